This is an optimization exercise on Yosys and OpenROAD, whose aim is small area, not a production implementation. At most, simulation tests tie the RTL to the original design; equivalence was not proved. Order is by start time. A run may have started before the one above it ended, and the first run may already hold edits. Some runs may be left out. An edit can pass the tests and still lose a function that they never use. For runs 2, 6 and 7, only the layout was checked, not whether the RTL still works. In runs 10 to 15 the design's own scripts or RTL, not TritonCTS, make the clock network. No driver is modelled on the clock port, so clock power and skew are understated where the tree is cut down; a real chip needs a root buffer or a tree. No activity file was given, so power comes from the tool's default toggle rates.

--- design/flow/design.v ---
`timescale 1ns / 1ps
module clock_divider(
	input clk,
	input rst,
	output timer_tick,
	output display_tick
);
	reg temp_display;
	reg temp_timer;
	integer cycles;
	always @ (posedge clk) begin
		if (rst) begin
			cycles <= 0;
			temp_display <= 1'b0;
			temp_timer <= 1'b0;
		end
		else begin
			cycles <= cycles + 1;
			if (cycles % 10 == 0) begin   
				temp_display <= ~temp_display;
			end
			if (cycles == 5_000) begin  
				temp_timer <= ~temp_timer;
				cycles <= 0;
			end
		end
	end
	assign display_tick = !rst && (cycles % 10 == 0) && !temp_display;
	assign timer_tick = !rst && (cycles == 5_000) && !temp_timer;
endmodule
`timescale 1ns / 1ps
module comparator(
   clk,
   rst,
  	sw,  
   number,
   is_equal
);
  	input clk;
   input rst;
   input [7:0]   sw;
  	input [7:0]	number;
   output reg is_equal;
   always@ (posedge clk) begin
        if (rst)
            is_equal <= 0;
        else if (sw == number)
            is_equal <= 1;
        else
            is_equal <= 0;
    end
endmodule
`timescale 1ns / 1ps
module random_number(
	clk,
	rst,
	is_equal,
   randnum
);
  input clk;
  input rst;
  input is_equal;
  output reg [7:0] randnum;  
  reg [7:0] ctr;
  always @(posedge clk) begin
	  if (rst) begin
		  ctr <= 0;
		  randnum <= 0;
	  end
	  else begin
		  ctr <= ctr + 1;
		  if (is_equal) begin
			 randnum <= ctr + 1;
		  end
	  end
  end
endmodule
`timescale 1ns / 1ps
module score_counter(
	clk,
	rst,
	is_equal,
	game_end,
	score
);
	input clk;
	input rst;
	input is_equal;
	input game_end;
	output reg [3:0] score;
	always @ (posedge clk) begin
		if (rst)
			score <= 0;
		else if (game_end)
			score <= score;
		else if (is_equal)
			score <= score + 1;
	end
endmodule
`timescale 1ns / 1ps
module timer(
	clk,
	timer_tick,
	rst,
	time_remaining,
	game_end
);
	input clk;
	input timer_tick;
	input rst;
	output reg [5:0] time_remaining;
	output reg game_end;
	wire [5:0] next_time = (time_remaining > 0) ? time_remaining - 6'd1 : time_remaining;
	always @ (posedge clk) begin
		if (rst) begin
			time_remaining <= 40;
			game_end <= 1'b0;
		end
		else if (timer_tick) begin
			time_remaining <= next_time;
			game_end <= (next_time == 0);
		end
	end
endmodule
`timescale 1ns / 1ps
module number_display (
	clk,
	rst,
	display_tick,
	number,
	game_end,
	score,
   seg,
	an
);
	input clk;
	input rst;
	input display_tick;
	input [7:0] number;  
	input game_end;
	input [3:0] score;
	 output reg [3:0] an;     
    output reg [6:0] seg;    
	 reg [3:0] LED_BCD;
    reg [1:0] LED_activating_counter;
    wire is_neg = number[7];  
    wire [7:0] absolute_value = is_neg ? (~number + 8'b1) : number;
    always @(posedge clk) begin
        if (rst)
            LED_activating_counter <= 0;
        else if (display_tick) begin
            if (LED_activating_counter == 3)
                LED_activating_counter <= 0;
            else
                LED_activating_counter <= LED_activating_counter + 1;
        end
    end
    always @(*) begin
		  if (game_end) begin
			case(LED_activating_counter)
			  2'b00: begin
					an = 4'b0111;
					LED_BCD = 5;
			  end
			  2'b01: begin
					an = 4'b1011;
					LED_BCD = 4'b1011;
					end
			  2'b10: begin
					an = 4'b1101;
					LED_BCD = (score / 10);
					end
			  default: begin
					an = 4'b1110;
					LED_BCD = score % 10;
					end
			  endcase
		  end
		  else begin
			  case(LED_activating_counter)
			  2'b00: begin
					an = 4'b0111;
					if (is_neg == 1)
						 LED_BCD = 4'b1010;
					else
						LED_BCD = 4'b1111;  
			  end
			  2'b01: begin
					an = 4'b1011;
					LED_BCD = (absolute_value/100)%10;
					end
			  2'b10: begin
					an = 4'b1101;
					LED_BCD = (absolute_value/10)%10;
					end
			  default: begin
					an = 4'b1110;
					LED_BCD = absolute_value%10;
					end
			  endcase
			end
    end
    always @(*) begin
    case(LED_BCD)
        4'b0000: seg = 7'b0000001;  
        4'b0001: seg = 7'b1001111;  
        4'b0010: seg = 7'b0010010;  
        4'b0011: seg = 7'b0000110;  
        4'b0100: seg = 7'b1001100;  
        4'b0101: seg = 7'b0100100;  
        4'b0110: seg = 7'b0100000;  
        4'b0111: seg = 7'b0001111;  
        4'b1000: seg = 7'b0000000;  
        4'b1001: seg = 7'b0000100;  
        4'b1010: seg = 7'b1111110;  
		  4'b1011: seg = 7'b1110110;  
        default: seg = 7'b1111111;  
        endcase
    end
endmodule
`timescale 1ns / 1ps
module timer_display(
	clk,
	rst,
	display_tick,
	time_remaining,   
	timer_seg,
	timer_anode
);
	input clk;
	input rst;
	input display_tick;
	input [5:0] time_remaining;
	output reg [6:0] timer_seg;
	output reg timer_anode;
	reg [3:0] LED_BCD;
	always @(posedge clk) begin
		if (rst)
			timer_anode <= 1'b0;
		else if (display_tick)
			timer_anode <= ~timer_anode;
	end
	always @(*) begin
		if (timer_anode == 1)
			LED_BCD = time_remaining % 10;
		else
			LED_BCD = (time_remaining / 10);
    end
    always @(*) begin
    case(LED_BCD)
        4'b0000: timer_seg = 7'b0111111;  
        4'b0001: timer_seg = 7'b0110000;  
        4'b0010: timer_seg = 7'b1011011;  
        4'b0011: timer_seg = 7'b1111001;  
        4'b0100: timer_seg = 7'b1110100;  
        4'b0101: timer_seg = 7'b1101101;  
        4'b0110: timer_seg = 7'b1101111;  
        4'b0111: timer_seg = 7'b0111000;  
        4'b1000: timer_seg = 7'b1111111;  
        4'b1001: timer_seg = 7'b1111101;  
        4'b1010: timer_seg = 7'b1111110;  
        default: timer_seg = 7'b0000000;  
        endcase
    end
endmodule
`timescale 1ns / 1ps
module game(
	clk,
	sw,
	btnR,
	an,
	seg,
	timer_seg,
	timer_anode
);
	input clk;
	input [7:0] sw;
	input btnR;
	output [3:0] an;
	output [6:0] seg;
	output [6:0] timer_seg;
	output timer_anode;
	wire timer_tick;
	wire display_tick;
	wire [7:0] randnum;
	wire is_equal;
	wire [3:0] score;
	wire [5:0] time_remaining;
	wire game_end;
	wire rst = btnR;
	clock_divider clk_div(
		.clk(clk),
		.rst(rst),
		.timer_tick(timer_tick),
		.display_tick(display_tick)
	);
	random_number rand_gen(
		.clk(clk),
		.rst(rst),
		.is_equal(is_equal),
		.randnum(randnum)
	);
	timer time_ctr(
		.clk(clk),
		.timer_tick(timer_tick),
		.rst(rst),
		.time_remaining(time_remaining),
		.game_end(game_end)
	);
	score_counter scorer(
		.clk(clk),
		.rst(rst),
		.is_equal(is_equal),
		.game_end(game_end),
		.score(score)
	);
	comparator compare(
		.clk(clk),
		.rst(rst),
		.sw(sw),
		.number(randnum),
		.is_equal(is_equal)
	);
	number_display num_display(
		.clk(clk),
		.rst(rst),
		.display_tick(display_tick),
		.number(randnum),
		.game_end(game_end),
		.score(score),
		.seg(seg),
		.an(an)
	);
	timer_display time_display(
		.clk(clk),
		.rst(rst),
		.display_tick(display_tick),
		.time_remaining(time_remaining),
		.timer_seg(timer_seg),
		.timer_anode(timer_anode)
	);
endmodule
--- design/flow/run.sh ---
#!/bin/bash
# synth_recipe.tcl (not shown) runs the flow's synth.tcl, then flattens the netlist and writes it again
# the make line also repeats each setting of config.mk as NAME=value (left out here)
make -C /OpenROAD-flow-scripts/flow DESIGN_CONFIG=/design/flow/config.mk WORK_HOME=/design/flow/orfs CLKGATE_MAP_FILE= SYNTH_SCRIPT=/design/flow/synth_recipe.tcl finish
--- design/flow/config.mk ---
export PLATFORM = sky130hd
export DESIGN_NAME = game
export DESIGN_NICKNAME = game
export VERILOG_FILES = /design/flow/design.v
export SDC_FILE = /design/flow/constraint.sdc
export NUM_CORES = 4
export LEC_CHECK = 0
export ABC_AREA = 1
export CAP_MARGIN = 20
export CORE_MARGIN = 2
export CORE_UTILIZATION = 40
export SLEW_MARGIN = 20
--- design/flow/constraint.sdc ---
create_clock -name core_clock -period 20.0 [get_ports {clk}]
set_input_delay 4.0000 -clock core_clock [delete_from_list [all_inputs] [get_ports {clk}]]
set_output_delay 4.0000 -clock core_clock [all_outputs]
set_load 0.01 [all_outputs]
==> results.py, run 1 <==
metrics = {
    "synthesis": {
        "async_flop_share_pct": 0,
        "ys_top_cells_by_area": "nand2_1, dfxtp_1, inv_1",
        "synth-main-ff-cell": "dfxtp_1",
        "syn_area_um2": 9550,
        "yosysMostFrequentCell": "nand2_1",
        "yosys.area.top_type": "nand2_1",
        "seq_area_frac_synth_pct": 13.6,
        "synth_common_cells": "nand2_1, inv_1, nand3_1",
        "synth_top_area_share_pct": 15.6,
        "synth-simple-area-share_pct": 46.0,
        "synthMuxAreaShare_pct": 0,
        "ys_types": 51,
        "yosys_warnings": 7,
        "avgSynthCellArea_um2": 5.76,
        "synth-compound-area-share_pct": 12.6,
        "synth_top_family_by_area": "simple AND/OR/NAND/NOR gates",
        "synth_edf_count": 0,
        "synthXorXnorAreaFrac_pct": 5.87,
        "synthAdderAreaFrac_pct": 9.43,
        "synth_nets": 1741,
        "ys_seq_elements": 65,
        "synthCells": 1659,
    },
    "die": {
        "core_um2": 23500,
        "die_h_um": 159,
        "dieArea_um2": 25100,
        "placementRows": 56,
        "die_w_um": 159,
        "start_util_pct": 40.7,
        "io_pins": 29,
    },
    "setup_path": {
        "critPathMaxFanout": 12,
        "cp.buffers_inverters": 17,
        "worstSetupStartpointType": "flip-flop",
        "crit_arrival_ns": 13.47,
        "cpMostUsedCell": "inv_1",
        "cpMaxStageDelayCell": "clkdlybuf4s50_1",
        "path_class": "reg2out",
        "cp.required_ns": 16.00,
        "worst_path_largest_cell_delay_ns": 0.56,
        "cp-end-kind": "output pin",
        "path_delay_family": "simple AND/OR/NAND/NOR gates",
    },
    "clocking": {
        "cts.repair.resized": 0,
        "h-tree-depth": 3,
        "post_cts_buffers": 0,
        "clkLatencyLatePin_ns": 0.34,
        "numCtsBuffers": 9,
        "path_clk_slew_ns": 0.05,
        "ctsHoldBuffers": 0,
        "tritoncts": "done",
        "clockRootBuffer": "clkbuf_16",
        "cts_buffer_depth": 2,
        "clock_sinks": 65,
    },
    "timing": {
        "holdWs_ns": 0.451,
        "relSlewSlack_pct": 47.4,
        "tns_ns": 0,
        "finalSetupViolations": 0,
        "rsz0062_at_grt": "no",
        "fin_skew_ns": 0.00836,
        "hold_viol": 0,
        "fin_crit_sh_pct": 87.3,
        "drv_slew": 0,
        "finalWorstSetupSlack_ns": 2.53,
        "tightest_slew_ns": 0.783,
        "fmax_mhz": 57.2,
        "layout_min_cycle_time_ns": 17.47,
    },
    "drt": {
        "drt_iter0_drc": 393,
        "vias": 9748,
        "vias_per_cell": 4.85,
        "wl_per_cell_um": 10.7,
        "ant_nets": 0,
        "drc": 0,
        "drt-total-wl_um": 21400,
        "firstDrtPassIters": 5,
        "met3WireLength_um": 401,
        "routed-wl-met2_um": 9980,
        "wl_met1_um": 10700,
        "topRoutingLayerUsed": "met4",
    },
    "pwr": {
        "ir_worst_vdd_uv": 35.0,
        "finalPower_mw": 0.539,
        "powerDensity_nw_per_um2": 51.5,
        "p_leak_nw": 5.80,
    },
    "layout": {
        "design_area_um2": 10500,
        "syn2layout_area_growth_pct": 9.52,
        "drive_gt1_share_pct": 11.9,
        "finalNetCount": 1768,
        "antenna_cells": 0,
    },
    "global_routing": {
        "antenna_found_initial": 0,
        "grt_max_degree": 32,
        "grt_pass1_vias": 8623,
        "grt_usage_pct": 17.4,
        "gr-total-overflow": 0,
        "grt_pass1_wl_um": 37000,
    },
    "place": {
        "io_buffers": 28,
        "gp_congestion": 0.829,
        "post-place-ws_ns": 2.93,
        "place_area_um2": 10200,
        "hpwl_um": 17500,
    },
    "run_status": {
        "outcome": "finished clean",
    },
    "worst_hold_path": {
        "min_path_type": "reg2reg",
    },
    "run": {
        "max-cap-violations": 0,
    },
}
-- stage by stage --
step,utilization [%],cells
3_3_place_gp,43.4,1994
5_1_grt,44.6,2010
4_1_cts,44.6,2010
3_5_place_dp,43.4,1994
2_1_floorplan,-,1659
6_report,44.6,2010
-- flip-flops by register name (all words and copies together), names as in the netlist --
signal                              flops
clk_div.cycles                         32
clk_div.temp_timer                      1
num_display.LED_activating_counter      2
time_ctr.time_remaining                 6
compare.is_equal                        1
rand_gen.randnum                        8
clk_div.temp_display                    1
scorer.score                            4
rand_gen.ctr                            8
time_ctr.game_end                       1
time_display.timer_anode                1
-- cell type report --
cell class | count | area, um^2
clock inverters | 3 | 15.0
clock buffers | 13 | 260
inverters | 299 | 1120
flip-flops and latches | 65 | 1300
fillers | 2536 | 13000
repair buffers | 31 | 303
multi-input cells | 1280 | 7060
well taps | 319 | 399
-- tightest hold or removal path, stage by stage, from the launching register on --
cell	delay, ns
dfxtp_1	0.30
nand2_1	0.06
nand2_1	0.04
-- kinds of logic after synthesis --
| kind of cell | count (synthesis) |
|---|---|
| and+or+nand+nor | 931 |
| AOI/OAI and AO/OA | 212 |
| adders and majority gates | 72 |
| DFF | 65 |
| other | 1 |
| buffers and inverters | 314 |
| xor gates and xnor gates | 64 |
-- final timing paths --
check	from	endpoint	slack [ns]	cells past startpoint
setup / recovery	rand_gen.randnum[0]	seg[3]	2.53	84
hold / removal	clk_div.temp_timer	clk_div.temp_timer	0.45	2
setup reg to reg	clk_div.cycles[0]	num_display.LED_activating_counter[0]	7.53	132
hold reg to reg	clk_div.temp_timer	clk_div.temp_timer	0.45	2
-- placed cells by master, fill, tap and decap left out, types with 3 or more instances in the layout --
cell type	netlist	layout
clkinv_2	1	4
buf_4	0	3
nor2_2	8	8
xnor2_1	7	7
a21oi_1	55	55
nor3_1	30	30
nand2_2	73	73
or2_2	8	8
nand2_1	398	398
o2111ai_1	5	5
clkbuf_16	0	9
ha_1	72	72
nand3_1	175	175
and2_1	3	3
nand4_1	24	24
o31ai_1	10	10
o21ai_0	100	100
inv_2	48	48
nand3b_1	4	4
dfxtp_1	65	65
nor2_1	153	153
o21ai_1	10	10
a211oi_1	3	3
clkdlybuf4s50_1	0	28
nor4_1	10	10
o21a_1	3	3
nand3_2	27	27
inv_1	249	249
o211ai_1	8	8
xor2_1	57	57
nand2_4	12	12
-- per-layer routing --
layer	vias to the layer above	global-route usage, %
met5	-	0
met4	0	4.42
met3	21	2.15
met2	79	30.6
met1	4258	22.5
li1	5390	-
-- where the power goes --
group / internal, mW / switching (mW)
Combinational: 0.103 / 0.153
Sequential: 0.132 / 0.00319
Clock: 0.0900 / 0.0572
Total: 0.325 / 0.213
==> run 2: changes to the inputs <==
==> design/flow/design.v (replaced) <==
`timescale 1ns / 1ps
module game(
	input clk,
	input [7:0] sw,
	input btnR,
	output [3:0] an,
	output reg [6:0] seg,
	output reg [6:0] timer_seg,
	output timer_anode
);
	reg [3:0] l;
	reg [8:0] h;
	reg T;
	reg [1:0] k;
	reg [5:0] t;
	reg [7:0] ctr;
	reg [7:0] N;
	reg E;
	reg [3:0] S;
	wire l0 = (l == 4'd0);
	wire l9 = l[3] & l[0];                                
	wire wrap = h[8] & h[7] & h[6] & h[5] & h[4] & h[2];   
	wire dtick = l0 & (T == h[0]);
	wire ttick = wrap & ~T;
	wire G = (t == 6'd0);
	always @(posedge clk) begin
		if (btnR) begin
			l <= 0; h <= 0; T <= 0; k <= 0; t <= 6'd40;
			ctr <= 0; N <= 0; E <= 0; S <= 0;
		end else begin
			if (wrap) begin
				l <= 0; h <= 0; T <= ~T;
			end else if (l9) begin
				l <= 0; h <= h + 9'd1;
			end else
				l <= l + 4'd1;
			if (dtick) k <= k + 2'd1;
			if (ttick && !G) t <= t - 6'd1;
			ctr <= ctr + 8'd1;
			if (E) N <= ctr + 8'd1;
			E <= (sw == N);
			if (!G && E) S <= S + 4'd1;
		end
	end
	assign an = ~(4'b1000 >> k);
	assign timer_anode = k[0];
	wire [7:0] M = N[7] ? (~N + 8'd1) : N;
	function [3:0] a3; input [3:0] x; a3 = (x >= 4'd5) ? x + 4'd3 : x; endfunction
	wire [3:0] s1 = a3({1'b0, M[7:5]});
	wire [3:0] s2 = a3({s1[2:0], M[4]});
	wire [3:0] s3 = a3({s2[2:0], M[3]});
	wire [3:0] s4 = a3({s3[2:0], M[2]});
	wire [3:0] s5 = a3({s4[2:0], M[1]});
	wire [3:0] r2 = a3({1'b0, s1[3], s2[3], s3[3]});
	wire [3:0] r3 = a3({r2[2:0], s4[3]});
	wire hd = r3[3];
	wire [3:0] td = {r3[2:0], s5[3]};
	wire [3:0] ud = {s5[2:0], M[0]};
	wire [3:0] tt = (t >= 6'd40) ? 4'd4 : (t >= 6'd30) ? 4'd3 : (t >= 6'd20) ? 4'd2 : (t >= 6'd10) ? 4'd1 : 4'd0;
	wire [5:0] tm = t - tt * 6'd10;
	wire [3:0] tu = tm[3:0];
	reg [3:0] L;
	always @(*) begin
		if (G)
			case (k)
				2'd0: L = 4'd5;
				2'd1: L = 4'd11;
				2'd2: L = S[3] & (S[2] | S[1]) ? 4'd1 : 4'd0;
				default: L = S[3] & (S[2] | S[1]) ? S - 4'd10 : S;
			endcase
		else
			case (k)
				2'd0: L = N[7] ? 4'd10 : 4'd15;
				2'd1: L = {3'b0, hd};
				2'd2: L = td;
				default: L = ud;
			endcase
	end
	always @(*) begin
		case (L)
			4'd0: seg = 7'b0000001;
			4'd1: seg = 7'b1001111;
			4'd2: seg = 7'b0010010;
			4'd3: seg = 7'b0000110;
			4'd4: seg = 7'b1001100;
			4'd5: seg = 7'b0100100;
			4'd6: seg = 7'b0100000;
			4'd7: seg = 7'b0001111;
			4'd8: seg = 7'b0000000;
			4'd9: seg = 7'b0000100;
			4'd10: seg = 7'b1111110;
			4'd11: seg = 7'b1110110;
			default: seg = 7'b1111111;
		endcase
	end
	wire [3:0] TL = k[0] ? tu : tt;
	always @(*) begin
		case (TL)
			4'd0: timer_seg = 7'b0111111;
			4'd1: timer_seg = 7'b0110000;
			4'd2: timer_seg = 7'b1011011;
			4'd3: timer_seg = 7'b1111001;
			4'd4: timer_seg = 7'b1110100;
			4'd5: timer_seg = 7'b1101101;
			4'd6: timer_seg = 7'b1101111;
			4'd7: timer_seg = 7'b0111000;
			4'd8: timer_seg = 7'b1111111;
			4'd9: timer_seg = 7'b1111101;
			4'd10: timer_seg = 7'b1111110;
			default: timer_seg = 7'b0000000;
		endcase
	end
endmodule
==> run 2 against run 1 <==
Clock skew shrank 0.0031 ns; flip-flop and latch count shrank 22; utilization grew 1.7 points; clock-buffer cell count shrank 7; cell count shrank 65%; synthesized cell count shrank 66%; total power shrank 60%; critical path type unchanged; global-route usage shrank 1.6 points; largest power group is now sequential cells; setup slack gained 7.3 ns; largest cell class unchanged; sequential power shrank 34%.
==> results.py, run 2 <==
metrics = {
    "synthesis": {
        "synthCells": 561,
        "synth_edf_count": 0,
        "synth_common_cells": "nand2_1, inv_1, dfxtp_1, nor2_1, ha_1",
        "async_flop_share_pct": 0,
        "synth-main-ff-cell": "dfxtp_1",
        "yosysMostFrequentCell": "nand2_1",
        "ys_seq_elements": 43,
        "syn_area_um2": 3790,
        "ys_types": 43,
        "synth_top_area_share_pct": 22.7,
        "yosys_warnings": 1,
        "synth_nets": 610,
        "ys_top_cells_by_area": "dfxtp_1, ha_1, nand2_1",
        "avgSynthCellArea_um2": 6.76,
        "seq_area_frac_synth_pct": 22.7,
        "yosys.area.top_type": "dfxtp_1",
    },
    "die": {
        "die_h_um": 101,
        "io_pins": 29,
        "placementRows": 35,
        "dieArea_um2": 10300,
        "start_util_pct": 41.2,
        "die_w_um": 101,
        "core_um2": 9200,
    },
    "global_routing": {
        "grt_max_degree": 20,
        "gr-total-overflow": 0,
        "antenna_found_initial": 0,
        "grt_usage_pct": 15.8,
        "grt_pass1_wl_um": 13600,
        "grt_pass1_vias": 3249,
    },
    "pwr": {
        "combPwrFrac_pct": 35.5,
        "finalPower_mw": 0.214,
        "netSwitchingPower_mw": 0.0681,
        "p_leak_nw": 2.10,
        "clockPowerShare_pct": 22.7,
        "swShare_pct": 31.8,
        "seqPwrFrac_pct": 41.8,
        "ir_worst_vdd_uv": 30.6,
        "power.internal_mw": 0.146,
        "powerDensity_nw_per_um2": 50.3,
    },
    "clocking": {
        "post_cts_buffers": 0,
        "clock_sinks": 43,
        "numCtsBuffers": 5,
        "path_clk_slew_ns": 0.07,
        "tritoncts": "done",
        "clkLatencyLatePin_ns": 0.28,
        "cts.repair.resized": 0,
        "clockRootBuffer": "clkbuf_8",
        "cts_buffer_depth": 2,
        "ctsHoldBuffers": 0,
        "h-tree-depth": 2,
    },
    "timing": {
        "drv_slew": 0,
        "layout_min_cycle_time_ns": 10.13,
        "tightest_slew_ns": 0.656,
        "hold_viol": 0,
        "relSlewSlack_pct": 56.2,
        "fin_crit_sh_pct": 50.7,
        "fmax_mhz": 98.7,
        "rsz0062_at_grt": "no",
        "finalSetupViolations": 0,
        "fin_skew_ns": 0.00524,
        "tns_ns": 0,
        "holdWs_ns": 0.475,
    },
    "layout": {
        "layout_common_cells": "nand2_1, inv_1, dfxtp_1, nor2_1, ha_1",
        "drive_gt1_share_pct": 12.7,
        "num-fill-cells": 960,
        "final_common_cell": "nand2_1",
        "regArea_um2": 861,
        "top_regs": "h: 9 flops, N: 8 flops, ctr: 8 flops",
        "antenna_cells": 0,
        "finalNetCount": 640,
        "top_register": "h",
        "multi_input_area_um2": 2500,
        "largest_reg_flops": 9,
        "final_util_pct": 46.3,
        "syn2layout_area_growth_pct": 12.4,
    },
    "setup_path": {
        "rrSetupSlack_ns": 17.76,
        "path_class": "reg2out",
        "cpMaxStageDelayCell": "clkdlybuf4s50_1",
        "critPathMaxFanout": 6,
        "timing.rr.start": "t[1]",
        "r2r-end": "t[3]",
        "crit_arrival_ns": 6.13,
        "cp-end-kind": "output pin",
        "reg2regPathDepth": 9,
        "worstSetupStartpointType": "flip-flop",
        "cp.required_ns": 16.00,
        "cpMostUsedCell": "nand2_1",
        "worst_path_largest_cell_delay_ns": 0.52,
    },
    "worst_hold_path": {
        "min_path_type": "reg2reg",
        "min-delay-start": "h[7]",
        "min_path_cells": 2,
        "holdPathEnd": "h[7]",
    },
    "run": {
        "max-cap-violations": 0,
    },
    "drt": {
        "wl_per_cell_um": 10.8,
        "drt_iter0_drc": 108,
        "drt-total-wl_um": 7550,
        "vias_per_cell": 4.89,
        "firstDrtPassIters": 4,
        "drc": 0,
        "vias": 3426,
        "ant_nets": 0,
    },
    "run_status": {
        "outcome": "finished clean",
    },
    "place": {
        "gp_congestion": 0.878,
        "io_buffers": 28,
        "hpwl_um": 6200,
    },
}
-- run 2: cell count changes after synthesis, moves of 18 or more --
| cell | delta |
|---|---|
| nand2_2 | -52 |
| dfxtp_1 | -22 |
| a21oi_1 | -23 |
| nand3_1 | -139 |
| nand2_1 | -290 |
| inv_2 | -38 |
| nor3_1 | -24 |
| ha_1 | -34 |
| o21ai_0 | -63 |
| nand3_2 | -18 |
| xor2_1 | -45 |
| nor2_1 | -110 |
| inv_1 | -152 |
-- run 2: per-layer routing --
layer  wire length, um  share of wire, %  vias to the layer above  track usage (%)
met2              3750                50                       40             29.2
li1                  -                 -                     1845                -
met5                 0                 0                        -                0
met4                69              0.91                        0             3.95
met1              3550                47                     1534             19.1
met3               182               2.4                        7             2.35
-- run 2: cell families (layout without fill, tap and decap cells) --
kind of cell / Yosys count / after routing / synth area share [%]
buffers and inverters: 113 / 142 / 11.4
AO/OA/AOI/OAI: 89 / 89 / 13.0
XOR/XNOR: 16 / 16 / 3.90
adder cells (fa/ha/maj): 39 / 39 / 13.1
flip-flops: 43 / 43 / 22.7
AND/OR/NAND/NOR: 261 / 261 / 36.0
-- run 2: layout make-up --
class,count,share of cell area [%]
clock buffer,6,1.70
inverter,108,9.58
multi-input combinational,405,58.7
tap,111,3.26
timing repair buffer,28,6.58
sequential,43,20.2
-- run 2: per-stage QoR --
step / area (um^2) / worst slack, ns / cells
2_1_floorplan: 3790 / 11.23 / 561
3_3_place_gp: 4190 / 10.49 / 695
3_5_place_dp: 4190 / 10.22 / 695
4_1_cts: 4260 / 9.89 / 701
5_1_grt: 4260 / 9.17 / 701
6_report: 4260 / 9.87 / 701
-- run 2: critical path, delay by kind of cell, from the launching register on --
family | cells | cell delay, ns
fa+ha+maj | 6 | 1.17
buf+inv | 10 | 1.19
flops | 1 | 0.36
simple gates | 30 | 3.14
-- run 2: power groups by stage --
stage,Combinational [mW],Sequential (mW),Clock [mW]
6_report,0.0761,0.0896,0.0486
4_1_cts,0.0770,0.0896,0.0516
3_3_place_gp,0.0758,0.0915,0
2_1_floorplan,0.0460,0.0911,0
5_1_grt,0.0861,0.0900,0.0553
3_5_place_dp,0.0768,0.0916,0
-- run 2: worst max-delay path by stage --
stage / from / end / slack (ns) / cells past startpoint
6_report: N[0] / seg[3] / 9.87 / 46
2_1_floorplan: N[0] / seg[3] / 11.23 / 45
3_3_place_gp: N[0] / seg[3] / 10.49 / 46
5_1_grt: N[1] / seg[3] / 9.17 / 46
3_5_place_dp: N[1] / seg[3] / 10.22 / 46
4_1_cts: N[1] / seg[3] / 9.89 / 46
==> run 3: changes to the inputs <==
--- a/design/flow/design.v
+++ b/design/flow/design.v
@@ -14,3 +14,4 @@
 	reg [1:0] k;
-	reg [5:0] t;
+	reg [2:0] tt;    
+	reg [3:0] tu;    
 	reg [7:0] ctr;
@@ -24,6 +25,6 @@
 	wire ttick = wrap & ~T;
-	wire G = (t == 6'd0);
+	wire G = (tt == 3'd0) & (tu == 4'd0);
 	always @(posedge clk) begin
 		if (btnR) begin
-			l <= 0; h <= 0; T <= 0; k <= 0; t <= 6'd40;
+			l <= 0; h <= 0; T <= 0; k <= 0; tt <= 3'd4; tu <= 4'd0;
 			ctr <= 0; N <= 0; E <= 0; S <= 0;
@@ -37,3 +38,8 @@
 			if (dtick) k <= k + 2'd1;
-			if (ttick && !G) t <= t - 6'd1;
+			if (ttick && !G) begin
+				if (tu == 4'd0) begin
+					tu <= 4'd9; tt <= tt - 3'd1;
+				end else
+					tu <= tu - 4'd1;
+			end
 			ctr <= ctr + 8'd1;
@@ -47,3 +53,8 @@
 	wire [7:0] M = N[7] ? (~N + 8'd1) : N;
-	function [3:0] a3; input [3:0] x; a3 = (x >= 4'd5) ? x + 4'd3 : x; endfunction
+	function [3:0] a3; input [3:0] x;
+		a3 = {x[3] | x[2]&x[1] | x[2]&x[0],
+		      x[2]&~x[1]&~x[0] | x[3]&x[0],
+		      ~x[2]&x[1] | x[2]&x[1]&x[0] | x[3]&~x[0],
+		      ~x[3]&~x[2]&x[0] | x[2]&x[1]&~x[0] | x[3]&~x[0]};
+	endfunction
 	wire [3:0] s1 = a3({1'b0, M[7:5]});
@@ -58,5 +69,2 @@
 	wire [3:0] ud = {s5[2:0], M[0]};
-	wire [3:0] tt = (t >= 6'd40) ? 4'd4 : (t >= 6'd30) ? 4'd3 : (t >= 6'd20) ? 4'd2 : (t >= 6'd10) ? 4'd1 : 4'd0;
-	wire [5:0] tm = t - tt * 6'd10;
-	wire [3:0] tu = tm[3:0];
 	reg [3:0] L;
@@ -95,3 +103,3 @@
 	end
-	wire [3:0] TL = k[0] ? tu : tt;
+	wire [3:0] TL = k[0] ? tu : {1'b0, tt};
 	always @(*) begin
@@ -108,3 +116,2 @@
 			4'd9: timer_seg = 7'b1111101;
-			4'd10: timer_seg = 7'b1111110;
 			default: timer_seg = 7'b0000000;
==> run 3 against run 2 <==
Clock power rose by 45%; maximum frequency rose by 30%; die area fell by 15%; sequential share of layout area rose by 3.5 points; largest cell class unchanged; via count fell by 15%.
==> results.py, run 3 <==
metrics = {
    "drt": {
        "topRoutingLayerUsed": "met4",
        "ant_nets": 0,
        "drt-total-wl_um": 6460,
        "routed-wl-met2_um": 3080,
        "met3WireLength_um": 136,
        "drc": 0,
        "wl_per_cell_um": 10.3,
        "vias_per_cell": 4.68,
        "wl_met1_um": 3190,
        "firstDrtPassIters": 4,
        "vias": 2929,
        "drt_iter0_drc": 77,
    },
    "timing": {
        "finalWorstSetupSlack_ns": 12.19,
        "fin_skew_ns": 0.00587,
        "finalSetupViolations": 0,
        "fin_crit_sh_pct": 39.1,
        "hold_viol": 0,
        "relSlewSlack_pct": 61.5,
        "tns_ns": 0,
        "layout_min_cycle_time_ns": 7.81,
        "fmax_mhz": 128,
        "drv_slew": 0,
        "tightest_slew_ns": 0.572,
        "rsz0062_at_grt": "no",
    },
    "synthesis": {
        "syn_area_um2": 3200,
        "ys_top_cells_by_area": "dfxtp_1, nand2_1, ha_1",
        "synth_edf_count": 0,
        "avgSynthCellArea_um2": 6.51,
        "seq_area_frac_synth_pct": 27.5,
        "synth_nets": 530,
        "yosysMostFrequentCell": "nand2_1",
        "ys_seq_elements": 44,
        "async_flop_share_pct": 0,
        "yosys.area.top_type": "dfxtp_1",
        "yosys_warnings": 1,
        "synth-main-ff-cell": "dfxtp_1",
        "ys_types": 36,
        "synth_common_cells": "nand2_1, inv_1, nor2_1",
        "synthCells": 492,
        "synth_top_area_share_pct": 27.5,
    },
    "layout": {
        "drive_gt1_share_pct": 8.97,
        "design_area_um2": 3720,
        "finalNetCount": 561,
        "syn2layout_area_growth_pct": 16.1,
        "final_cells": 626,
        "layout_common_cells": "nand2_1, inv_1, nor2_1",
        "final_common_cell": "nand2_1",
        "antenna_cells": 0,
        "largest_reg_flops": 9,
        "top_regs": "h: 9 flops, N: 8 flops, ctr: 8 flops",
        "top_register": "h",
    },
    "clocking": {
        "tritoncts": "done",
        "cts_buffer_depth": 2,
        "numCtsBuffers": 5,
        "path_clk_slew_ns": 0.08,
        "post_cts_buffers": 0,
        "h-tree-depth": 2,
        "clkLatencyLatePin_ns": 0.29,
        "clock_sinks": 44,
        "clockRootBuffer": "clkbuf_8",
        "cts.repair.resized": 0,
        "ctsHoldBuffers": 0,
    },
    "setup_path": {
        "cp-end-kind": "output pin",
        "critPathMaxFanout": 4,
        "rrSetupSlack_ns": 17.97,
        "crit_arrival_ns": 3.81,
        "cp.required_ns": 16.00,
        "path_class": "reg2out",
        "r2r-end": "tt[1]",
        "worstSetupStartpointType": "flip-flop",
        "timing.rr.start": "tt[0]",
        "reg2regPathDepth": 10,
    },
    "place": {
        "post-place-ws_ns": 12.53,
        "hpwl_um": 5190,
        "dp.cells": 618,
        "io_buffers": 28,
        "place_area_um2": 3600,
        "gp_congestion": 0.858,
    },
    "worst_hold_path": {
        "min-delay-start": "ctr[0]",
        "min_path_type": "reg2reg",
        "holdPathEnd": "ctr[0]",
        "min_path_cells": 1,
    },
    "die": {
        "core_um2": 7730,
        "dieArea_um2": 8730,
        "io_pins": 29,
        "placementRows": 32,
        "die_w_um": 93.5,
        "start_util_pct": 41.4,
        "die_h_um": 93.5,
    },
    "pwr": {
        "powerDensity_nw_per_um2": 63.7,
        "ir_worst_vdd_uv": 45.1,
        "p_leak_nw": 1.72,
    },
    "global_routing": {
        "grt_pass1_wl_um": 11700,
        "antenna_found_initial": 0,
        "grt_pass1_vias": 2819,
        "grt_usage_pct": 16.1,
        "gr-total-overflow": 0,
        "grt_max_degree": 21,
    },
    "run_status": {
        "outcome": "finished clean",
    },
    "run": {
        "max-cap-violations": 0,
    },
}
-- run 3: changes by cell type after synthesis, sizes merged, moves of 2 or more --
cell / change
a21oi: +3
a221oi: -2
a31oi: +3
and2: -2
ha: -10
inv: -22
nand2: -18
nand3: -14
nand4: -6
nor2: +9
o21ai: -9
xnor2: +4
xor2: -4
-- run 3: cells by family (layout without fill, tap and decap cells) --
family          after synthesis  after routing  synth area share [%]
simple gates                228            228                  31.9
buf+inv                      92            124                  10.9
compound gates               84             84                  14.3
flops                        44             44                  27.5
fa+ha+maj                    28             28                  10.9
xor+xnor                     16             16                  4.38
-- run 3: where the power goes --
part | switching (mW) | total [mW] | internal (mW)
registers | 0.00225 | 0.0915 | 0.0893
logic | 0.0388 | 0.0747 | 0.0360
clock network | 0.0299 | 0.0707 | 0.0408
-- run 3: cell type report --
type / instances / area [um^2]
Inverter: 87 / 329
Sequential cell: 44 / 881
Fill cell: 802 / 4010
Clock inverter: 2 / 38.8
Clock buffer: 6 / 82.6
Timing Repair Buffer: 29 / 288
Tap cell: 102 / 128
Multi-Input combinational cell: 356 / 1970
-- run 3: worst max path at each step --
stage	cells past startpoint	slack (ns)	end	startpoint
finish	26	12.19	seg[3]	N[1]
global placement	28	12.60	seg[3]	N[1]
CTS	26	12.19	seg[3]	N[1]
floorplan	27	13.39	seg[3]	N[1]
global route	28	11.77	seg[3]	N[1]
detailed placement	26	12.53	seg[3]	N[1]
-- run 3: layer usage --
layer	up-vias	GRT usage (%)
li1	1611	-
met1	1288	19.5
met2	24	29.3
met3	6	2.82
met4	0	3.80
met5	-	0
-- run 3: metrics by stage --
stage               utilization [%]  hold WS [ns]  power [mW]
floorplan                         -         0.430       0.137
global placement               46.5         0.453       0.169
global route                   48.1         0.502       0.254
detailed placement             46.5         0.457       0.169
finish                         48.1         0.478       0.237
CTS                            48.1         0.479       0.241
-- run 3: worst max-delay path, cell delays in order (launching register included) --
cell,delay [ns]
dfxtp_1,0.41
inv_1,0.08
ha_1,0.23
nand3_2,0.10
nand3_1,0.08
nand2_2,0.14
nand2_2,0.08
nor2_2,0.15
nand3_2,0.13
nand2_1,0.12
nor2_1,0.06
nor2_2,0.12
nand3_1,0.09
nand3_1,0.14
nand2_1,0.07
nand2_1,0.07
nand2_1,0.05
nand2_1,0.06
nand2_1,0.07
nand2_1,0.13
inv_1,0.11
ha_1,0.29
inv_1,0.04
nand2_1,0.07
nand3_1,0.06
nand2_1,0.06
clkdlybuf4s50_1,0.52
==> run 4: changes to the inputs <==
==> design/flow/flow/run.sh (new file) <==
#!/bin/bash
# Own layout flow: the standard synthesis, then an area re-mapping of its combinational
# logic (flip-flops untouched), then the standard layout steps with port buffers of the
# smallest buffer cell. Each tool's output goes to a log file in this folder.
set -euo pipefail
R=orfs/results/$FLOW_PLATFORM/game/base
LIB=$FLOW_HOME/platforms/$FLOW_PLATFORM/lib/sky130_fd_sc_hd__tt_025C_1v80.lib
bash standard.sh synth > 1_standard_synth.log 2>&1
cp $R/1_2_yosys.v $R/1_2_yosys_standard.v
sed -e "s|@IN@|$R/1_2_yosys_standard.v|; s|@OUT@|$R/1_2_yosys.v|; s|@ABC@|flow/area.abc|; s|@LIB@|$LIB|g; s|@TOP@|$FLOW_TOP|g" flow/reopt.ys > reopt_run.ys
yosys -s reopt_run.ys > 2_reopt_yosys.log 2>&1
rm -f $R/1_synth.odb
bash standard.sh "BUFFER_PORTS_ARGS=-buffer_cell sky130_fd_sc_hd__buf_1" finish > 3_standard_layout.log 2>&1
==> design/flow/flow/area.abc (new file) <==
strash
balance -l; resub -K 6 -l; rewrite -l; resub -K 6 -N 2 -l; refactor -l; resub -K 8 -l; balance -l; resub -K 8 -N 2 -l; rewrite -l; resub -K 10 -l; rewrite -z -l; resub -K 10 -N 2 -l; balance -l; resub -K 12 -l; refactor -z -l; resub -K 12 -N 2 -l; rewrite -z -l; balance -l
dch -f
amap
topo
==> design/flow/flow/reopt.ys (new file) <==
# Re-map the combinational logic of the standard synthesis netlist for area.
# The flip-flops (and their instance names) are kept as they are.
read_liberty -ignore_miss_func @LIB@
read_verilog @IN@
hierarchy -top @TOP@
setattr -mod -set keep_hierarchy 1 sky130_fd_sc_hd__dfxtp_1
flatten
rename -hide w:*.*
opt_clean -purge
opt -fast
abc -script @ABC@ -liberty @LIB@ -dont_use *probe* -dont_use *lpflow* -dont_use *clkdly* -dont_use *dlygate* -dont_use *dlymetal*
opt_clean -purge
hilomap -singleton -hicell sky130_fd_sc_hd__conb_1 HI -locell sky130_fd_sc_hd__conb_1 LO
splitnets
opt_clean -purge
select @TOP@
tee -o reopt_stat.txt stat -liberty @LIB@
write_verilog -noattr -selected @OUT@
==> design/flow/standard.sh (new file) <==
#!/bin/bash
# synth_recipe.tcl (not shown) runs the flow's synth.tcl, then flattens the netlist and writes it again
# the make line also repeats each setting of config.mk as NAME=value (left out here)
make -C /OpenROAD-flow-scripts/flow DESIGN_CONFIG=/design/flow/config.mk WORK_HOME=/design/flow/orfs CLKGATE_MAP_FILE= SYNTH_SCRIPT=/design/flow/synth_recipe.tcl "${@:-finish}"
removed: design/flow/run.sh
==> run 4 against run 3 <==
Still clean on timing, DRC and antenna; first-iteration DRC count is 3.9% higher; critical path depth rose by 16; total power fell by 5.4%; clock power increased by about 30%; sequential share of layout area increased by 9.9 points; synthesized cell count fell by 32%; clock skew is 0.0010 ns higher.
==> results.py, run 4 <==
metrics = {
    "global_routing": {
        "grt_usage_pct": 17.1,
        "antenna_found_initial": 0,
        "grt_max_degree": 28,
        "grt_pass1_wl_um": 8760,
        "gr-total-overflow": 0,
        "grt_pass1_vias": 2034,
    },
    "setup_path": {
        "cp-end-kind": "output pin",
        "rrSetupSlack_ns": 17.52,
        "cp.required_ns": 16.00,
        "worst_path_largest_cell_delay_ns": 0.38,
        "critPathMaxFanout": 9,
        "cpMaxStageDelayCell": "o21ai_0",
        "r2r-end": "tt[2]",
        "worstSetupStartpointType": "flip-flop",
        "reg2regPathDepth": 13,
        "timing.rr.start": "tu[1]",
        "path_class": "reg2out",
        "crit_arrival_ns": 6.40,
        "cpMostUsedCell": "nor2_1",
    },
    "pwr": {
        "ir_worst_vdd_uv": 52.9,
        "p_leak_nw": 0.945,
        "powerDensity_nw_per_um2": 85.5,
    },
    "layout": {
        "syn2layout_area_growth_pct": 16.0,
        "finalNetCount": 380,
        "final_common_cell": "nor2_1",
        "num-fill-cells": 579,
        "final_cells": 443,
        "largest_reg_flops": 9,
        "layout_common_cells": "nor2_1, clkinv_1, dfxtp_1",
        "drive_gt1_share_pct": 2.43,
        "top_register": "h",
        "antenna_cells": 0,
        "top_regs": "h: 9 flops, N: 8 flops, ctr: 8 flops",
    },
    "timing": {
        "tightest_slew_ns": 0.669,
        "fmax_mhz": 96.2,
        "fin_skew_ns": 0.00688,
        "finalSetupViolations": 0,
        "holdWs_ns": 0.448,
        "rsz0062_at_grt": "no",
        "relSlewSlack_pct": 54.8,
        "layout_min_cycle_time_ns": 10.40,
        "fin_crit_sh_pct": 52.0,
        "tns_ns": 0,
        "drv_slew": 0,
        "hold_viol": 0,
    },
    "clocking": {
        "path_clk_slew_ns": 0.08,
        "cts_buffer_depth": 2,
        "numCtsBuffers": 5,
        "clock_sinks": 44,
        "cts.repair.resized": 0,
        "post_cts_buffers": 0,
        "tritoncts": "done",
        "clockRootBuffer": "clkbuf_8",
        "clkLatencyLatePin_ns": 0.29,
        "h-tree-depth": 2,
        "ctsHoldBuffers": 0,
    },
    "place": {
        "gp_congestion": 0.816,
        "io_buffers": 28,
        "hpwl_um": 3690,
        "dp.cells": 435,
    },
    "worst_hold_path": {
        "holdPathEnd": "ctr[0]",
        "min_path_type": "reg2reg",
        "min-delay-start": "ctr[0]",
        "min_path_cells": 1,
    },
    "die": {
        "die_w_um": 79.2,
        "placementRows": 27,
        "die_h_um": 79.2,
        "dieArea_um2": 6270,
        "core_um2": 5470,
        "start_util_pct": 41.3,
        "io_pins": 29,
    },
    "drt": {
        "firstDrtPassIters": 4,
        "drc": 0,
        "drt-total-wl_um": 4860,
        "wl_per_cell_um": 11.0,
        "drt_iter0_drc": 80,
        "ant_nets": 0,
        "vias_per_cell": 5.08,
        "vias": 2251,
    },
    "synthesis": {
        "avgSynthCellArea_um2": 6.77,
        "yosys_warnings": 1,
        "synthCells": 334,
        "synth_nets": 344,
        "syn_area_um2": 2260,
    },
    "run_status": {
        "outcome": "finished clean",
    },
    "run": {
        "max-cap-violations": 0,
    },
}
[run 4: layout make-up]
| type | count | area (um^2) | area share, % |
|---|---|---|---|
| multi-input cells | 242 | 1200 | 45.8 |
| clock inverters | 3 | 90.1 | 3.44 |
| repair buffers | 29 | 113 | 4.29 |
| inverters | 48 | 180 | 6.87 |
| well taps | 72 | 90.1 | 3.44 |
| clock buffers | 5 | 68.8 | 2.62 |
| flip-flops and latches | 44 | 881 | 33.6 |
[run 4: how the worst max path moves through the flow]
stage                     slack [ns]  start     end
after detailed placement       10.06   N[7]  seg[2]
after global placement         10.25   N[7]  seg[2]
after floorplan                10.71   N[7]  seg[2]
after global routing            8.61   N[7]  seg[2]
after CTS                       9.69   N[7]  seg[2]
final                           9.60   N[7]  seg[2]
[run 4: layer usage]
metal  GRT usage [%]  up-vias  share of wire (%)  wire [um]
met5               0        -                  0          0
met4            5.69        0                1.2         60
met3            3.07        6                2.9        142
met2            28.4       29                 46       2220
met1            22.4      987                 50       2440
li1                -     1229                  -          -
[run 4: power breakdown]
| group | internal (mW) | total (mW) | switching [mW] |
|---|---|---|---|
| logic | 0.0140 | 0.0417 | 0.0277 |
| clock network | 0.0624 | 0.0918 | 0.0294 |
| registers | 0.0890 | 0.0906 | 0.00164 |
| total | 0.165 | 0.224 | 0.0588 |
[run 4: through the flow]
stage	power (mW)	setup WS [ns]	instance area, um^2	util [%]
CTS	0.227	9.69	2620	47.9
detailed placement	0.134	10.06	2460	45.0
floorplan	0.121	10.71	2260	-
finish	0.224	9.60	2620	47.9
global route	0.237	8.61	2620	47.9
global placement	0.134	10.25	2460	45.0
[run 4: worst max-delay path, delay by kind of cell (launching register included)]
kind            cells  cell delay (ns)
compound gates     12             1.99
buf+inv             6             0.80
simple gates       24             2.94
flops               1             0.35
==> run 5: changes to the inputs <==
--- a/design/flow/flow/run.sh
+++ b/design/flow/flow/run.sh
@@ -12,2 +12,2 @@
 rm -f $R/1_synth.odb
-bash standard.sh "BUFFER_PORTS_ARGS=-buffer_cell sky130_fd_sc_hd__buf_1" finish > 3_standard_layout.log 2>&1
+bash standard.sh "BUFFER_PORTS_ARGS=-buffer_cell sky130_fd_sc_hd__buf_1" "CTS_ARGS=-sink_clustering_enable -repair_clock_nets -dont_use_dummy_load -sink_clustering_size 50 -sink_clustering_max_diameter 500 -buf_list sky130_fd_sc_hd__clkbuf_8 -root_buf sky130_fd_sc_hd__clkbuf_8" finish > 3_standard_layout.log 2>&1
==> run 5 against run 4 <==
Still clean on timing, DRC and antenna; flip-flop and latch count did not move; utilization is 1.6 points lower; critical path depth unchanged; combinational power about the same; routed wire length down 0.93%; total power down 19%; clock skew is 0.0088 ns higher; global-route usage is essentially flat; critical endpoint unchanged.
==> results.py, run 5 <==
metrics = {
    "layout": {
        "syn2layout_area_growth_pct": 12.0,
        "top_regs": "h: 9 flops, N: 8 flops, ctr: 8 flops",
        "top_register": "h",
        "final_common_cell": "nor2_1",
        "finalNetCount": 380,
        "final_cells": 440,
        "drive_gt1_share_pct": 1.63,
        "largest_reg_flops": 9,
        "antenna_cells": 0,
        "layout_common_cells": "nor2_1, clkinv_1, dfxtp_1",
    },
    "global_routing": {
        "grt_pass1_wl_um": 8720,
        "gr-total-overflow": 0,
        "antenna_found_initial": 0,
        "grt_usage_pct": 17.0,
        "grt_pass1_vias": 2012,
        "grt_max_degree": 28,
    },
    "clocking": {
        "h-tree-depth": 2,
        "numCtsBuffers": 5,
        "path_clk_slew_ns": 0.07,
        "post_cts_buffers": 0,
        "ctsHoldBuffers": 0,
        "clock_sinks": 44,
        "cts.repair.resized": 0,
        "clkLatencyLatePin_ns": 0.29,
        "clockRootBuffer": "clkbuf_8",
        "tritoncts": "done",
        "cts_buffer_depth": 2,
    },
    "die": {
        "core_um2": 5470,
        "die_h_um": 79.2,
        "die_w_um": 79.2,
        "placementRows": 27,
        "dieArea_um2": 6270,
        "io_pins": 29,
        "start_util_pct": 41.3,
    },
    "drt": {
        "drc": 0,
        "wl_per_cell_um": 11.0,
        "vias": 2265,
        "vias_per_cell": 5.15,
        "drt-total-wl_um": 4820,
        "firstDrtPassIters": 4,
        "drt_iter0_drc": 68,
        "ant_nets": 0,
    },
    "place": {
        "dp.cells": 435,
        "hpwl_um": 3690,
        "io_buffers": 28,
        "gp_congestion": 0.816,
    },
    "pwr": {
        "p_leak_nw": 0.903,
        "powerDensity_nw_per_um2": 71.5,
        "ir_worst_vdd_uv": 46.8,
        "finalPower_mw": 0.181,
    },
    "timing": {
        "rsz0062_at_grt": "no",
        "hold_viol": 0,
        "fin_crit_sh_pct": 51.8,
        "drv_slew": 0,
        "tns_ns": 0,
        "layout_min_cycle_time_ns": 10.35,
        "relSlewSlack_pct": 54.7,
        "fin_skew_ns": 0.0157,
        "fmax_mhz": 96.6,
        "finalSetupViolations": 0,
        "tightest_slew_ns": 0.670,
    },
    "setup_path": {
        "cp-end-kind": "output pin",
        "cpMaxStageDelayCell": "o21ai_0",
        "path_class": "reg2out",
        "cpMostUsedCell": "nor2_1",
        "worstSetupStartpointType": "flip-flop",
        "crit_arrival_ns": 6.35,
        "critPathMaxFanout": 9,
        "cp.required_ns": 16.00,
        "worst_path_largest_cell_delay_ns": 0.38,
    },
    "synthesis": {
        "syn_area_um2": 2260,
        "avgSynthCellArea_um2": 6.77,
        "synthCells": 334,
        "synth_nets": 344,
        "yosys_warnings": 1,
    },
    "run": {
        "max-cap-violations": 0,
    },
    "run_status": {
        "outcome": "finished clean",
    },
    "worst_hold_path": {
        "min_path_type": "reg2reg",
    },
}
[run 5: cell count changes in the layout (fill, tap and decap cells not counted)]
cell       before  now
bufinv_16       3    0
[run 5: layout make-up]
cell class,count,area (um^2)
fill,592,2940
sequential,44,881
tap,72,90.1
inverter,48,180
timing repair buffer,29,113
clock buffer,5,68.8
multi-input combinational,242,1200
[run 5: layer usage]
metal | track usage (%) | part of all wire [%]
met5 | 0 | 0
met4 | 5.69 | 1.2
met3 | 3.07 | 3.2
met2 | 28.4 | 45
met1 | 22.2 | 50
[run 5: critical path: cells and delay by family, from the launching register on]
kind | cells | cell delay (ns)
flip-flops | 1 | 0.35
buffers and inverters | 6 | 0.79
AND/OR/NAND/NOR | 24 | 2.93
AO/OA/AOI/OAI | 12 | 2.00
[run 5: power breakdown]
group	leakage [nW]	switching (mW)	internal, mW
Combinational	0.511	0.0277	0.0140
Clock	0.0359	0.0261	0.0225
Sequential	0.356	0.00164	0.0891
Total	0.903	0.0554	0.126
[run 5: stage by stage]
stage	cell area, um^2	utilization [%]	setup WS (ns)	hold slack, ns
after floorplan	2260	-	10.71	0.407
after global placement	2460	45.0	10.25	0.427
after detailed placement	2460	45.0	10.06	0.431
after CTS	2530	46.3	9.70	0.449
after global routing	2530	46.3	8.63	0.460
final	2530	46.3	9.65	0.446
[run 5: worst paths after layout]
check / slack, ns / depth (start not counted) / to / start
max: 9.65 / 42 / seg[2] / N[7]
min: 0.45 / 1 / ctr[0] / ctr[0]
max reg2reg: 17.52 / 13 / tt[2] / tu[1]
min reg2reg: 0.45 / 1 / ctr[0] / ctr[0]
==> run 6: changes to the inputs <==
--- a/design/flow/design.v
+++ b/design/flow/design.v
@@ -26,2 +26,8 @@
 	wire G = (tt == 3'd0) & (tu == 4'd0);
+	wire [7:0] ctr_n = btnR ? 8'd0 : ctr + 8'd1;
+	always @(posedge clk) begin
+		ctr <= ctr_n;
+		if (E | btnR) N <= ctr_n;
+		E <= ~btnR & (sw == N);
+	end
 	always @(posedge clk) begin
@@ -29,3 +35,3 @@
 			l <= 0; h <= 0; T <= 0; k <= 0; tt <= 3'd4; tu <= 4'd0;
-			ctr <= 0; N <= 0; E <= 0; S <= 0;
+			S <= 0;
 		end else begin
@@ -44,5 +50,2 @@
 			end
-			ctr <= ctr + 8'd1;
-			if (E) N <= ctr + 8'd1;
-			E <= (sw == N);
 			if (!G && E) S <= S + 4'd1;
@@ -80,3 +83,3 @@
 			case (k)
-				2'd0: L = N[7] ? 4'd10 : 4'd15;
+				2'd0: L = N[7] ? 4'd15 : 4'd10;
 				2'd1: L = {3'b0, hd};
@@ -98,4 +101,8 @@
 			4'd9: seg = 7'b0000100;
-			4'd10: seg = 7'b1111110;
+			4'd10: seg = 7'b1111111;
 			4'd11: seg = 7'b1110110;
+			4'd12: seg = 7'b1001100;
+			4'd13: seg = 7'b0100100;
+			4'd14: seg = 7'b1111101;
+			4'd15: seg = 7'b1111110;
 			default: seg = 7'b1111111;
==> design/flow/flow/area.abc (replaced) <==
strash
balance -l; resub -K 6 -l; rewrite -l; resub -K 6 -N 2 -l; refactor -l; resub -K 8 -l; balance -l; resub -K 8 -N 2 -l; rewrite -l; resub -K 10 -l; rewrite -z -l; resub -K 10 -N 2 -l; balance -l; resub -K 12 -l; refactor -z -l; resub -K 12 -N 2 -l; rewrite -z -l; balance -l
&get -n
&deepsyn -T 60
&put
balance -l; resub -K 6 -l; rewrite -l; resub -K 6 -N 2 -l; refactor -l; resub -K 8 -l; balance -l; resub -K 8 -N 2 -l; rewrite -l; resub -K 10 -l; rewrite -z -l; resub -K 10 -N 2 -l; balance -l; resub -K 12 -l; refactor -z -l; resub -K 12 -N 2 -l; rewrite -z -l; balance -l
dch -f
amap
topo
--- a/design/flow/config.mk
+++ b/design/flow/config.mk
@@ -10,3 +10,3 @@
 export CORE_MARGIN = 2
-export CORE_UTILIZATION = 40
+export CORE_UTILIZATION = 65
 export SLEW_MARGIN = 20
==> run 6 against run 5 <==
The flow now stops in netlist read-in after synthesis.
==> results.py, run 6 <==
metrics = {
    "synthesis": {
        "yosys_warnings": 1,
    },
    "run_status": {
        "outcome": "stopped before the end",
        "firstError": "[ERROR STA-0171] /design/flow/orfs/results/sky130hd/game/base/1_2_yosys.v line 244, syntax error",
        "stop_stage": "netlist read-in after synthesis",
    },
}
==> run 7: changes to the inputs <==
--- a/design/flow/config.mk
+++ b/design/flow/config.mk
@@ -10,3 +10,3 @@
 export CORE_MARGIN = 2
-export CORE_UTILIZATION = 65
+export CORE_UTILIZATION = 40
 export SLEW_MARGIN = 20
==> run 7 against run 6 <==
The run again fails in netlist read-in after synthesis.
==> results.py, run 7 <==
metrics = {
    "run_status": {
        "stop_stage": "netlist read-in after synthesis",
        "outcome": "stopped before the end",
        "firstError": "[ERROR STA-0171] /design/flow/orfs/results/sky130hd/game/base/1_2_yosys.v line 244, syntax error",
    },
    "synthesis": {
        "yosys_warnings": 1,
    },
}
==> run 8: changes to the inputs <==
--- a/design/flow/design.v
+++ b/design/flow/design.v
@@ -26,8 +26,2 @@
 	wire G = (tt == 3'd0) & (tu == 4'd0);
-	wire [7:0] ctr_n = btnR ? 8'd0 : ctr + 8'd1;
-	always @(posedge clk) begin
-		ctr <= ctr_n;
-		if (E | btnR) N <= ctr_n;
-		E <= ~btnR & (sw == N);
-	end
 	always @(posedge clk) begin
@@ -35,3 +29,3 @@
 			l <= 0; h <= 0; T <= 0; k <= 0; tt <= 3'd4; tu <= 4'd0;
-			S <= 0;
+			ctr <= 0; N <= 0; E <= 0; S <= 0;
 		end else begin
@@ -50,2 +44,5 @@
 			end
+			ctr <= ctr + 8'd1;
+			if (E) N <= ctr + 8'd1;
+			E <= (sw == N);
 			if (!G && E) S <= S + 4'd1;
@@ -62,4 +59,3 @@
 	endfunction
-	wire [3:0] s1 = a3({1'b0, M[7:5]});
-	wire [3:0] s2 = a3({s1[2:0], M[4]});
+	wire [3:0] s2 = a3(M[7:4]);
 	wire [3:0] s3 = a3({s2[2:0], M[3]});
@@ -67,4 +63,3 @@
 	wire [3:0] s5 = a3({s4[2:0], M[1]});
-	wire [3:0] r2 = a3({1'b0, s1[3], s2[3], s3[3]});
-	wire [3:0] r3 = a3({r2[2:0], s4[3]});
+	wire [3:0] r3 = a3({1'b0, s2[3], s3[3], s4[3]});
 	wire hd = r3[3];
@@ -83,3 +78,3 @@
 			case (k)
-				2'd0: L = N[7] ? 4'd15 : 4'd10;
+				2'd0: L = N[7] ? 4'd10 : 4'd15;
 				2'd1: L = {3'b0, hd};
@@ -101,3 +96,3 @@
 			4'd9: seg = 7'b0000100;
-			4'd10: seg = 7'b1111111;
+			4'd10: seg = 7'b1111110;
 			4'd11: seg = 7'b1110110;
@@ -105,4 +100,4 @@
 			4'd13: seg = 7'b0100100;
-			4'd14: seg = 7'b1111101;
-			4'd15: seg = 7'b1111110;
+			4'd14: seg = 7'b1111100;
+			4'd15: seg = 7'b1111111;
 			default: seg = 7'b1111111;
==> design/flow/flow/run.sh (replaced) <==
#!/bin/bash
# Own layout flow:
#  1. the standard synthesis (standard.sh synth), unchanged;
#  2. an area re-mapping of its combinational logic with Yosys/ABC (reopt.ys, area.abc);
#     the flip-flops, their names and cell types are kept as the standard synthesis made them;
#  3. the standard floorplan and placement, with the smallest buffer cell on each port;
#  4. a small manual clock tree (mycts.tcl) in place of TritonCTS, picked by trial runs;
#  5. the standard flow from CTS (repair, routing) to the finished layout.
# Each tool's output goes to its own log file in this folder.
set -euo pipefail
R=orfs/results/$FLOW_PLATFORM/game/base
LIB=$FLOW_HOME/platforms/$FLOW_PLATFORM/lib/sky130_fd_sc_hd__tt_025C_1v80.lib
export CKT_DIR=$PWD/flow

bash standard.sh synth > 1_standard_synth.log 2>&1

cp $R/1_2_yosys.v $R/1_2_yosys_standard.v
sed -e "s|@IN@|$R/1_2_yosys_standard.v|; s|@OUT@|$R/1_2_yosys.v|; s|@ABC@|flow/area.abc|; s|@LIB@|$LIB|g; s|@TOP@|$FLOW_TOP|g" flow/reopt.ys > reopt_run.ys
yosys -s reopt_run.ys > 2_reopt_yosys.log 2>&1
rm -f $R/1_synth.odb

ARGS=("BUFFER_PORTS_ARGS=-buffer_cell sky130_fd_sc_hd__buf_1" "PRE_CTS_TCL=$CKT_DIR/ckt_hook.tcl")
bash standard.sh "${ARGS[@]}" place > 3_standard_place.log 2>&1

choice=""
for cfg in "2 sky130_fd_sc_hd__clkbuf_8" "3 sky130_fd_sc_hd__clkbuf_8" "2 sky130_fd_sc_hd__clkbuf_16" \
           "4 sky130_fd_sc_hd__clkbuf_8" "3 sky130_fd_sc_hd__clkbuf_16" "4 sky130_fd_sc_hd__clkbuf_16"; do
  set -- $cfg
  echo "== trial $cfg" >> 4_clock_trials.log
  s=$(CKT_DB=$R/3_place.odb CKT_SDC=$R/3_place.sdc CKT_N=$1 CKT_CELL=$2 \
      openroad -no_init -exit flow/ckt_trial.tcl 2>&1 | tee -a 4_clock_trials.log | awk '/^CKT_SLEW/{print $2}')
  if [ -n "$s" ] && awk -v s="$s" 'BEGIN { exit !(s <= 0.105) }'; then choice="$cfg"; break; fi
done
[ -n "$choice" ] || choice="4 sky130_fd_sc_hd__clkbuf_16"
echo "$choice" > ckt_choice.txt
echo "chosen: $choice" >> 4_clock_trials.log

bash standard.sh "${ARGS[@]}" finish > 5_standard_layout.log 2>&1
==> design/flow/flow/ckt_hook.tcl (new file) <==
# PRE_CTS_TCL hook: replaces clock_tree_synthesis by the manual tree chosen in ckt_choice.txt.
source $::env(CKT_DIR)/mycts.tcl
set ckt_f [open $::env(CKT_DIR)/../ckt_choice.txt r]
set ckt_choice [string trim [read $ckt_f]]
close $ckt_f
rename clock_tree_synthesis orfs_clock_tree_synthesis
proc clock_tree_synthesis {args} {
  global ckt_choice
  my_apply_tree {*}$ckt_choice
}
==> design/flow/flow/ckt_trial.tcl (new file) <==
# One trial of a manual clock tree on the placed design: prints the worst clock slew.
set plat $::env(FLOW_HOME)/platforms/$::env(FLOW_PLATFORM)
read_liberty $plat/lib/sky130_fd_sc_hd__tt_025C_1v80.lib
read_db $::env(CKT_DB)
read_sdc $::env(CKT_SDC)
source $plat/setRC.tcl
source $::env(CKT_DIR)/mycts.tcl
my_apply_tree $::env(CKT_N) $::env(CKT_CELL)
detailed_placement
puts "CKT_SLEW [my_ckt_worst_slew]"
==> design/flow/flow/mycts.tcl (new file) <==
# Manual clock tree, used in place of clock_tree_synthesis: the clock port drives a few clock
# buffers straight away, and each buffer drives one group of flip-flops. The groups come from a
# k-means split of the flip-flop positions. The smallest tree (by cell area) whose worst
# flip-flop clock slew, estimated from the placement, stays under a target is picked by
# trial runs (ckt_trial.tcl), one per candidate tree.
proc my_ckt_sinks {} {
  set block [ord::get_db_block]
  set pts {}
  foreach it [[$block findNet clk] getITerms] {
    set inst [$it getInst]
    set bb [$inst getBBox]
    lappend pts [list [expr {([$bb xMin] + [$bb xMax]) / 2.0}] \
      [expr {([$bb yMin] + [$bb yMax]) / 2.0}] [$inst getName] [[$it getMTerm] getName]]
  }
  return $pts
}

proc my_ckt_kmeans {pts ngroups} {
  set n [llength $pts]
  set sorted [lsort -real -index 0 $pts]
  set cent {}
  for {set g 0} {$g < $ngroups} {incr g} {
    set p [lindex $sorted [expr {int(($g + 0.5) * $n / $ngroups)}]]
    lappend cent [list [lindex $p 0] [lindex $p 1]]
  }
  for {set iter 0} {$iter < 100} {incr iter} {
    set sx {}; set sy {}; set cnt {}
    for {set g 0} {$g < $ngroups} {incr g} { lappend sx 0.0; lappend sy 0.0; lappend cnt 0 }
    set asg {}
    foreach p $pts {
      set best 0; set bd 1e30
      for {set g 0} {$g < $ngroups} {incr g} {
        set c [lindex $cent $g]
        set d [expr {abs([lindex $p 0] - [lindex $c 0]) + abs([lindex $p 1] - [lindex $c 1])}]
        if {$d < $bd} { set bd $d; set best $g }
      }
      lappend asg $best
      lset sx $best [expr {[lindex $sx $best] + [lindex $p 0]}]
      lset sy $best [expr {[lindex $sy $best] + [lindex $p 1]}]
      lset cnt $best [expr {[lindex $cnt $best] + 1}]
    }
    for {set g 0} {$g < $ngroups} {incr g} {
      if {[lindex $cnt $g] > 0} {
        lset cent $g [list [expr {[lindex $sx $g] / [lindex $cnt $g]}] [expr {[lindex $sy $g] / [lindex $cnt $g]}]]
      }
    }
  }
  return [list $asg $cent]
}

proc my_ckt_worst_slew {} {
  estimate_parasitics -placement
  set worst 0
  foreach p [get_pins -hierarchical */CLK] {
    set s [get_property $p slew_max]
    if {$s > $worst} { set worst $s }
  }
  return $worst
}

proc my_apply_tree {ngroups cell} {
  set dbu [[ord::get_db_block] getDbUnitsPerMicron]
  set pts [my_ckt_sinks]
  lassign [my_ckt_kmeans $pts $ngroups] asg cent
  for {set g 0} {$g < $ngroups} {incr g} {
    set loads {}
    foreach p $pts a $asg {
      if {$a == $g} { lappend loads [get_pins "[lindex $p 2]/[lindex $p 3]"] }
    }
    if {[llength $loads] == 0} continue
    set c [lindex $cent $g]
    set x [expr {[lindex $c 0] / $dbu}]; set y [expr {[lindex $c 1] / $dbu}]
    puts "my_apply_tree: group $g, [llength $loads] flip-flops, $cell at $x $y"
    insert_buffer -buffer_cell $cell -net clk -load_pins $loads -location [list $x $y] \
      -buffer_name clkbuf_leaf_${g}_ -net_name clknet_leaf_${g}_
  }
  set_propagated_clock [all_clocks]
}
--- a/design/flow/flow/reopt.ys
+++ b/design/flow/flow/reopt.ys
@@ -5,3 +5,3 @@
 hierarchy -top @TOP@
-setattr -mod -set keep_hierarchy 1 sky130_fd_sc_hd__dfxtp_1
+setattr -mod -set keep_hierarchy 1 sky130_fd_sc_hd__*df* sky130_fd_sc_hd__*dl*
 flatten
==> run 8 against run 7 <==
The run fails in clock tree synthesis.
==> results.py, run 8 <==
metrics = {
    "synthesis": {
        "syn_area_um2": 2240,
        "synth_nets": 332,
        "yosys_warnings": 1,
        "synthCells": 322,
        "avgSynthCellArea_um2": 6.96,
    },
    "place": {
        "dp.cells": 422,
        "io_buffers": 28,
        "hpwl_um": 3790,
        "gp_congestion": 0.800,
    },
    "die": {
        "start_util_pct": 40.9,
        "placementRows": 27,
        "io_pins": 29,
        "die_w_um": 78.9,
        "die_h_um": 78.9,
    },
    "run_status": {
        "outcome": "stopped before the end",
        "stop_stage": "clock tree synthesis",
        "firstError": "Error: cts.tcl, 36 can't read \"ckt_choice\": no such variable",
    },
}
run 8: worst max path at each step:
stage	depth (start not counted)	start	to	slack, ns
2_1_floorplan	21	N[6]	seg[3]	11.81
3_3_place_gp	22	N[6]	seg[3]	11.63
3_5_place_dp	22	N[6]	seg[3]	11.32
run 8: per-stage QoR:
step	setup slack, ns	hold slack [ns]	area [um^2]	utilization, %	power (mW)
3_3_place_gp	11.63	0.430	2440	44.5	0.127
2_1_floorplan	11.81	0.420	2240	-	0.116
3_5_place_dp	11.32	0.441	2440	44.5	0.127
run 8: power by group through the flow:
stage               clock [mW]  sequential (mW)  combinational (mW)
floorplan                    0           0.0923              0.0240
global placement             0           0.0926              0.0347
detailed placement           0           0.0926              0.0348
==> run 9: changes to the inputs <==
--- a/design/flow/config.mk
+++ b/design/flow/config.mk
@@ -10,3 +10,3 @@
 export CORE_MARGIN = 2
-export CORE_UTILIZATION = 40
+export CORE_UTILIZATION = 65
 export SLEW_MARGIN = 20
==> run 9 against run 8 <==
The run again fails in clock tree synthesis; synthesized cell count unchanged; synthesized area unchanged.
==> results.py, run 9 <==
metrics = {
    "place": {
        "place_area_um2": 2400,
        "io_buffers": 28,
        "hpwl_um": 3560,
        "dp.cells": 396,
        "gp_congestion": 0.881,
    },
    "die": {
        "start_util_pct": 67.7,
        "die_w_um": 62.7,
        "placementRows": 21,
        "die_h_um": 62.7,
        "io_pins": 29,
    },
    "synthesis": {
        "yosys_warnings": 1,
        "synth_nets": 332,
        "syn_area_um2": 2240,
        "avgSynthCellArea_um2": 6.96,
        "synthCells": 322,
    },
    "run_status": {
        "firstError": "Error: cts.tcl, 36 can't read \"ckt_choice\": no such variable",
        "outcome": "stopped before the end",
        "stop_stage": "clock tree synthesis",
    },
}
## run 9: worst max-delay path by stage
| stage | start | end | slack (ns) | cells past startpoint |
|---|---|---|---|---|
| after floorplan | N[6] | seg[3] | 11.81 | 21 |
| after global placement | N[6] | seg[3] | 11.65 | 22 |
| after detailed placement | N[6] | seg[3] | 11.41 | 22 |
## run 9: stage by stage
step	setup WS [ns]	power [mW]	hold WS, ns
detailed placement	11.41	0.127	0.440
global placement	11.65	0.127	0.436
floorplan	11.81	0.116	0.420
## run 9: power groups by stage
stage / logic [mW] / clock network (mW) / registers (mW)
floorplan: 0.0240 / 0 / 0.0923
global placement: 0.0343 / 0 / 0.0925
detailed placement: 0.0346 / 0 / 0.0926
==> run 10: changes to the inputs <==
==> design/flow/flow/ckt_hook.tcl (replaced) <==
# PRE_CTS_TCL hook: replaces clock_tree_synthesis by the manual tree chosen in ckt_choice.txt.
source $::env(CKT_DIR)/mycts.tcl
set ckt_f [open $::env(CKT_DIR)/../ckt_choice.txt r]
set ::ckt_choice [string trim [read $ckt_f]]
close $ckt_f
rename clock_tree_synthesis orfs_clock_tree_synthesis
proc clock_tree_synthesis {args} {
  puts "manual clock tree: $::ckt_choice"
  my_apply_tree {*}$::ckt_choice
}
--- a/design/flow/config.mk
+++ b/design/flow/config.mk
@@ -10,3 +10,3 @@
 export CORE_MARGIN = 2
-export CORE_UTILIZATION = 65
+export CORE_UTILIZATION = 40
 export SLEW_MARGIN = 20
==> run 10 against run 9 <==
The run now finishes clean; synthesized area did not move; synthesized cell count did not move.
==> results.py, run 10 <==
metrics = {
    "run_status": {
        "outcome": "finished clean",
    },
    "clocking": {
        "clkLatencyLatePin_ns": 0.15,
        "post_cts_buffers": 0,
        "cts.repair.resized": 0,
        "path_clk_slew_ns": 0.09,
        "ctsHoldBuffers": 0,
    },
    "pwr": {
        "p_leak_nw": 0.811,
        "power.internal_mw": 0.119,
        "swShare_pct": 27.8,
        "netSwitchingPower_mw": 0.0461,
        "ir_worst_vdd_uv": 46.6,
        "combPwrFrac_pct": 21.0,
        "powerDensity_nw_per_um2": 66.6,
        "seqPwrFrac_pct": 54.7,
        "clockPowerShare_pct": 24.2,
    },
    "timing": {
        "tightest_slew_ns": 0.635,
        "finalSetupViolations": 0,
        "fin_skew_ns": 0.00547,
        "hold_viol": 0,
        "fin_crit_sh_pct": 44.6,
        "tns_ns": 0,
        "drv_slew": 0,
        "rsz0062_at_grt": "no",
        "fmax_mhz": 112,
        "layout_min_cycle_time_ns": 8.93,
        "relSlewSlack_pct": 57.7,
    },
    "global_routing": {
        "grt_max_degree": 24,
        "antenna_found_initial": 0,
        "gr-total-overflow": 0,
        "grt_pass1_wl_um": 8510,
        "grt_usage_pct": 15.9,
        "grt_pass1_vias": 2014,
    },
    "run": {
        "max-cap-violations": 0,
    },
    "setup_path": {
        "path_class": "reg2out",
        "critPathMaxFanout": 5,
        "cp-end-kind": "output pin",
        "worstSetupStartpointType": "flip-flop",
        "crit_arrival_ns": 4.93,
        "cp.required_ns": 16.00,
    },
    "layout": {
        "syn2layout_area_growth_pct": 10.9,
        "finalNetCount": 364,
        "layout_common_cells": "nor2_1, clkinv_1, dfxtp_1",
        "final_common_cell": "nor2_1",
        "drive_gt1_share_pct": 0.568,
        "final_cells": 424,
        "largest_reg_flops": 9,
        "top_regs": "h: 9 flops, N: 8 flops, ctr: 8 flops",
        "top_register": "h",
        "antenna_cells": 0,
    },
    "synthesis": {
        "synthCells": 322,
        "syn_area_um2": 2240,
        "synth_nets": 332,
        "avgSynthCellArea_um2": 6.96,
        "yosys_warnings": 1,
    },
    "worst_hold_path": {
        "min_path_type": "reg2reg",
    },
    "die": {
        "die_w_um": 78.9,
        "die_h_um": 78.9,
        "placementRows": 27,
        "io_pins": 29,
        "dieArea_um2": 6220,
        "core_um2": 5470,
        "start_util_pct": 40.9,
    },
    "place": {
        "hpwl_um": 3790,
        "gp_congestion": 0.800,
        "io_buffers": 28,
        "dp.cells": 422,
    },
    "drt": {
        "vias": 2223,
        "drc": 0,
        "drt-total-wl_um": 4790,
        "firstDrtPassIters": 4,
        "vias_per_cell": 5.24,
        "ant_nets": 0,
        "drt_iter0_drc": 90,
        "wl_per_cell_um": 11.3,
    },
}
==> run 10: final timing paths <==
check             from      to  slack [ns]  cells past startpoint
setup reg to reg  h[6]   tt[1]       18.09                     10
setup / recovery  N[6]  seg[3]       11.07                     22
hold reg to reg   h[3]    h[3]        0.45                      1
hold / removal    h[3]    h[3]        0.45                      1
==> run 10: critical path, stage by stage (launching register included) <==
cell       delay, ns
dfxtp_1         0.36
clkinv_1        0.15
nor2_1          0.19
clkinv_1        0.13
a2111oi_0       0.45
a311o_1         0.25
nor2_1          0.06
a21oi_1         0.16
o41ai_1         0.11
or2_0           0.24
o31ai_1         0.44
clkinv_1        0.19
nor2_1          0.16
o22ai_1         0.10
a311o_1         0.35
o22ai_1         0.30
clkinv_1        0.17
o21ai_0         0.32
nand2_1         0.11
o21ai_0         0.11
or2_0           0.16
o21a_1          0.12
buf_1           0.14
==> run 10: cell type report, clock buffers not listed <==
type	count	area (um^2)
fill	604	2990
inverter	57	214
multi-input combinational	221	1150
sequential	44	881
tap	72	90.1
timing repair buffer	28	105
==> run 10: power by group through the flow <==
| stage | clock network, mW | logic [mW] | registers, mW |
|---|---|---|---|
| after floorplan | 0 | 0.0240 | 0.0923 |
| after global placement | 0 | 0.0347 | 0.0926 |
| after detailed placement | 0 | 0.0348 | 0.0926 |
| after CTS | 0.0423 | 0.0350 | 0.0906 |
| after global routing | 0.0448 | 0.0394 | 0.0909 |
| final | 0.0401 | 0.0348 | 0.0906 |
==> run 10: per-layer routing <==
| metal | track usage [%] | vias up | share of wire (%) |
|---|---|---|---|
| met5 | 0 | - | 0 |
| met4 | 1.03 | 0 | 0.83 |
| met3 | 0.682 | 3 | 3.7 |
| met2 | 29.6 | 47 | 48 |
| met1 | 21.3 | 986 | 48 |
| li1 | - | 1187 | - |
==> run 10: metrics by stage <==
step	setup WS, ns	hold slack (ns)	utilization, %	total power [mW]	area, um^2
6_report	11.07	0.455	45.4	0.166	2490
5_1_grt	10.41	0.473	45.4	0.175	2490
4_1_cts	11.12	0.454	45.4	0.168	2490
3_5_place_dp	11.32	0.441	44.5	0.127	2440
3_3_place_gp	11.63	0.430	44.5	0.127	2440
2_1_floorplan	11.81	0.420	-	0.116	2240
==> run 11: changes to the inputs <==
--- a/design/flow/config.mk
+++ b/design/flow/config.mk
@@ -10,3 +10,3 @@
 export CORE_MARGIN = 2
-export CORE_UTILIZATION = 40
+export CORE_UTILIZATION = 65
 export SLEW_MARGIN = 20
==> run 11 against run 10 <==
Cell count shrank 5.9%; flip-flop and latch count is the same; critical path depth unchanged; first-iteration DRC count up 51%; combinational power barely moved; global-route usage up 8.0 points; setup slack improved by 0.11 ns; total power shrank 3.6%; routed wire length down 7.0%; utilization increased by 28 points; clock skew increased by 0.0089 ns; largest cell class unchanged.
==> results.py, run 11 <==
metrics = {
    "run_status": {
        "outcome": "finished clean",
    },
    "timing": {
        "tns_ns": 0,
        "tightest_slew_ns": 0.632,
        "layout_min_cycle_time_ns": 8.82,
        "fin_skew_ns": 0.0144,
        "relSlewSlack_pct": 57.9,
        "finalSetupViolations": 0,
        "fmax_mhz": 113,
        "fin_crit_sh_pct": 44.1,
        "hold_viol": 0,
        "rsz0062_at_grt": "no",
        "drv_slew": 0,
    },
    "setup_path": {
        "critPathMaxFanout": 5,
        "worstPathCellList": "clkinv_1 -> nor2_1 -> clkinv_1 -> a2111oi_0 -> a311o_1 -> nor2_1 -> a21oi_1 -> o41ai_1 -> or2_0 -> o31ai_1 -> clkinv_1 -> nor2_1 -> o22ai_1 -> a311o_1 -> o22ai_1 -> clkinv_1 -> o21ai_0 -> nand2_1 -> o21ai_0 -> or2_0 -> o21a_1 -> buf_1",
        "cp.buffers_inverters": 5,
        "cpMostUsedCell": "clkinv_1",
        "cp.required_ns": 16.00,
        "worstSetupStartpointType": "flip-flop",
        "crit_arrival_ns": 4.82,
        "worst_path_largest_cell_delay_ns": 0.43,
        "cpMaxStageDelayCell": "a2111oi_0",
        "path_delay_family": "compound AO/OA/AOI/OAI gates",
        "path_class": "reg2out",
        "timing.rr.start": "l[3]",
        "cp-startpoint": "N[6]",
        "cp-end-kind": "output pin",
    },
    "place": {
        "hpwl_um": 3560,
        "io_buffers": 28,
        "gp_congestion": 0.881,
    },
    "layout": {
        "drive_gt1_share_pct": 0.850,
        "layout_common_cells": "nor2_1, clkinv_1, dfxtp_1",
        "finalNetCount": 365,
        "top_regs": "h: 9 flops, N: 8 flops, ctr: 8 flops",
        "antenna_cells": 0,
        "top_register": "h",
        "final_common_cell": "nor2_1",
        "largest_reg_flops": 9,
        "syn2layout_area_growth_pct": 9.10,
        "final_util_pct": 73.8,
    },
    "clocking": {
        "post_cts_buffers": 0,
        "clkLatencyLatePin_ns": 0.15,
        "ctsHoldBuffers": 0,
        "cts.repair.resized": 0,
        "path_clk_slew_ns": 0.10,
    },
    "synthesis": {
        "avgSynthCellArea_um2": 6.96,
        "synthCells": 322,
        "synth_nets": 332,
        "yosys_warnings": 1,
        "syn_area_um2": 2240,
    },
    "global_routing": {
        "antenna_found_initial": 0,
        "grt_pass1_wl_um": 8180,
        "gr-total-overflow": 0,
        "grt_usage_pct": 23.9,
        "grt_max_degree": 17,
        "grt_pass1_vias": 2027,
    },
    "die": {
        "start_util_pct": 67.7,
        "dieArea_um2": 3930,
        "placementRows": 21,
        "die_w_um": 62.7,
        "die_h_um": 62.7,
        "io_pins": 29,
        "core_um2": 3310,
    },
    "drt": {
        "vias": 2251,
        "drc": 0,
        "drt-total-wl_um": 4460,
        "vias_per_cell": 5.64,
        "firstDrtPassIters": 4,
        "drt_iter0_drc": 136,
        "ant_nets": 0,
        "wl_per_cell_um": 11.2,
    },
    "pwr": {
        "p_leak_nw": 0.808,
        "ir_worst_vdd_uv": 65.7,
        "powerDensity_nw_per_um2": 65.3,
    },
    "worst_hold_path": {
        "min_path_type": "reg2reg",
        "min-delay-start": "h[3]",
    },
    "run": {
        "max-cap-violations": 0,
    },
}
-- run 11: cell count changes in the layout (fill, tap and decap cells not counted), sizes merged --
cell    before  now
clkbuf       2    3
-- run 11: layout make-up, clock buffers not listed --
cell class              count  area [um^2]
multi-input cells         221         1150
repair buffers             28          105
flip-flops and latches     44          881
well taps                  46         57.6
fillers                   296          866
inverters                  57          214
-- run 11: final timing paths --
check | to | slack [ns] | depth (start not counted)
worst max-delay path | seg[3] | 11.18 | 22
worst min-delay path | h[3] | 0.46 | 1
worst max register to register | h[8] | 18.12 | 11
worst min register to register | h[3] | 0.46 | 1
-- run 11: power breakdown --
group	leakage (nW)	internal, mW	switching, mW
sequential	0.356	0.0890	0.00158
clock	0.0216	0.0138	0.0206
combinational	0.431	0.0123	0.0224
total	0.808	0.115	0.0446
-- run 11: stage by stage --
step                      hold slack, ns  worst slack, ns  total power, mW  cells  instance area [um^2]
after detailed placement           0.440            11.41            0.127    396                  2400
after CTS                          0.461            11.23            0.160    399                  2440
after global routing               0.497            10.59            0.169    399                  2440
final                              0.462            11.18            0.160    399                  2440
after global placement             0.436            11.65            0.127    396                  2400
after floorplan                    0.420            11.81            0.116    322                  2240
-- run 11: layer usage --
| metal | share of wire, % | wire (um) | vias up | global-route usage [%] |
|---|---|---|---|---|
| li1 | - | - | 1199 | - |
| met1 | 50 | 2240 | 1006 | 33.6 |
| met2 | 45 | 2010 | 43 | 42.5 |
| met3 | 3.5 | 156 | 3 | 0.901 |
| met4 | 1.1 | 49 | 0 | 2.22 |
| met5 | 0 | 0 | - | 0 |
==> run 12: changes to the inputs <==
--- a/design/flow/flow/run.sh
+++ b/design/flow/flow/run.sh
@@ -25,3 +25,5 @@
 choice=""
-for cfg in "2 sky130_fd_sc_hd__clkbuf_8" "3 sky130_fd_sc_hd__clkbuf_8" "2 sky130_fd_sc_hd__clkbuf_16" \
+# candidate trees, smallest cell area first
+for cfg in "2 sky130_fd_sc_hd__clkbuf_4" "3 sky130_fd_sc_hd__clkbuf_4" "2 sky130_fd_sc_hd__clkbuf_8" \
+           "4 sky130_fd_sc_hd__clkbuf_4" "3 sky130_fd_sc_hd__clkbuf_8" "2 sky130_fd_sc_hd__clkbuf_16" \
            "4 sky130_fd_sc_hd__clkbuf_8" "3 sky130_fd_sc_hd__clkbuf_16" "4 sky130_fd_sc_hd__clkbuf_16"; do
@@ -31,3 +33,3 @@
       openroad -no_init -exit flow/ckt_trial.tcl 2>&1 | tee -a 4_clock_trials.log | awk '/^CKT_SLEW/{print $2}')
-  if [ -n "$s" ] && awk -v s="$s" 'BEGIN { exit !(s <= 0.105) }'; then choice="$cfg"; break; fi
+  if [ -n "$s" ] && awk -v s="$s" 'BEGIN { exit !(s <= 0.115) }'; then choice="$cfg"; break; fi
 done
--- a/design/flow/config.mk
+++ b/design/flow/config.mk
@@ -10,3 +10,3 @@
 export CORE_MARGIN = 2
-export CORE_UTILIZATION = 65
+export CORE_UTILIZATION = 75
 export SLEW_MARGIN = 20
==> run 12 against run 11 <==
Cell count is 3.8% lower; first-iteration DRC count is 22% higher; critical path depth unchanged; clock skew is 0.0054 ns higher; cell area shrank 0.77%; clock power hardly changed; utilization is 13 points higher; maximum frequency down 1.1%; sequential share of layout area is 0.28 points higher; hold slack worse by 0.0056 ns; synthesized area did not move; global-route usage up 5.7 points.
==> results.py, run 12 <==
metrics = {
    "worst_hold_path": {
        "min_path_cells": 1,
        "min-delay-start": "h[3]",
        "min_path_type": "reg2reg",
        "holdPathEnd": "h[3]",
    },
    "global_routing": {
        "gr-total-overflow": 0,
        "antenna_found_initial": 0,
        "grt_pass1_vias": 2107,
        "grt_usage_pct": 29.6,
        "grt_pass1_wl_um": 8340,
        "grt_max_degree": 19,
    },
    "setup_path": {
        "critPathMaxFanout": 5,
        "worst_path_largest_cell_delay_ns": 0.46,
        "path_class": "reg2out",
        "rrSetupSlack_ns": 17.98,
        "r2r-end": "h[8]",
        "crit_arrival_ns": 4.91,
        "path_delay_family": "compound AO/OA/AOI/OAI gates",
        "cpMostUsedCell": "clkinv_1",
        "cp.buffers_inverters": 5,
        "cp-end-kind": "output pin",
        "cpMaxStageDelayCell": "a2111oi_0",
        "cp.required_ns": 16.00,
        "reg2regPathDepth": 11,
        "worstPathCellList": "clkinv_1 -> nor2_1 -> clkinv_1 -> a2111oi_0 -> a311o_1 -> nor2_1 -> a21oi_1 -> o41ai_1 -> or2_0 -> o31ai_1 -> clkinv_1 -> nor2_1 -> o22ai_1 -> a311o_1 -> o22ai_1 -> clkinv_1 -> o21ai_0 -> nand2_1 -> o21ai_0 -> or2_0 -> o21a_1 -> buf_1",
        "cp-startpoint": "N[6]",
        "worstSetupStartpointType": "flip-flop",
        "timing.rr.start": "l[3]",
    },
    "timing": {
        "layout_min_cycle_time_ns": 8.91,
        "drv_slew": 0,
        "fin_crit_sh_pct": 44.6,
        "tightest_slew_ns": 0.635,
        "hold_viol": 0,
        "finalWorstSetupSlack_ns": 11.09,
        "rsz0062_at_grt": "no",
        "fmax_mhz": 112,
        "finalSetupViolations": 0,
        "tns_ns": 0,
        "fin_skew_ns": 0.0198,
        "relSlewSlack_pct": 57.7,
    },
    "layout": {
        "design_area_um2": 2430,
        "final_common_cell": "nor2_1",
        "top_regs": "h: 9 flops, N: 8 flops, ctr: 8 flops",
        "multi_input_area_um2": 1150,
        "layout_common_cells": "nor2_1, clkinv_1, dfxtp_1",
        "num-fill-cells": 173,
        "finalNetCount": 365,
        "antenna_cells": 0,
        "regArea_um2": 881,
        "syn2layout_area_growth_pct": 8.26,
        "largest_reg_flops": 9,
        "top_register": "h",
        "drive_gt1_share_pct": 0.850,
    },
    "pwr": {
        "powerDensity_nw_per_um2": 66.1,
        "ir_worst_vdd_uv": 68.3,
        "p_leak_nw": 0.808,
    },
    "clocking": {
        "cts.repair.resized": 0,
        "ctsHoldBuffers": 0,
        "clkLatencyLatePin_ns": 0.15,
        "post_cts_buffers": 0,
        "path_clk_slew_ns": 0.10,
    },
    "drt": {
        "vias_per_cell": 6.22,
        "drt_iter0_drc": 166,
        "vias": 2389,
        "firstDrtPassIters": 21,
        "ant_nets": 0,
        "drc": 0,
        "wl_per_cell_um": 13.1,
        "drt-total-wl_um": 5010,
    },
    "die": {
        "dieArea_um2": 3440,
        "placementRows": 19,
        "start_util_pct": 79.9,
        "die_h_um": 58.7,
        "io_pins": 29,
        "die_w_um": 58.7,
        "core_um2": 2810,
    },
    "synthesis": {
        "avgSynthCellArea_um2": 6.96,
        "synth_nets": 332,
        "synthCells": 322,
        "syn_area_um2": 2240,
        "yosys_warnings": 1,
    },
    "place": {
        "place_area_um2": 2380,
        "gp_congestion": 0.943,
        "io_buffers": 28,
        "post-place-ws_ns": 11.40,
        "hpwl_um": 3840,
    },
    "run_status": {
        "outcome": "finished clean",
    },
    "run": {
        "max-cap-violations": 0,
    },
}
run 12: metal layers:
metal | vias up | GRT usage (%) | wire length, um
li1 | 1198 | - | -
met1 | 1071 | 37.4 | 2170
met2 | 111 | 55.1 | 2470
met3 | 9 | 2.42 | 325
met4 | 0 | 6.17 | 48
met5 | - | 0 | 0
run 12: worst max-delay path by stage:
| stage | slack [ns] | cells after the start | endpoint |
|---|---|---|---|
| after CTS | 11.22 | 22 | seg[3] |
| final | 11.09 | 22 | seg[3] |
| after floorplan | 11.81 | 21 | seg[3] |
| after detailed placement | 11.40 | 22 | seg[3] |
| after global routing | 10.69 | 22 | seg[3] |
| after global placement | 11.70 | 22 | seg[3] |
run 12: stage by stage:
step,instances,hold slack [ns],util (%),power [mW]
after floorplan,322,0.420,-,0.116
after global placement,381,0.435,85.0,0.126
after detailed placement,381,0.437,85.0,0.127
after CTS,384,0.456,86.5,0.160
after global routing,384,0.477,86.5,0.167
final,384,0.457,86.5,0.160
run 12: power breakdown:
| group | internal, mW | total, mW | switching, mW |
|---|---|---|---|
| registers | 0.0890 | 0.0906 | 0.00166 |
| clock network | 0.0138 | 0.0343 | 0.0205 |
| logic | 0.0123 | 0.0353 | 0.0231 |
run 12: cell type report, clock buffers not listed:
cell class / instances / area share [%]
multi-input combinational: 221 / 47.2
sequential: 44 / 36.3
inverter: 57 / 8.82
timing repair buffer: 28 / 4.33
tap: 31 / 1.60
run 12: worst register-to-register path, delay by kind of cell (launching register included):
family        cells  cell delay [ns]
simple gates     11             1.58
flops             1             0.40
==> run 13: changes to the inputs <==
--- a/design/flow/flow/run.sh
+++ b/design/flow/flow/run.sh
@@ -33,3 +33,3 @@
       openroad -no_init -exit flow/ckt_trial.tcl 2>&1 | tee -a 4_clock_trials.log | awk '/^CKT_SLEW/{print $2}')
-  if [ -n "$s" ] && awk -v s="$s" 'BEGIN { exit !(s <= 0.115) }'; then choice="$cfg"; break; fi
+  if [ -n "$s" ] && awk -v s="$s" 'BEGIN { exit !(s <= 0.122) }'; then choice="$cfg"; break; fi
 done
--- a/design/flow/flow/mycts.tcl
+++ b/design/flow/flow/mycts.tcl
@@ -28,14 +28,35 @@
     for {set g 0} {$g < $ngroups} {incr g} { lappend sx 0.0; lappend sy 0.0; lappend cnt 0 }
-    set asg {}
+    # balanced assignment: each group takes at most ceil(n / ngroups) flip-flops; points
+    # are placed in order of how much they lose by not getting their nearest centre
+    set cap [expr {($n + $ngroups - 1) / $ngroups}]
+    set order {}
+    set i 0
     foreach p $pts {
-      set best 0; set bd 1e30
+      set ds {}
       for {set g 0} {$g < $ngroups} {incr g} {
         set c [lindex $cent $g]
-        set d [expr {abs([lindex $p 0] - [lindex $c 0]) + abs([lindex $p 1] - [lindex $c 1])}]
-        if {$d < $bd} { set bd $d; set best $g }
+        lappend ds [list $g [expr {abs([lindex $p 0] - [lindex $c 0]) + abs([lindex $p 1] - [lindex $c 1])}]]
       }
-      lappend asg $best
-      lset sx $best [expr {[lindex $sx $best] + [lindex $p 0]}]
-      lset sy $best [expr {[lindex $sy $best] + [lindex $p 1]}]
-      lset cnt $best [expr {[lindex $cnt $best] + 1}]
+      set ds [lsort -real -index 1 $ds]
+      set regret [expr {[llength $ds] > 1 ? [lindex $ds 1 1] - [lindex $ds 0 1] : 0}]
+      lappend order [list $i $regret $ds]
+      incr i
+    }
+    set asg [lrepeat $n 0]
+    set used [lrepeat $ngroups 0]
+    foreach o [lsort -real -decreasing -index 1 $order] {
+      lassign $o i regret ds
+      foreach d $ds {
+        set g [lindex $d 0]
+        if {[lindex $used $g] < $cap} {
+          lset asg $i $g
+          lset used $g [expr {[lindex $used $g] + 1}]
+          break
+        }
+      }
+    }
+    foreach p $pts a $asg {
+      lset sx $a [expr {[lindex $sx $a] + [lindex $p 0]}]
+      lset sy $a [expr {[lindex $sy $a] + [lindex $p 1]}]
+      lset cnt $a [expr {[lindex $cnt $a] + 1}]
     }
--- a/design/flow/config.mk
+++ b/design/flow/config.mk
@@ -10,3 +10,3 @@
 export CORE_MARGIN = 2
-export CORE_UTILIZATION = 75
+export CORE_UTILIZATION = 65
 export SLEW_MARGIN = 20
==> run 13 against run 12 <==
Still clean on timing, DRC and antenna; setup slack improved by 0.047 ns; utilization decreased by 13 points; synthesized cell count unchanged; flip-flop and latch count unchanged; die area is 14% higher; total power decreased by 2.7%; hold slack better by 0.012 ns; largest cell class unchanged; largest power group unchanged.
==> results.py, run 13 <==
metrics = {
    "setup_path": {
        "cp.buffers_inverters": 5,
        "cpMostUsedCell": "clkinv_1",
        "rrSetupSlack_ns": 18.12,
        "critPathMaxFanout": 5,
        "worstPathCellList": "clkinv_1 -> nor2_1 -> clkinv_1 -> a2111oi_0 -> a311o_1 -> nor2_1 -> a21oi_1 -> o41ai_1 -> or2_0 -> o31ai_1 -> clkinv_1 -> nor2_1 -> o22ai_1 -> a311o_1 -> o22ai_1 -> clkinv_1 -> o21ai_0 -> nand2_1 -> o21ai_0 -> or2_0 -> o21a_1 -> buf_1",
        "crit_arrival_ns": 4.87,
        "cp.required_ns": 16.00,
        "cpMaxStageDelayCell": "o31ai_1",
        "path_class": "reg2out",
        "worstSetupStartpointType": "flip-flop",
        "path_delay_family": "compound AO/OA/AOI/OAI gates",
        "cp-end-kind": "output pin",
        "worst_path_largest_cell_delay_ns": 0.45,
    },
    "pwr": {
        "powerDensity_nw_per_um2": 64.1,
        "ir_worst_vdd_uv": 50.4,
        "p_leak_nw": 0.805,
        "finalPower_mw": 0.156,
    },
    "place": {
        "dp.cells": 396,
        "hpwl_um": 3560,
        "place_area_um2": 2400,
        "gp_congestion": 0.881,
        "io_buffers": 28,
    },
    "die": {
        "start_util_pct": 67.7,
        "die_h_um": 62.7,
        "dieArea_um2": 3930,
        "placementRows": 21,
        "die_w_um": 62.7,
        "core_um2": 3310,
        "io_pins": 29,
    },
    "clocking": {
        "ctsHoldBuffers": 0,
        "clkLatencyLatePin_ns": 0.17,
        "cts.repair.resized": 0,
        "path_clk_slew_ns": 0.12,
        "post_cts_buffers": 0,
    },
    "global_routing": {
        "gr-total-overflow": 0,
        "grt_pass1_wl_um": 8230,
        "globalRouteMet3Util_pct": 1.08,
        "grt.met1_usage_pct": 33.6,
        "grt-busiest-layer": "met2",
        "grt_use_met2_pct": 42.7,
        "antenna_found_initial": 0,
        "grt_pass1_vias": 2033,
        "grt_max_degree": 14,
        "grt_usage_pct": 24.1,
    },
    "timing": {
        "relSlewSlack_pct": 58.8,
        "finalSetupViolations": 0,
        "rsz0062_at_grt": "no",
        "fin_crit_sh_pct": 44.3,
        "fmax_mhz": 113,
        "drv_slew": 0,
        "layout_min_cycle_time_ns": 8.87,
        "tns_ns": 0,
        "hold_viol": 0,
        "fin_skew_ns": 0.0206,
        "tightest_slew_ns": 0.618,
    },
    "synthesis": {
        "yosys_warnings": 1,
        "synthCells": 322,
        "synth_nets": 332,
        "avgSynthCellArea_um2": 6.96,
        "syn_area_um2": 2240,
    },
    "layout": {
        "drive_gt1_share_pct": 1.13,
        "top_regs": "h: 9 flops, N: 8 flops, ctr: 8 flops",
        "final_cells": 400,
        "antenna_cells": 0,
        "design_area_um2": 2430,
        "final_common_cell": "nor2_1",
        "syn2layout_area_growth_pct": 8.60,
        "final_util_pct": 73.5,
        "top_register": "h",
        "largest_reg_flops": 9,
        "finalNetCount": 366,
        "layout_common_cells": "nor2_1, clkinv_1, dfxtp_1",
    },
    "drt": {
        "vias_per_cell": 5.60,
        "vias": 2238,
        "wl_per_cell_um": 11.2,
        "drc": 0,
        "drt-total-wl_um": 4490,
        "drt_iter0_drc": 131,
        "firstDrtPassIters": 4,
        "ant_nets": 0,
    },
    "run": {
        "max-cap-violations": 0,
    },
    "run_status": {
        "outcome": "finished clean",
    },
    "worst_hold_path": {
        "min_path_type": "reg2reg",
    },
}
[run 13: changes by cell type in the layout (fill, tap and decap cells not counted)]
| cell | previous run | this run |
|---|---|---|
| clkbuf_4 | 0 | 4 |
| clkbuf_8 | 3 | 0 |
[run 13: final timing paths]
kind / startpoint / end / depth (start not counted)
worst max-delay path: N[6] / seg[3] / 22
worst min-delay path: h[3] / h[3] / 1
worst max register to register: l[3] / h[8] / 11
worst min register to register: h[3] / h[3] / 1
[run 13: worst register-to-register path: stages, from the launching register on]
cell and delay [ns]:
dfxtp_1 0.40, nand2_1 0.10, nor2_1 0.16, nand2_1 0.11
nor2_1 0.19, nand2_1 0.10, nor2_1 0.17, and2_0 0.24
nand2_1 0.10, nor2_1 0.14, nor2_1 0.05, nor2_1 0.07
[run 13: layout make-up, clock buffers not listed]
cell class              count  area [um^2]
inverters                  57          214
repair buffers             28          105
flip-flops and latches     44          881
multi-input cells         221         1150
well taps                  46         57.6
fillers                   295          877
[run 13: routing by layer]
| layer | vias to the layer above | routed length, um |
|---|---|---|
| li1 | 1201 | - |
| met1 | 993 | 2270 |
| met2 | 39 | 2000 |
| met3 | 5 | 148 |
| met4 | 0 | 60 |
| met5 | - | 0 |
[run 13: per-stage QoR]
| stage | setup slack [ns] | hold WS (ns) |
|---|---|---|
| finish | 11.13 | 0.468 |
| global route | 10.54 | 0.502 |
| CTS | 11.18 | 0.462 |
| detailed placement | 11.41 | 0.440 |
| global placement | 11.65 | 0.436 |
| floorplan | 11.81 | 0.420 |
[run 13: power breakdown]
group / total, mW / internal [mW] / switching [mW] / leakage [nW]
sequential: 0.0906 / 0.0890 / 0.00160 / 0.356
clock: 0.0307 / 0.00962 / 0.0211 / 0.0184
combinational: 0.0347 / 0.0123 / 0.0224 / 0.431
total: 0.156 / 0.111 / 0.0451 / 0.805
==> run 14: changes to the inputs <==
--- a/design/flow/flow/run.sh
+++ b/design/flow/flow/run.sh
@@ -3,3 +3,4 @@
 #  1. the standard synthesis (standard.sh synth), unchanged;
-#  2. an area re-mapping of its combinational logic with Yosys/ABC (reopt.ys, area.abc);
+#  2. an area re-mapping of its combinational logic with Yosys/ABC (reopt.ys, area.abc),
+#     from four seeds, keeping the smallest;
 #     the flip-flops, their names and cell types are kept as the standard synthesis made them;
@@ -17,4 +18,17 @@
 cp $R/1_2_yosys.v $R/1_2_yosys_standard.v
-sed -e "s|@IN@|$R/1_2_yosys_standard.v|; s|@OUT@|$R/1_2_yosys.v|; s|@ABC@|flow/area.abc|; s|@LIB@|$LIB|g; s|@TOP@|$FLOW_TOP|g" flow/reopt.ys > reopt_run.ys
-yosys -s reopt_run.ys > 2_reopt_yosys.log 2>&1
+# ABC's deep synthesis is run from a few random seeds at once; the smallest result is kept
+best=""; best_area=""
+for seed in 1 2 3 4; do
+  sed -e "s|@SEED@|$seed|" flow/area.abc > area_$seed.abc
+  sed -e "s|@IN@|$R/1_2_yosys_standard.v|; s|@OUT@|reopt_$seed.v|; s|@ABC@|area_$seed.abc|; s|@LIB@|$LIB|g; s|@TOP@|$FLOW_TOP|g; s|reopt_stat.txt|reopt_stat_$seed.txt|" flow/reopt.ys > reopt_run_$seed.ys
+  yosys -s reopt_run_$seed.ys > 2_reopt_yosys_$seed.log 2>&1 &
+done
+wait
+for seed in 1 2 3 4; do
+  a=$(awk '/Chip area/ {print $NF}' reopt_stat_$seed.txt)
+  echo "seed $seed: $a" >> 2_reopt_choice.log
+  if [ -z "$best" ] || awk -v a="$a" -v b="$best_area" 'BEGIN { exit !(a < b) }'; then best=$seed; best_area=$a; fi
+done
+echo "kept seed $best" >> 2_reopt_choice.log
+cp reopt_$best.v $R/1_2_yosys.v
 rm -f $R/1_synth.odb
--- a/design/flow/flow/area.abc
+++ b/design/flow/flow/area.abc
@@ -3,3 +3,3 @@
 &get -n
-&deepsyn -T 60
+&deepsyn -T 60 -S @SEED@
 &put
==> run 14 against run 13 <==
Via count shrank 1.4%; hold slack lost 0.0023 ns; sequential share of layout area grew 0.32 points; register-to-register slack lost 0.06 ns; first-iteration DRC count shrank 2.3%; clock skew shrank 0.013 ns; largest power group unchanged; global-route usage shrank 0.26 points; flip-flop and latch count is the same; critical endpoint is now seg[1]; clock power is essentially flat; critical path type unchanged; synthesized area shrank 0.95%; largest cell class unchanged.
==> results.py, run 14 <==
metrics = {
    "pwr": {
        "seqPwrFrac_pct": 57.7,
        "power.internal_mw": 0.111,
        "combPwrFrac_pct": 22.6,
        "netSwitchingPower_mw": 0.0465,
        "swShare_pct": 29.6,
        "powerDensity_nw_per_um2": 65.2,
        "ir_worst_vdd_uv": 47.0,
        "p_leak_nw": 0.834,
        "clockPowerShare_pct": 19.7,
    },
    "die": {
        "io_pins": 29,
        "die_w_um": 62.4,
        "start_util_pct": 67.0,
        "placementRows": 21,
        "die_h_um": 62.4,
        "dieArea_um2": 3900,
        "core_um2": 3310,
    },
    "layout": {
        "final_common_cell": "nor2_1",
        "antenna_cells": 0,
        "finalNetCount": 364,
        "top_register": "h",
        "drive_gt1_share_pct": 1.14,
        "top_regs": "h: 9 flops, N: 8 flops, ctr: 8 flops",
        "syn2layout_area_growth_pct": 8.68,
        "largest_reg_flops": 9,
        "layout_common_cells": "nor2_1, clkinv_1, dfxtp_1",
    },
    "run": {
        "max-cap-violations": 0,
    },
    "timing": {
        "tns_ns": 0,
        "rsz0062_at_grt": "no",
        "fmax_mhz": 117,
        "drv_slew": 0,
        "tightest_slew_ns": 0.620,
        "hold_viol": 0,
        "holdWs_ns": 0.466,
        "finalSetupViolations": 0,
        "fin_skew_ns": 0.00764,
        "layout_min_cycle_time_ns": 8.56,
        "relSlewSlack_pct": 57.6,
        "fin_crit_sh_pct": 42.8,
        "finalWorstSetupSlack_ns": 11.44,
    },
    "drt": {
        "firstDrtPassIters": 5,
        "vias": 2206,
        "drt_iter0_drc": 128,
        "drt-total-wl_um": 4490,
        "vias_per_cell": 5.54,
        "wl_per_cell_um": 11.3,
        "drc": 0,
        "ant_nets": 0,
    },
    "setup_path": {
        "reg2regPathDepth": 14,
        "cpMostUsedCell": "nor2_1",
        "crit_arrival_ns": 4.56,
        "path_class": "reg2out",
        "cpMaxStageDelayCell": "dfxtp_1",
        "worstSetupStartpointType": "flip-flop",
        "r2r-end": "N[7]",
        "cp.required_ns": 16.00,
        "critPathMaxFanout": 7,
        "worst_path_largest_cell_delay_ns": 0.45,
        "cp-end-kind": "output pin",
        "worstPathCellList": "clkinv_1 -> nor2_1 -> nor2_1 -> nor2_1 -> o21ai_0 -> a21oi_1 -> nor2_1 -> o21ai_0 -> clkinv_1 -> a22oi_1 -> o21ai_0 -> nor2_1 -> clkinv_1 -> a221oi_1 -> a311oi_1 -> a31oi_1 -> clkinv_1 -> o21a_1 -> nor2_1 -> o21ai_0 -> a32oi_1 -> buf_1",
        "timing.rr.start": "ctr[0]",
        "rrSetupSlack_ns": 18.06,
    },
    "global_routing": {
        "grt_pass1_vias": 1954,
        "grt_usage_pct": 23.8,
        "gr-total-overflow": 0,
        "grt_max_degree": 14,
        "grt_pass1_wl_um": 8090,
        "antenna_found_initial": 0,
    },
    "clocking": {
        "path_clk_slew_ns": 0.11,
        "clkLatencyLatePin_ns": 0.17,
        "cts.repair.resized": 0,
        "post_cts_buffers": 0,
        "ctsHoldBuffers": 0,
    },
    "worst_hold_path": {
        "min_path_type": "reg2reg",
        "min_path_cells": 1,
        "holdPathEnd": "ctr[7]",
        "min-delay-start": "ctr[7]",
    },
    "synthesis": {
        "yosys_warnings": 1,
        "synth_nets": 330,
        "syn_area_um2": 2220,
        "avgSynthCellArea_um2": 6.94,
        "synthCells": 320,
    },
    "place": {
        "gp_congestion": 0.895,
        "io_buffers": 28,
        "hpwl_um": 3570,
        "post-place-ws_ns": 11.83,
    },
    "run_status": {
        "outcome": "finished clean",
    },
}
## run 14: metal layers
| metal | share of wire, % | vias to the layer above | GRT usage (%) | wire length, um |
|---|---|---|---|---|
| met2 | 47 | 56 | 43.1 | 2110 |
| li1 | - | 1187 | - | - |
| met5 | 0 | - | 0 | 0 |
| met1 | 47 | 954 | 31.7 | 2120 |
| met4 | 1.3 | 0 | 3.61 | 57 |
| met3 | 4.5 | 9 | 1.80 | 202 |
## run 14: critical path: cells and delay by family (launching register included)
| family | cells | cell delay, ns |
|---|---|---|
| flip-flops | 1 | 0.45 |
| buffers and inverters | 5 | 0.81 |
| AO/OA/AOI/OAI | 11 | 2.35 |
| AND/OR/NAND/NOR | 6 | 0.78 |
## run 14: layout make-up, clock buffers not listed
class / count / area [um^2]
multi-input combinational: 221 / 1130
fill: 309 / 898
sequential: 44 / 881
inverter: 55 / 206
timing repair buffer: 28 / 105
tap: 46 / 57.6
## run 14: stage by stage
stage          cell area (um^2)  utilization (%)  total power [mW]  instances
2_1_floorplan              2220                -             0.117        320
3_3_place_gp               2380             72.0             0.127        394
3_5_place_dp               2380             72.0             0.128        394
4_1_cts                    2410             72.9             0.158        398
5_1_grt                    2410             72.9             0.167        398
6_report                   2410             72.9             0.157        398
## run 14: worst max path at each step
stage	end	start	cells after the start	slack, ns
floorplan	seg[6]	N[7]	21	12.24
detailed placement	seg[1]	N[7]	22	11.83
finish	seg[1]	N[7]	22	11.44
global placement	seg[1]	N[7]	22	12.05
CTS	seg[1]	N[7]	22	11.61
global route	seg[6]	N[7]	22	10.81
## run 14: power by group through the flow
| stage | Sequential (mW) | Clock [mW] | Combinational (mW) |
|---|---|---|---|
| floorplan | 0.0923 | 0 | 0.0247 |
| global placement | 0.0926 | 0 | 0.0349 |
| detailed placement | 0.0926 | 0 | 0.0356 |
| CTS | 0.0907 | 0.0319 | 0.0357 |
| global route | 0.0910 | 0.0356 | 0.0406 |
| finish | 0.0907 | 0.0310 | 0.0356 |
==> run 15: changes to the inputs <==
--- a/design/flow/flow/run.sh
+++ b/design/flow/flow/run.sh
@@ -4,3 +4,3 @@
 #  2. an area re-mapping of its combinational logic with Yosys/ABC (reopt.ys, area.abc),
-#     from four seeds, keeping the smallest;
+#     from twelve seeds, keeping the smallest;
 #     the flip-flops, their names and cell types are kept as the standard synthesis made them;
@@ -20,3 +20,4 @@
 best=""; best_area=""
-for seed in 1 2 3 4; do
+seeds="1 2 3 4 5 6 7 8 9 10 11 12"
+for seed in $seeds; do
   sed -e "s|@SEED@|$seed|" flow/area.abc > area_$seed.abc
@@ -24,5 +25,7 @@
   yosys -s reopt_run_$seed.ys > 2_reopt_yosys_$seed.log 2>&1 &
+  # four at a time, one per CPU
+  if (( seed % 4 == 0 )); then wait; fi
 done
 wait
-for seed in 1 2 3 4; do
+for seed in $seeds; do
   a=$(awk '/Chip area/ {print $NF}' reopt_stat_$seed.txt)
==> run 15 against run 14 <==
Still clean on timing, DRC and antenna; hold slack gained 0.0096 ns; register-to-register slack gained 0.05 ns; first-iteration DRC count grew 42%; setup slack lost 0.39 ns; global-route usage shrank 1.0 points; synthesized cell count shrank 2.8%; critical path depth grew 1; total power shrank 6.1%; flip-flop and latch count is the same; critical path type unchanged; largest power group unchanged; highest routed layer unchanged.
==> results.py, run 15 <==
metrics = {
    "run_status": {
        "outcome": "finished clean",
    },
    "run": {
        "max-cap-violations": 0,
    },
    "layout": {
        "syn2layout_area_growth_pct": 8.80,
        "drive_gt1_share_pct": 1.17,
        "top_register": "h",
        "num-fill-cells": 285,
        "top_regs": "h: 9 flops, N: 8 flops, ctr: 8 flops",
        "multi_input_area_um2": 1140,
        "finalNetCount": 355,
        "final_common_cell": "nor2_1",
        "largest_reg_flops": 9,
        "regArea_um2": 881,
        "layout_common_cells": "nor2_1, dfxtp_1, clkinv_1",
        "antenna_cells": 0,
    },
    "drt": {
        "topRoutingLayerUsed": "met4",
        "vias": 2234,
        "drt_iter0_drc": 182,
        "drc": 0,
        "wl_met1_um": 2140,
        "routed-wl-met2_um": 2080,
        "firstDrtPassIters": 6,
        "drt-total-wl_um": 4470,
        "ant_nets": 0,
        "vias_per_cell": 5.74,
        "met3WireLength_um": 219,
        "wl_per_cell_um": 11.5,
    },
    "timing": {
        "holdWs_ns": 0.476,
        "finalSetupViolations": 0,
        "layout_min_cycle_time_ns": 8.95,
        "tightest_slew_ns": 0.721,
        "fin_skew_ns": 0.0116,
        "rsz0062_at_grt": "no",
        "hold_viol": 0,
        "finalWorstSetupSlack_ns": 11.05,
        "tns_ns": 0,
        "relSlewSlack_pct": 51.5,
        "drv_slew": 0,
        "fmax_mhz": 112,
        "fin_crit_sh_pct": 44.8,
    },
    "die": {
        "core_um2": 3280,
        "io_pins": 29,
        "dieArea_um2": 3850,
        "die_w_um": 62.0,
        "die_h_um": 62.0,
        "placementRows": 21,
        "start_util_pct": 66.6,
    },
    "place": {
        "gp_congestion": 0.944,
        "hpwl_um": 3420,
        "post-place-ws_ns": 11.39,
        "io_buffers": 28,
    },
    "worst_hold_path": {
        "holdPathEnd": "h[2]",
        "min_path_cells": 2,
        "min-delay-start": "h[2]",
        "min_path_type": "reg2reg",
    },
    "global_routing": {
        "grt_pass1_vias": 1680,
        "antenna_found_initial": 0,
        "gr-total-overflow": 0,
        "grt_pass1_wl_um": 7020,
        "grt_max_degree": 15,
        "grt_usage_pct": 22.8,
    },
    "clocking": {
        "ctsHoldBuffers": 0,
        "cts.repair.resized": 0,
        "clkLatencyLatePin_ns": 0.17,
        "path_clk_slew_ns": 0.12,
        "post_cts_buffers": 0,
    },
    "setup_path": {
        "rrSetupSlack_ns": 18.11,
        "critPathMaxFanout": 6,
        "reg2regPathDepth": 15,
        "r2r-end": "N[7]",
        "cp-end-kind": "output pin",
        "cp.required_ns": 16.00,
        "crit_arrival_ns": 4.95,
        "path_class": "reg2out",
        "worstSetupStartpointType": "flip-flop",
        "timing.rr.start": "ctr[0]",
        "cp-startpoint": "N[5]",
    },
    "synthesis": {
        "avgSynthCellArea_um2": 7.04,
        "synth_nets": 321,
        "yosys_warnings": 1,
        "synthCells": 311,
        "syn_area_um2": 2190,
    },
    "pwr": {
        "powerDensity_nw_per_um2": 62.0,
        "p_leak_nw": 0.804,
        "ir_worst_vdd_uv": 36.5,
    },
}
## run 15: report_power, final
part / internal, mW / leakage [nW] / switching (mW) / total (mW)
clock: 0.00962 / 0.0184 / 0.0212 / 0.0308
sequential: 0.0890 / 0.356 / 0.00198 / 0.0909
combinational: 0.00868 / 0.429 / 0.0172 / 0.0259
total: 0.107 / 0.804 / 0.0404 / 0.148
## run 15: worst max path at each step
stage                     endpoint  slack (ns)  cells past startpoint
final                       seg[5]       11.05                     23
after global routing        seg[5]       10.27                     23
after CTS                   seg[5]       11.15                     23
after detailed placement    seg[5]       11.39                     23
after global placement      seg[5]       11.60                     23
after floorplan             seg[5]       11.79                     22
## run 15: layer usage
metal  track usage (%)  vias to the layer above
li1                  -                     1159
met1              32.2                     1004
met2              39.3                       69
met3              1.86                        2
met4              2.43                        0
met5                 0                        -
## run 15: through the flow
stage	cell area (um^2)	utilization (%)	total power [mW]	instances
after floorplan	2190	-	0.110	311
after global placement	2350	71.6	0.118	385
after detailed placement	2350	71.6	0.119	385
after CTS	2380	72.5	0.148	389
after global routing	2380	72.5	0.155	389
final	2380	72.5	0.148	389
## run 15: cell type report, clock buffers not listed
class | count | share of cell area [%]
Inverter | 44 | 6.94
Sequential cell | 44 | 37.0
Multi-Input combinational cell | 223 | 48.0
Tap cell | 46 | 2.42
Timing Repair Buffer | 28 | 4.41
## run 15: worst max-delay path, stage by stage (launching register included)
cell	delay, ns
dfxtp_1	0.39
clkinv_1	0.17
nor2_1	0.18
nor2_1	0.09
o21ai_0	0.22
nor2_1	0.08
nor2_1	0.14
clkinv_1	0.12
o21ai_0	0.31
nor2_1	0.07
a21oi_1	0.28
nand2_1	0.12
o221ai_1	0.18
o21ai_0	0.17
nor2_1	0.20
xor2_1	0.21
a2111oi_0	0.12
nor4_1	0.63
nor2_1	0.11
or3_1	0.38
o21ai_0	0.15
clkinv_1	0.14
o21ai_0	0.16
buf_1	0.16

==> separate check: timing with driven ports <==
The results above use ideal ports. As a check the final layouts listed here were re-extracted and re-timed, cells and wires unchanged.
Step 1 assumes that a clkbuf_16 drives the clock port and a buf_2 every other input.
Step 2 also shifts input and output timing later by t, the mid clock arrival at the registers, as if the neighbouring blocks saw the same clock.
Slacks: no drivers / after step 1 / after step 2; pairs: no drivers / after step 1.
run	shift t [ns]	setup slack, ns	worst data-port slew with drivers (ns)
run 1	0.379	2.532 / 2.485 / 2.864	0.05
run 2	0.309	9.868 / 9.840 / 10.149	0.03
run 3	0.316	12.185 / 12.160 / 12.476	0.04
run 4	0.315	9.600 / 9.574 / 9.888	0.03
run 5	0.312	9.649 / 9.622 / 9.934	0.03
run 10	0.195	11.072 / 11.026 / 11.221	0.03
run 11	0.193	11.184 / 11.138 / 11.331	0.03
run 12	0.187	11.085 / 11.042 / 11.229	0.03
run 13	0.208	11.133 / 11.089 / 11.296	0.03
run 14	0.211	11.440 / 11.395 / 11.606	0.03
run 15	0.209	11.046 / 11.006 / 11.215	0.03
After both steps setup and hold are still met in every run listed.
